What follows belongs to an exercise in optimizing a design on an open flow for small area; a production flow would make more cautious choices.
In this exercise RTL edits were held to simulation tests only and were not proved equivalent to the original.
Order is by start time. A run may have started before the one above it ended, and the first run may already hold edits.
The series may have gaps, and a smaller design here may also do less where the tests do not look.

### constraint.sdc
create_clock -name core_clock -period 5.0 [get_ports {clk}]
set_input_delay 1.0000 -clock core_clock [delete_from_list [all_inputs] [get_ports {clk}]]
set_output_delay 1.0000 -clock core_clock [all_outputs]
set_load 0.01 [all_outputs]
### design.v
module conway_life #(
	parameter ROW = 16,
	parameter COL = 16
) (
	input clk,
	input rst,
	input load,
	input [255:0] data,
	output [255:0] q
); 
	reg [255:0] q_reg, q_next;
	assign q = q_reg;
	generate
		genvar i,j;
		for (i=0;i<16;i=i+1) begin: gen_row
			for (j=0;j<16;j=j+1) begin: gen_clm
				wire [9:1] t;
				assign t[1] = q_reg[((i+15)%16)*16+((j+15)%16)];
				assign t[2] = q_reg[((i+15)%16)*16+((j+0)%16)];
				assign t[3] = q_reg[((i+15)%16)*16+((j+1)%16)];
				assign t[4] = q_reg[i*16+((j+15)%16)];
				assign t[5] = q_reg[i*16+j];
				assign t[6] = q_reg[i*16+((j+1)%16)];
				assign t[7] = q_reg[((i+1)%16)*16+((j+15)%16)];
				assign t[8] = q_reg[((i+1)%16)*16+((j+0)%16)];
				assign t[9] = q_reg[((i+1)%16)*16+((j+1)%16)];
				wire [3:0] sum = t[1]+t[2]+t[3]+t[4]+t[6]+t[7]+t[8]+t[9];
				always @(*) begin
					case (sum) 
						0: begin
							q_next[i*16+j] = 1'b0;
						end 
						1: begin
							q_next[i*16+j] = 1'b0;
						end 
						2: begin
							q_next[i*16+j] = q_reg[i*16+j];
						end 
						3: begin
							q_next[i*16+j] = 1'b1;
						end
						default:
							q_next[i*16+j] = 1'b0;
					endcase
				end
			end
		end
	endgenerate
	always @(posedge clk) begin
		if (load) begin
			q_reg <= data;
		end else begin
			q_reg <= q_next;
		end
	end
endmodule
### config.mk
export PLATFORM = sky130hd
export DESIGN_NAME = conway_life
export DESIGN_NICKNAME = conway_life
export VERILOG_FILES = /design/flow/design.v
export SDC_FILE = /design/flow/constraint.sdc
export NUM_CORES = 4
export LEC_CHECK = 0
export CAP_MARGIN = 20
export CORE_MARGIN = 2
export CORE_UTILIZATION = 40
export SLEW_MARGIN = 20
### run.sh
#!/bin/bash
# synth_recipe.tcl (not shown) runs the flow's synth.tcl, then flattens the netlist and writes it again
# the make line also repeats each setting of config.mk as NAME=value (left out here)
make -C /OpenROAD-flow-scripts/flow DESIGN_CONFIG=/design/flow/config.mk WORK_HOME=/design/flow/orfs CLKGATE_MAP_FILE= SYNTH_SCRIPT=/design/flow/synth_recipe.tcl finish
==> results.py, run 1 <==
metrics = {
    "placement": {
        "post_dp_cell_area_um2": 61880,
        "io_buffers": 513,
        "hpwl_um": 131400,
        "dp_cells": 7709,
        "pre_cts_ws_ns": 0.7434,
        "gp_congestion": 0.8662,
    },
    "logic_synthesis": {
        "synth_xor_area_share_pct": 0,
        "ys_types": 21,
        "synth_nets": 7504,
        "synthAdderAreaFrac_pct": 55.03,
        "synthFlopType": "edfxtp_1",
        "synth_compound_area_share_pct": 8.233,
        "netlist_area_um2": 54680,
        "synth_area_per_cell_um2": 10.03,
        "synth-edff-count": 256,
        "synth-simple-area-share_pct": 12.87,
        "async_reset_ff_share_pct": 0,
        "muxShareOfSynthArea_pct": 0,
        "ys_seq_area_share_pct": 14.06,
        "synth_seq_cells": 256,
        "yosys_warnings": 1,
        "postSynthCellCount": 5454,
        "synth_top_family_by_area": "adder cells",
    },
    "cells_and_area": {
        "fin_area_um2": 63170,
        "multiInputGateArea_um2": 41630,
        "largest_register_ffs": 256,
        "final_cell_mix": "1279 x inv_1, 1023 x fa_1, 768 x ha_1",
        "stdcell_count": 7794,
        "ff_latch_area_um2": 7687,
        "drive_above_1_share_pct": 2.463,
        "n_fill_cell": 12845,
        "final_common_cell": "inv_1",
        "area_growth_syn_to_layout_pct": 15.53,
        "nNetsFinal": 8024,
    },
    "clock_network": {
        "holdBufCountCts": 0,
        "cts.sinks": 256,
        "numCtsBuffers": 44,
        "cts-root-buf": "clkbuf_16",
        "clk_pin_slew_ns": 0.06,
        "post_cts_buffers": 0,
        "htreeDepth": 2,
        "clk_path_buf_depth": 3,
        "clk_latency_ns": 0.63,
        "cts_tree": "yes",
        "post_cts_resized": 0,
    },
    "route": {
        "antenna_left": 0,
        "via_per_inst": 5.118,
        "wire_per_inst_um": 19.94,
        "dr.pass1.iters": 5,
        "initialDrtViolationCount": 1909,
        "num_vias": 39891,
        "drcViolationCount": 0,
        "wl_um": 155400,
    },
    "status": {
        "status": "no timing/DRC/antenna violations",
    },
    "critical_path": {
        "crit_path_max_fanout": 7,
        "crit_chain": "inv_1 -> fa_1 -> fa_1 -> fa_1 -> inv_1 -> ha_1 -> fa_1 -> nor2_1 -> a21oi_1 -> or4b_2",
        "worstPathRequired_ns": 5.37,
        "crit_type": "flop to flop",
        "crit_path_end_kind": "flop",
        "startpoint_type": "flop",
        "path_delay_family": "adder cells",
        "cp_common_cell": "fa_1",
        "crit_path_max_incr_delay_ns": 0.61,
        "path_buf_inv": 2,
        "cp_slowest_cell": "or4b_2",
        "worstPathArrival_ns": 4.60,
    },
    "timing": {
        "fin_crit_ns": 4.233,
        "setup_ws_ns": 0.7671,
        "finalHoldViolCount": 0,
        "worstMarginPinSlew_ns": 0.8344,
        "slew-limit-headroom_pct": 44.31,
        "tns_ns": 0,
        "finClkSkew_ns": 0.01801,
        "fmax_mhz": 236.2,
        "finalCritPeriodShare_pct": 84.66,
        "rsz0062_at_grt": "false",
        "setup_violations": 0,
        "slew_viol_final": 0,
    },
    "floorplan": {
        "fp-row-count": 135,
        "start_util_pct": 40.31,
        "ios": 515,
        "die_area_um2": 139700,
        "die_x_um": 373.7,
        "fp.dieH_um": 373.7,
        "coreArea_um2": 135600,
    },
    "global_route": {
        "grt_usage_pct": 22.85,
        "grt_max_degree": 125,
        "grt_overflow": 0,
        "antenna_found_initial": 8,
        "grt_pass1_vias": 41808,
        "grt_first_pass_wirelength_um": 243200,
    },
    "flow_run": {
        "cap_violations": 0,
    },
    "min_path": {
        "min_path_type": "flop to flop",
    },
}
## cell type report
type / count / share of cell area, %
Antenna cell: 3 / 0.01188
Clock buffer: 57 / 1.854
Clock inverter: 25 / 0.1782
Inverter: 1279 / 7.599
Multi-Input combinational cell: 3835 / 65.89
Sequential cell: 256 / 12.17
Tap cell: 1781 / 3.527
Timing Repair Buffer: 558 / 8.770
## layer usage
layer / wire (um) / share of wire [%] / GRT usage [%]
met5: 0 / 0 / 0
met4: 5999 / 3.9 / 7.761
met3: 9060 / 5.8 / 3.457
met2: 72990 / 47 / 37.89
met1: 67340 / 43 / 30.52
## tightest hold or removal path, delay by kind of cell, from the launching register on
kind	cells	cell delay [ns]
fa+ha+maj	1	0.16
flops	1	0.37
simple gates	1	0.11
## Yosys cell counts, drive strengths merged (5+ instances only)
cell | instances | share of area, %
ha | 768 | 18
fa | 1023 | 37
or4b | 252 | 4.6
a21oi | 504 | 4.6
edfxtp | 256 | 14
o21ai | 5 | 0.046
and2 | 252 | 2.9
o31ai | 251 | 3.4
clkbuf | 5 | 0.046
inv | 1279 | 8.8
nor2 | 252 | 1.7
buf | 79 | 0.99
nand2 | 507 | 3.5
nand3b | 5 | 0.069
## path summary, 6_finish.rpt
check,from,to,slack [ns],depth (start not counted)
max,q_reg[38],q_reg[39],0.77,10
min,q_reg[43],q_reg[58],0.77,2
max reg2reg,q_reg[38],q_reg[39],0.77,10
min reg2reg,q_reg[43],q_reg[58],0.77,2
## logic make-up (layout without fill, tap and decap cells)
| family | Yosys count | after routing |
|---|---|---|
| AND/OR/NAND/NOR | 1276 | 1276 |
| adder cells (fa/ha/maj) | 1791 | 1791 |
| other | 0 | 3 |
| AO/OA/AOI/OAI | 768 | 768 |
| buffers and inverters | 1363 | 1919 |
| flip-flops | 256 | 256 |
## metrics by stage
step | hold slack, ns | util [%]
finish | 0.7674 | 46.58
global route | 0.8087 | 46.57
CTS | 0.7732 | 46.57
detailed placement | 0.7479 | 45.62
global placement | 0.7402 | 45.62
floorplan | 0.7756 | -
Power of run 1 is not shown: default switching activity piles up to over one toggle a cycle in this logic, so the estimate is an artifact.
==> inputs of run 2 (changes only) <==
==> design.v (replaced) <==
module conway_life #(
	parameter ROW = 16,
	parameter COL = 16
) (
	input clk,
	input rst,
	input load,
	input [255:0] data,
	output [255:0] q
);
	reg [255:0] q_reg;
	assign q = q_reg;
	wire [255:0] hs, hk, nxt;
	genvar i, j;
	generate
		for (i = 0; i < 16; i = i + 1) begin : g_r
			for (j = 0; j < 16; j = j + 1) begin : g_c
				wire a = q_reg[i*16+(j+15)%16], b = q_reg[i*16+j], c = q_reg[i*16+(j+1)%16];
				assign hs[i*16+j] = a ^ b ^ c;
				assign hk[i*16+j] = (a & b) | (a & c) | (b & c);
			end
		end
		for (i = 0; i < 16; i = i + 1) begin : g_r2
			for (j = 0; j < 16; j = j + 1) begin : g_c2
				wire sa = hs[((i+15)%16)*16+j], sb = hs[i*16+j], sc = hs[((i+1)%16)*16+j];
				wire ka = hk[((i+15)%16)*16+j], kb = hk[i*16+j], kc = hk[((i+1)%16)*16+j];
				wire S0 = sa ^ sb ^ sc, S1 = (sa & sb) | (sa & sc) | (sb & sc);
				wire K0 = ka ^ kb ^ kc, K1 = (ka & kb) | (ka & kc) | (kb & kc);
				assign nxt[i*16+j] = S0 ? (~K1 & (S1 ^ K0)) : (q_reg[i*16+j] & ((~S1 & ~K0 & K1) | (S1 & K0 & ~K1)));
			end
		end
	endgenerate
	always @(posedge clk) begin
		if (load)
			q_reg <= data;
		else
			q_reg <= nxt;
	end
endmodule
--- a/config.mk
+++ b/config.mk
@@ -5,6 +5,7 @@
 export SDC_FILE = /design/flow/constraint.sdc
 export NUM_CORES = 4
 export LEC_CHECK = 0
+export ABC_AREA = 1
 export CAP_MARGIN = 20
 export CORE_MARGIN = 2
 export CORE_UTILIZATION = 40
==> run 2 against run 1 <==
Non-clock buffer count decreased by 40. Die area decreased by 12%. Global-route usage increased by 0.22 points. Routed wire length decreased by 8.0%. Via count decreased by 0.49%. Design area decreased by 14%. Clock-buffer cell count decreased by 12. Register-to-register slack improved by 1.2 ns.
==> results.py, run 2 <==
metrics = {
    "timing": {
        "setup_violations": 0,
        "rsz0062_at_grt": "false",
        "finClkSkew_ns": 0.01640,
        "tns_ns": 0,
        "slew-limit-headroom_pct": 30.03,
        "worstMarginPinSlew_ns": 1.049,
        "fmax_mhz": 324.7,
        "fin_crit_ns": 3.080,
        "finalHoldViolCount": 0,
        "finalCritPeriodShare_pct": 61.59,
        "slew_viol_final": 0,
    },
    "route": {
        "drcViolationCount": 0,
        "wl_um": 143000,
        "dr.pass1.iters": 5,
        "antenna_left": 0,
        "wire_per_inst_um": 17.15,
        "num_vias": 39695,
        "via_per_inst": 4.761,
        "initialDrtViolationCount": 2174,
    },
    "global_route": {
        "use_met3_pct": 3.112,
        "grt-busiest-layer": "met2",
        "met1_usage_pct": 30.45,
        "grtUsageMet2_pct": 39.26,
        "antenna_found_initial": 0,
        "grt_overflow": 0,
        "grt_usage_pct": 23.07,
        "grt_first_pass_wirelength_um": 219600,
        "grt_max_degree": 147,
        "grt_pass1_vias": 39841,
    },
    "logic_synthesis": {
        "synthMostInstantiatedCell": "nand2_1",
        "async_reset_ff_share_pct": 0,
        "yosys_warnings": 1,
        "ys_seq_area_share_pct": 10.61,
        "synth_seq_cells": 256,
        "netlist_area_um2": 48320,
        "yosysTopAreaCell": "fa_1",
        "synthTopCellsByArea": "fa_1 21%, ha_1 20%, nand2_1 11%",
        "synth_area_per_cell_um2": 7.474,
        "synthFlopType": "dfxtp_1",
        "synth_common_cells": "1394 x nand2_1, 1382 x inv_1, 768 x ha_1",
        "synth_top_area_share_pct": 21.30,
        "synth_nets": 8006,
        "postSynthCellCount": 6465,
        "synth-edff-count": 0,
        "ys_types": 25,
    },
    "clock_network": {
        "post_cts_buffers": 0,
        "htreeDepth": 2,
        "clk_latency_ns": 0.61,
        "cts.sinks": 256,
        "clk_pin_slew_ns": 0.07,
        "holdBufCountCts": 0,
        "cts_tree": "yes",
        "cts-root-buf": "clkbuf_16",
        "clk_path_buf_depth": 3,
        "numCtsBuffers": 37,
        "post_cts_resized": 0,
    },
    "floorplan": {
        "die_x_um": 351.6,
        "ios": 515,
        "start_util_pct": 40.33,
        "coreArea_um2": 119800,
        "die_area_um2": 123600,
        "fp-row-count": 127,
        "fp.dieH_um": 351.6,
    },
    "critical_path": {
        "crit_type": "flop to primary output",
        "crit_path_max_incr_delay_ns": 0.78,
        "path_delay_family": "flip-flops",
        "worstPathRequired_ns": 4.00,
        "crit_path_max_fanout": 5,
        "worstPathArrival_ns": 2.08,
        "crit_path_end_kind": "primary output",
        "startpoint_type": "flop",
        "cp_slowest_cell": "dfxtp_1",
        "path_buf_inv": 1,
        "crit_chain": "clkdlybuf4s50_1",
    },
    "cells_and_area": {
        "final_cell_mix": "1394 x nand2_1, 1382 x inv_1, 768 x ha_1",
        "nNetsFinal": 8236,
        "drive_above_1_share_pct": 1.324,
        "largest_register_ffs": 256,
        "final_common_cell": "nand2_1",
        "area_growth_syn_to_layout_pct": 12.77,
    },
    "min_path": {
        "min_path_type": "flop to flop",
    },
    "placement": {
        "io_buffers": 513,
        "gp_congestion": 0.9305,
        "hpwl_um": 124500,
    },
    "status": {
        "status": "no timing/DRC/antenna violations",
    },
    "flow_run": {
        "cap_violations": 0,
    },
}
run 2: kinds of logic after synthesis:
logic type,after synthesis,synth area share (%)
compound gates,257,2.732
xor+xnor,436,7.903
fa+ha+maj,1282,41.18
buf+inv,1711,15.78
flops,256,10.61
simple gates,2523,21.79
run 2: path summary, 6_finish.rpt:
check | from | endpoint | slack, ns | cells past startpoint
max | q_reg[245] | q[245] | 1.92 | 1
min | q_reg[57] | q_reg[57] | 0.57 | 4
max reg2reg | q_reg[33] | q_reg[18] | 2.01 | 13
min reg2reg | q_reg[57] | q_reg[57] | 0.57 | 4
run 2: layout make-up:
type | instances | area [um2]
Multi-Input combinational cell | 4498 | 35570
Antenna cell | 2 | 5.005
Sequential cell | 256 | 5125
Tap cell | 1612 | 2017
Fill cell | 11940 | 65320
Inverter | 1384 | 5202
Clock inverter | 23 | 320.3
Clock buffer | 45 | 1039
Timing Repair Buffer | 518 | 5214
run 2: routing by layer:
layer	vias up	wire length (um)
met5	-	0
met4	0	4227
met3	163	7171
met2	834	67620
met1	18788	63970
li1	19910	-
run 2: through the flow:
stage / instances / worst slack (ns) / util [%] / area, um2 / hold slack [ns]
floorplan: 6465 / 2.673 / - / 48320 / 0.5367
global placement: 8268 / 2.135 / 44.34 / 53130 / 0.5628
detailed placement: 8268 / 2.061 / 44.34 / 53130 / 0.5638
CTS: 8336 / 1.879 / 45.48 / 54480 / 0.5811
global route: 8336 / 1.835 / 45.48 / 54480 / 0.6110
finish: 8338 / 1.920 / 45.48 / 54490 / 0.5728
run 2: tightest hold or removal path: cells and delay by family, from the launching register on:
family	cells	cell delay [ns]
AND/OR/NAND/NOR	4	0.21
flip-flops	1	0.32
Power of run 2 is left out for the same reason.
==> inputs of run 3 (changes only) <==
==> flow/run.sh (new file) <==
#!/bin/bash
# Own layout flow: the standard synthesis (for the register names), then a hand-structured
# netlist of the same registers (flow/gen_net.py) in place of Yosys's logic, then the standard
# ORFS layout with 1x port buffers. Each tool's output goes to a log file in this folder.
set -euo pipefail
W=$(pwd)
R=$W/orfs/results/$FLOW_PLATFORM/conway_life/base
bash standard.sh synth > "$W/log_1_standard_synth.txt" 2>&1
python3 flow/gen_net.py > "$W/own_netlist.v" 2> "$W/log_2_gen_net.txt"
python3 flow/check_regs.py "$R/1_2_yosys.v" "$W/own_netlist.v" > "$W/log_3_check_regs.txt" 2>&1
cp "$R/1_2_yosys.v" "$W/standard_1_2_yosys.v"
cp "$W/own_netlist.v" "$R/1_2_yosys.v"
rm -f "$R/1_synth.odb" "$R/1_synth.sdc"
touch "$R/1_2_yosys.v"
BUFFER_PORTS_ARGS="-buffer_cell sky130_fd_sc_hd__buf_1" bash standard.sh finish > "$W/log_4_layout.txt" 2>&1
==> flow/check_regs.py (new file) <==
# Check that the generated netlist has exactly the standard synthesis's registers (name and cell type).
import re, sys
def regs(path):
    t = open(path).read()
    return sorted(re.findall(r'^\s*(sky130_fd_sc_hd__(?:dfxtp|dfxbp|edfxtp|dfrtp|sdfxtp)\w*)\s+(\\\S+|\S+)\s*\(', t, re.M))
a, b = regs(sys.argv[1]), regs(sys.argv[2])
norm = lambda l: sorted((re.sub(r'_\d+$', '', t), n) for t, n in l)
print(len(a), 'registers in the standard synthesis,', len(b), 'in the generated netlist')
if norm(a) != norm(b):
    print('MISMATCH'); print(set(norm(a)) ^ set(norm(b))); sys.exit(1)
print('registers match')
==> flow/gen_net.py (new file) <==
# Structural netlist for conway_life, architecture A:
#  per cell: FA for the horizontal 3-sum (s,k); FA over the three s of rows r-1..r+1 (S0,S1);
#  FA over the three k (K0,K1); rule+load logic; dfxtp flop.
import sys
P = 'sky130_fd_sc_hd__'
L = []
def cell(t, name, **pins):
    L.append(f'  {P}{t} {name} (' + ', '.join(f'.{p}({n})' for p, n in pins.items()) + ');')
def idx(i, j): return (i % 16) * 16 + (j % 16)
def q(i, j): return f'q[{idx(i, j)}]'
wires = []
def w(n): wires.append(n); return n
for i in range(16):
    for j in range(16):
        cell('fa_1', f'h_{i}_{j}', A=q(i, j - 1), B=q(i, j), CIN=q(i, j + 1), COUT=w(f'hk_{i}_{j}'), SUM=w(f'hs_{i}_{j}'))
for i in range(16):
    for j in range(16):
        c = f'{i}_{j}'
        r0, r2 = (i - 1) % 16, (i + 1) % 16
        cell('fa_1', f'vs_{c}', A=f'hs_{r0}_{j}', B=f'hs_{i}_{j}', CIN=f'hs_{r2}_{j}', COUT=w(f'S1_{c}'), SUM=w(f'S0_{c}'))
        cell('fa_1', f'vk_{c}', A=f'hk_{r0}_{j}', B=f'hk_{i}_{j}', CIN=f'hk_{r2}_{j}', COUT=w(f'K1_{c}'), SUM=w(f'K0_{c}'))
        S0, S1, K0, K1, me, d = f'S0_{c}', f'S1_{c}', f'K0_{c}', f'K1_{c}', q(i, j), f'data[{idx(i, j)}]'
        cell('inv_1', f'r0_{c}', A=d, Y=w(f'dn_{c}'))
        cell('or2_1', f'r1_{c}', A=S1, B=K0, X=w(f'n10_{c}'))
        cell('nand2_1', f'r2_{c}', A=f'n10_{c}', B=K1, Y=w(f'n11_{c}'))
        cell('a21oi_1', f'r3_{c}', A1=S1, A2=K0, B1=K1, Y=w(f'n12_{c}'))
        cell('nor2_1', f'r4_{c}', A=S0, B=f'n12_{c}', Y=w(f'n13_{c}'))
        cell('nand3_1', f'r5_{c}', A=f'n11_{c}', B=f'n13_{c}', C=me, Y=w(f'n14_{c}'))
        cell('a31oi_1', f'r6_{c}', A1=f'n10_{c}', A2=f'n12_{c}', A3=S0, B1='load', Y=w(f'n15_{c}'))
        cell('a22oi_1', f'r7_{c}', A1='load', A2=f'dn_{c}', B1=f'n14_{c}', B2=f'n15_{c}', Y=w(f'nx_{c}'))
        cell('dfxtp_1', f'\\q_reg[{idx(i, j)}]$_DFF_P_ ', CLK='clk', D=f'nx_{c}', Q=q(i, j))
print('module conway_life (clk, rst, load, data, q);')
print('  input clk;\n  input rst;\n  input load;\n  input [255:0] data;\n  output [255:0] q;')
for n in wires: print(f'  wire {n};')
print('\n'.join(L))
print('endmodule')
==> standard.sh (new file) <==
#!/bin/bash
# synth_recipe.tcl (not shown) runs the flow's synth.tcl, then flattens the netlist and writes it again
# the make line also repeats each setting of config.mk as NAME=value (left out here)
make -C /OpenROAD-flow-scripts/flow DESIGN_CONFIG=/design/flow/config.mk WORK_HOME=/design/flow/orfs CLKGATE_MAP_FILE= SYNTH_SCRIPT=/design/flow/synth_recipe.tcl "${@:-finish}"
--- a/config.mk
+++ b/config.mk
@@ -5,8 +5,8 @@
 export SDC_FILE = /design/flow/constraint.sdc
 export NUM_CORES = 4
 export LEC_CHECK = 0
-export ABC_AREA = 1
 export CAP_MARGIN = 20
 export CORE_MARGIN = 2
-export CORE_UTILIZATION = 40
+export CORE_UTILIZATION = 50
+export CTS_BUF_LIST = sky130_fd_sc_hd__clkbuf_4 sky130_fd_sc_hd__clkbuf_8
 export SLEW_MARGIN = 20
removed: run.sh
==> run 3 against run 2 <==
Fmax increased by 21%. Via count down 33%. Die area decreased by 48%. Sequential share of layout area increased by 5.1 points. Worst hold slack worse by 0.021 ns. Design area fell by 35%. Still clean on timing, DRC and antenna. Worst setup slack better by 0.53 ns. Sequential cell count unchanged. Clock-buffer cell count rose by 55.
==> results.py, run 3 <==
metrics = {
    "route": {
        "dr.pass1.iters": 5,
        "drcViolationCount": 0,
        "wl_um": 101900,
        "wire_per_inst_um": 22.50,
        "num_vias": 26642,
        "antenna_left": 0,
        "via_per_inst": 5.880,
        "initialDrtViolationCount": 2058,
    },
    "critical_path": {
        "path_delay_family": "flip-flops",
        "crit_path_max_fanout": 5,
        "startpoint_type": "flop",
        "cp_slowest_cell": "dfxtp_1",
        "path_buf_inv": 1,
        "r2r_cells": 5,
        "r2r-end": "q_reg[134]",
        "worstPathArrival_ns": 1.55,
        "worstPathRequired_ns": 4.00,
        "r2r_slack_ns": 2.59,
        "crit_chain": "buf_1",
        "crit_type": "flop to primary output",
        "reg2reg_from": "q_reg[118]",
        "crit_path_max_incr_delay_ns": 0.58,
        "crit_path_end_kind": "primary output",
    },
    "cells_and_area": {
        "area_growth_syn_to_layout_pct": 13.63,
        "largest_register_ffs": 256,
        "final_cell_mix": "768 x fa_1, 512 x buf_1",
        "n_fill_cell": 5521,
        "drive_above_1_share_pct": 2.899,
        "multiInputGateArea_um2": 24980,
        "final_common_cell": "fa_1",
        "nNetsFinal": 4676,
        "fin_area_um2": 35300,
        "ff_latch_area_um2": 5125,
    },
    "timing": {
        "hold_slack_ns": 0.5516,
        "rsz0062_at_grt": "false",
        "finalHoldViolCount": 0,
        "setup_ws_ns": 2.450,
        "slew_viol_final": 0,
        "fin_crit_ns": 2.550,
        "slew-limit-headroom_pct": 44.29,
        "finalCritPeriodShare_pct": 51.00,
        "setup_violations": 0,
        "finClkSkew_ns": 0.01682,
        "fmax_mhz": 392.1,
        "worstMarginPinSlew_ns": 0.8357,
        "tns_ns": 0,
    },
    "logic_synthesis": {
        "synth_nets": 4099,
        "netlist_area_um2": 31070,
        "synth_area_per_cell_um2": 10.11,
        "postSynthCellCount": 3072,
        "yosys_warnings": 1,
    },
    "clock_network": {
        "post_cts_resized": 0,
        "clk_path_buf_depth": 3,
        "clk_latency_ns": 0.68,
        "htreeDepth": 2,
        "cts-root-buf": "clkbuf_8",
        "cts.sinks": 256,
        "cts_tree": "yes",
        "clk_pin_slew_ns": 0.06,
        "post_cts_buffers": 0,
        "numCtsBuffers": 57,
        "holdBufCountCts": 0,
    },
    "floorplan": {
        "ios": 515,
        "fp.dieH_um": 253.3,
        "fp-row-count": 91,
        "die_area_um2": 64150,
        "coreArea_um2": 61600,
        "start_util_pct": 50.44,
        "die_x_um": 253.3,
    },
    "flow_run": {
        "cap_violations": 0,
    },
    "global_route": {
        "grt_overflow": 0,
        "antenna_found_initial": 12,
        "grt_first_pass_wirelength_um": 158500,
        "grt_pass1_vias": 28105,
        "grt_usage_pct": 32.63,
        "grt_max_degree": 167,
    },
    "status": {
        "status": "no timing/DRC/antenna violations",
    },
    "placement": {
        "io_buffers": 513,
        "post_dp_cell_area_um2": 34120,
        "hpwl_um": 86660,
        "pre_cts_ws_ns": 2.296,
        "gp_congestion": 0.9768,
    },
    "min_path": {
        "hold_end": "q_reg[149]",
        "hold_depth": 3,
        "hp-start": "data[149]",
        "min_path_type": "input pin to flop",
    },
}
==> run 3: changes by cell type in the layout (fill, tap and decap cells not counted), sizes merged, moves of 256 or more <==
cell / previous run / this run
ha: 768 / 0
buf: 5 / 517
inv: 1389 / 256
nand2: 1395 / 256
a22oi: 0 / 256
clkdlybuf4s50: 512 / 0
==> run 3: how the worst max path moves through the flow <==
stage | start | to | slack (ns) | cells after the start
after floorplan | q_reg[241] | q_reg[0] | 2.98 | 5
after global placement | load | q_reg[121] | 2.32 | 4
after detailed placement | load | q_reg[153] | 2.30 | 3
after CTS | q_reg[254] | q[254] | 2.38 | 1
after global routing | q_reg[250] | q[250] | 2.38 | 1
final | q_reg[254] | q[254] | 2.45 | 1
==> run 3: layout make-up <==
cell class	instances	area share [%]
clock buffer	100	3.314
timing repair buffer	518	5.678
antenna	3	0.02126
tap	837	2.966
sequential	256	14.52
multi-input combinational	2560	70.77
inverter	256	2.722
clock inverter	1	0.01418
==> run 3: routing by layer <==
metal,wire (um),GRT usage [%],up-vias
met5,108,0,-
met2,49370,53.63,961
met4,4094,12.48,18
li1,-,-,11868
met3,8053,7.278,238
met1,40310,42.36,13557
==> run 3: per-stage QoR <==
stage,util [%],cells
after floorplan,-,3072
after global placement,55.39,4427
after detailed placement,55.39,4427
after CTS,57.30,4528
after global routing,57.31,4531
final,57.31,4531
==> run 3: worst min-delay path: stages <==
cell and delay (ns):
buf_1 0.07, inv_1 0.04, a22oi_1 0.07
Power of run 3 is left out for the same reason.
==> inputs of run 4 (changes only) <==
--- a/flow/run.sh
+++ b/flow/run.sh
@@ -12,4 +12,7 @@
 cp "$W/own_netlist.v" "$R/1_2_yosys.v"
 rm -f "$R/1_synth.odb" "$R/1_synth.sdc"
 touch "$R/1_2_yosys.v"
-BUFFER_PORTS_ARGS="-buffer_cell sky130_fd_sc_hd__buf_1" bash standard.sh finish > "$W/log_4_layout.txt" 2>&1
+export BUFFER_PORTS_ARGS="-buffer_cell sky130_fd_sc_hd__buf_1"
+# fewer, larger sink clusters and no dummy loads: the clock tree only has to reach 256 flops
+export CTS_ARGS="-sink_clustering_enable -repair_clock_nets -dont_use_dummy_load -sink_clustering_size 20 -sink_clustering_max_diameter 60 -buf_list {sky130_fd_sc_hd__clkbuf_4 sky130_fd_sc_hd__clkbuf_8}"
+bash standard.sh finish > "$W/log_4_layout.txt" 2>&1
==> flow/gen_net.py (replaced) <==
P = 'sky130_fd_sc_hd__'
L, wires = [], []
def cell(t, name, **pins):
    L.append(f'  {P}{t} {name} (' + ', '.join(f'.{p}({n})' for p, n in pins.items()) + ');')
def w(n): wires.append(n); return n
def idx(i, j): return (i % 16) * 16 + (j % 16)
def q(i, j): return f'q[{idx(i, j)}]'

# rule for one cell: inputs o t f (pair sum), s k (the other row's 3-sum), m (cell), d (data)
RULE = [
    ('nor2_1',    dict(A='d', B='nload', Y='#16')),
    ('o21ai_0',   dict(A1='t', A2='k', B1='f', Y='#17')),
    ('a21o_1',    dict(A1='t', A2='k', B1='f', X='#19')),
    ('nor2_1',    dict(A='o', B='s', Y='#20')),
    ('nand4_1',   dict(A='#19', B='m', C='#17', D='#20', Y='#21')),
    ('nand2_1',   dict(A='o', B='s', Y='#22')),
    ('nor2_1',    dict(A='t', B='k', Y='#23')),
    ('nor3_1',    dict(A='#23', B='#20', C='#19', Y='#24')),
    ('o21ai_0',   dict(A1='m', A2='#22', B1='#24', Y='#25')),
    ('a31oi_1',   dict(A1='#25', A2='nload', A3='#21', B1='#16', Y='n')),
]
def rule(tag, nets):
    for g, (t, pins) in enumerate(RULE):
        pm = {}
        for p, n in pins.items():
            if n.startswith('#'):
                nn = f'x{n[1:]}_{tag}'
                if p in ('Y', 'X'): w(nn)
                pm[p] = nn
            else:
                pm[p] = nets.get(n, n)
        cell(t, f'g{g}_{tag}', **pm)

cell('inv_1', 'g_nload', A='load', Y=w('nload'))
for i in range(16):
    for j in range(16):
        cell('fa_1', f'h_{i}_{j}', A=q(i, j - 1), B=q(i, j), CIN=q(i, j + 1), COUT=w(f'hk_{i}_{j}'), SUM=w(f'hs_{i}_{j}'))
for i in range(0, 16, 2):
    for j in range(16):
        p = f'{i}_{j}'
        cell('ha_1', f'u_po_{p}', A=f'hs_{i}_{j}', B=f'hs_{i+1}_{j}', COUT=w(f'pc_{p}'), SUM=w(f'po_{p}'))
        cell('fa_1', f'u_pt_{p}', A=f'hk_{i}_{j}', B=f'hk_{i+1}_{j}', CIN=f'pc_{p}', COUT=w(f'pf_{p}'), SUM=w(f'pt_{p}'))
        for r, other in ((i, (i - 1) % 16), (i + 1, (i + 2) % 16)):
            c = f'{r}_{j}'
            rule(c, dict(o=f'po_{p}', t=f'pt_{p}', f=f'pf_{p}', s=f'hs_{other}_{j}', k=f'hk_{other}_{j}',
                         m=q(r, j), d=f'data[{idx(r, j)}]', n=w(f'nx_{c}')))
            cell('dfxtp_1', f'\\q_reg[{idx(r, j)}]$_DFF_P_ ', CLK='clk', D=f'nx_{c}', Q=q(r, j))
print('module conway_life (clk, rst, load, data, q);')
print('  input clk;\n  input rst;\n  input load;\n  input [255:0] data;\n  output [255:0] q;')
for n in wires: print(f'  wire {n};')
print('\n'.join(L))
print('endmodule')
==> run 4 against run 3 <==
Register-to-register slack lost 0.33 ns. Global-route usage grew 2.6 points. Via count grew 11%. Largest cell class unchanged. Critical path type is now flop to flop.
==> results.py, run 4 <==
metrics = {
    "status": {
        "status": "no timing/DRC/antenna violations",
    },
    "critical_path": {
        "critPathCapture": "q_reg[253]",
        "crit_type": "flop to flop",
        "worstPathRequired_ns": 5.55,
        "worstPathArrival_ns": 3.29,
        "cp_common_cell": "fa_1",
        "crit_chain": "fa_1 -> ha_1 -> fa_1 -> a21o_1 -> nor3_1 -> o21ai_0 -> a31oi_1",
        "crit_path_max_fanout": 6,
        "path_delay_family": "adder cells",
        "cp_num_cells": 7,
        "cp_slowest_cell": "dfxtp_1",
        "path_buf_inv": 0,
        "crit_path_max_incr_delay_ns": 0.65,
        "r2r_slack_ns": 2.26,
        "reg2reg_from": "q_reg[254]",
        "r2r_cells": 7,
        "r2r-end": "q_reg[253]",
        "startpoint": "q_reg[254]",
        "crit_path_end_kind": "flop",
        "startpoint_type": "flop",
    },
    "timing": {
        "finalCritPeriodShare_pct": 54.75,
        "slew-limit-headroom_pct": 40.99,
        "finClkSkew_ns": 0.03833,
        "tns_ns": 0,
        "setup_ws_ns": 2.262,
        "rsz0062_at_grt": "false",
        "fin_crit_ns": 2.738,
        "worstMarginPinSlew_ns": 0.8833,
        "slew_viol_final": 0,
        "setup_violations": 0,
        "finalHoldViolCount": 0,
        "fmax_mhz": 365.3,
    },
    "cells_and_area": {
        "drive_above_1_share_pct": 1.412,
        "final_cell_mix": "768 x nor2_1, 513 x buf_1, 512 x o21ai_0",
        "area_growth_syn_to_layout_pct": 13.05,
        "final_common_cell": "nor2_1",
        "n_fill_cell": 5139,
        "stdcell_count": 4601,
        "multiInputGateArea_um2": 22100,
        "nNetsFinal": 4669,
        "ff_latch_area_um2": 5125,
        "largest_register_ffs": 256,
    },
    "floorplan": {
        "ios": 515,
        "fp-row-count": 85,
        "coreArea_um2": 53810,
        "die_x_um": 237.4,
        "die_area_um2": 56340,
        "fp.dieH_um": 237.4,
        "start_util_pct": 50.60,
    },
    "route": {
        "m1WireLength_um": 41690,
        "antenna_left": 0,
        "wire_per_inst_um": 22.24,
        "drcViolationCount": 0,
        "via_per_inst": 6.436,
        "wl_met2_um": 46540,
        "initialDrtViolationCount": 2713,
        "dr.pass1.iters": 8,
        "wl_um": 102300,
        "num_vias": 29611,
        "top_layer_used": "met5",
        "wl_met3_um": 9429,
    },
    "global_route": {
        "grt_first_pass_wirelength_um": 155000,
        "grt_pass1_vias": 28129,
        "grt_overflow": 0,
        "antenna_found_initial": 18,
        "grt_max_degree": 132,
        "grt_usage_pct": 35.22,
    },
    "clock_network": {
        "post_cts_buffers": 0,
        "cts.sinks": 256,
        "clk_pin_slew_ns": 0.08,
        "numCtsBuffers": 44,
        "cts_tree": "yes",
        "clk_path_buf_depth": 3,
        "holdBufCountCts": 0,
        "clk_latency_ns": 0.66,
        "cts-root-buf": "clkbuf_8",
        "htreeDepth": 2,
        "post_cts_resized": 0,
    },
    "logic_synthesis": {
        "yosys_warnings": 1,
        "synth_nets": 4100,
        "postSynthCellCount": 3329,
        "netlist_area_um2": 27230,
        "synth_area_per_cell_um2": 8.180,
    },
    "flow_run": {
        "cap_violations": 0,
    },
    "placement": {
        "io_buffers": 513,
        "hpwl_um": 82560,
        "dp_cells": 4548,
        "gp_congestion": 0.9354,
        "pre_cts_ws_ns": 2.134,
    },
    "min_path": {
        "min_path_type": "input pin to flop",
    },
}
-- run 4: layout make-up --
| class | instances | share of cell area, % |
|---|---|---|
| multi-input cells | 3072 | 71.80 |
| flip-flops and latches | 256 | 16.65 |
| repair buffers | 523 | 6.662 |
| well taps | 696 | 2.829 |
| clock buffers | 44 | 1.967 |
| diodes | 9 | 0.07316 |
| inverters | 1 | 0.02439 |
-- run 4: metrics by stage --
step	utilization, %	instance area (um2)	hold WS (ns)
6_report	57.20	30780	0.5845
5_1_grt	57.20	30780	0.5839
4_1_cts	57.16	30760	0.5476
3_5_place_dp	56.04	30160	0.6389
3_3_place_gp	56.04	30160	0.6234
2_1_floorplan	-	27230	0.6195
-- run 4: worst min-delay path, stage by stage --
cell	delay (ns)
buf_1	0.07
nor2_1	0.09
a31oi_1	0.04
-- run 4: metal layers --
layer	GRT usage [%]	up-vias
li1	-	13522
met1	46.22	14364
met2	56.04	1448
met3	7.467	259
met4	16.10	18
met5	0	-
-- run 4: worst min path at each step --
stage	end	from	depth (start not counted)	slack (ns)
2_1_floorplan	q_reg[0]	q_reg[0]	2	0.62
3_3_place_gp	q_reg[151]	q_reg[151]	2	0.62
3_5_place_dp	q_reg[173]	q_reg[173]	2	0.64
4_1_cts	q_reg[25]	data[25]	3	0.55
5_1_grt	q_reg[60]	data[60]	3	0.58
6_report	q_reg[148]	data[148]	3	0.58
Power of run 4 is left out for the same reason.
==> inputs of run 5 (changes only) <==
--- a/flow/run.sh
+++ b/flow/run.sh
@@ -14,5 +14,5 @@
 touch "$R/1_2_yosys.v"
 export BUFFER_PORTS_ARGS="-buffer_cell sky130_fd_sc_hd__buf_1"
 # fewer, larger sink clusters and no dummy loads: the clock tree only has to reach 256 flops
-export CTS_ARGS="-sink_clustering_enable -repair_clock_nets -dont_use_dummy_load -sink_clustering_size 20 -sink_clustering_max_diameter 60 -buf_list {sky130_fd_sc_hd__clkbuf_4 sky130_fd_sc_hd__clkbuf_8}"
+export CTS_ARGS="-sink_clustering_enable -repair_clock_nets -dont_use_dummy_load -sink_clustering_size 12 -sink_clustering_max_diameter 60 -buf_list {sky130_fd_sc_hd__clkbuf_8}"
 bash standard.sh finish > "$W/log_4_layout.txt" 2>&1
--- a/config.mk
+++ b/config.mk
@@ -8,5 +8,4 @@
 export CAP_MARGIN = 20
 export CORE_MARGIN = 2
 export CORE_UTILIZATION = 50
-export CTS_BUF_LIST = sky130_fd_sc_hd__clkbuf_4 sky130_fd_sc_hd__clkbuf_8
 export SLEW_MARGIN = 20
==> run 5 against run 4 <==
Still clean on timing, DRC and antenna. Final cell count unchanged. Global-route usage about the same. Clock skew decreased by 0.0076 ns. Synthesized cell count unchanged. Design area unchanged. Non-clock buffer count unchanged. Worst setup slack got worse by 0.015 ns. Clock-buffer cell count unchanged. Area after synthesis unchanged. Sequential cell count unchanged. Highest routed layer unchanged.
==> results.py, run 5 <==
metrics = {
    "global_route": {
        "grt_max_degree": 132,
        "grt_usage_pct": 35.24,
        "grt_pass1_vias": 28130,
        "grt_overflow": 0,
        "antenna_found_initial": 18,
        "grt_first_pass_wirelength_um": 155000,
    },
    "logic_synthesis": {
        "synth_area_per_cell_um2": 8.180,
        "netlist_area_um2": 27230,
        "yosys_warnings": 1,
        "postSynthCellCount": 3329,
        "synth_nets": 4100,
    },
    "flow_run": {
        "cap_violations": 0,
    },
    "timing": {
        "fmax_mhz": 363.3,
        "finalCritPeriodShare_pct": 55.06,
        "worstMarginPinSlew_ns": 0.8993,
        "fin_crit_ns": 2.753,
        "slew-limit-headroom_pct": 39.92,
        "rsz0062_at_grt": "false",
        "setup_violations": 0,
        "tns_ns": 0,
        "finalHoldViolCount": 0,
        "slew_viol_final": 0,
        "finClkSkew_ns": 0.03076,
    },
    "clock_network": {
        "cts_tree": "yes",
        "clk_pin_slew_ns": 0.08,
        "post_cts_buffers": 0,
        "clk_latency_ns": 0.64,
        "cts.sinks": 256,
        "clk_path_buf_depth": 3,
        "holdBufCountCts": 0,
        "htreeDepth": 2,
        "numCtsBuffers": 44,
        "post_cts_resized": 0,
        "cts-root-buf": "clkbuf_8",
    },
    "critical_path": {
        "worstPathRequired_ns": 5.56,
        "crit_path_end_kind": "flop",
        "crit_chain": "fa_1 -> ha_1 -> fa_1 -> a21o_1 -> nor3_1 -> o21ai_0 -> a31oi_1",
        "path_buf_inv": 0,
        "crit_path_max_fanout": 6,
        "worstPathArrival_ns": 3.31,
        "startpoint_type": "flop",
        "crit_path_max_incr_delay_ns": 0.65,
        "crit_type": "flop to flop",
        "path_delay_family": "adder cells",
        "cp_slowest_cell": "dfxtp_1",
        "cp_common_cell": "fa_1",
    },
    "min_path": {
        "min_path_type": "input pin to flop",
    },
    "cells_and_area": {
        "nNetsFinal": 4669,
        "ff_latch_area_um2": 5125,
        "final_cell_mix": "768 x nor2_1, 513 x buf_1, 512 x o21ai_0",
        "n_fill_cell": 5140,
        "largest_register_ffs": 256,
        "stdcell_count": 4601,
        "area_growth_syn_to_layout_pct": 13.05,
        "drive_above_1_share_pct": 1.412,
        "final_common_cell": "nor2_1",
        "multiInputGateArea_um2": 22100,
        "utilization_pct": 57.20,
    },
    "floorplan": {
        "ios": 515,
        "fp-row-count": 85,
        "coreArea_um2": 53810,
        "start_util_pct": 50.60,
        "die_x_um": 237.4,
        "fp.dieH_um": 237.4,
        "die_area_um2": 56340,
    },
    "status": {
        "status": "no timing/DRC/antenna violations",
    },
    "placement": {
        "hpwl_um": 82560,
        "gp_congestion": 0.9354,
        "dp_cells": 4548,
        "io_buffers": 513,
    },
    "route": {
        "initialDrtViolationCount": 2723,
        "wire_per_inst_um": 22.29,
        "drcViolationCount": 0,
        "via_per_inst": 6.424,
        "antenna_left": 0,
        "wl_um": 102600,
        "num_vias": 29555,
        "dr.pass1.iters": 6,
    },
}
## run 5: worst paths after layout
check	from	endpoint	slack, ns	cells past startpoint
worst max-delay path	q_reg[254]	q_reg[253]	2.25	7
worst min-delay path	data[45]	q_reg[45]	0.59	3
worst max register to register	q_reg[254]	q_reg[253]	2.25	7
worst min register to register	q_reg[173]	q_reg[173]	0.64	2
## run 5: routing by layer
| layer | GRT usage (%) | vias up | part of all wire, % |
|---|---|---|---|
| li1 | - | 13496 | - |
| met4 | 16.12 | 18 | 4.3 |
| met2 | 56.07 | 1410 | 46 |
| met1 | 46.24 | 14373 | 41 |
| met5 | 0 | - | 0.12 |
| met3 | 7.467 | 258 | 9.1 |
## run 5: through the flow
step / setup WS, ns / cell area, um2 / hold WS, ns
after floorplan: -1.168 / 27230 / 0.6195
after global placement: 2.180 / 30160 / 0.6234
after detailed placement: 2.134 / 30160 / 0.6389
after CTS: 2.321 / 30760 / 0.5475
after global routing: 2.151 / 30780 / 0.5806
final: 2.247 / 30780 / 0.5863
## run 5: layout make-up
type	count	area share, %
Tap cell	696	2.829
Multi-Input combinational cell	3072	71.80
Sequential cell	256	16.65
Timing Repair Buffer	523	6.662
Inverter	1	0.02439
Clock buffer	44	1.967
Antenna cell	9	0.07316
## run 5: worst reg2reg max path, stage by stage, from the launching register on
cell	delay, ns
dfxtp_1	0.65
fa_1	0.57
ha_1	0.22
fa_1	0.53
a21o_1	0.22
nor3_1	0.18
o21ai_0	0.13
a31oi_1	0.16
Power of run 5 is left out for the same reason.
==> inputs of run 6 (changes only) <==
--- a/flow/run.sh
+++ b/flow/run.sh
@@ -14,5 +14,5 @@
 touch "$R/1_2_yosys.v"
 export BUFFER_PORTS_ARGS="-buffer_cell sky130_fd_sc_hd__buf_1"
 # fewer, larger sink clusters and no dummy loads: the clock tree only has to reach 256 flops
-export CTS_ARGS="-sink_clustering_enable -repair_clock_nets -dont_use_dummy_load -sink_clustering_size 12 -sink_clustering_max_diameter 60 -buf_list {sky130_fd_sc_hd__clkbuf_8}"
+export CTS_ARGS="-sink_clustering_enable -repair_clock_nets -dont_use_dummy_load -sink_clustering_size 14 -sink_clustering_max_diameter 70 -buf_list {sky130_fd_sc_hd__clkbuf_8}"
 bash standard.sh finish > "$W/log_4_layout.txt" 2>&1
--- a/config.mk
+++ b/config.mk
@@ -7,5 +7,5 @@
 export LEC_CHECK = 0
 export CAP_MARGIN = 20
 export CORE_MARGIN = 2
-export CORE_UTILIZATION = 50
+export CORE_UTILIZATION = 65
 export SLEW_MARGIN = 20
==> run 6 against run 5 <==
Routed wire length shrank 2.3%. Clock skew up 0.033 ns. Critical path depth unchanged. Synthesized cell count stayed put. Sequential share of layout area up 0.21 points. Utilization grew 17 points. Fmax down 2.2%. Sequential cell count is the same. Final cell count down 3.8%. Non-clock buffer count fell by 4. Die area down 23%. Via count is 4.5% higher. Critical endpoint is now q_reg[23].
==> results.py, run 6 <==
metrics = {
    "clock_network": {
        "clk_path_buf_depth": 3,
        "post_cts_buffers": 0,
        "clk_pin_slew_ns": 0.09,
        "cts_tree": "yes",
        "holdBufCountCts": 0,
        "numCtsBuffers": 35,
        "cts-root-buf": "clkbuf_8",
        "post_cts_resized": 0,
        "clk_latency_ns": 0.65,
        "htreeDepth": 2,
        "cts.sinks": 256,
    },
    "critical_path": {
        "startpoint_type": "flop",
        "r2r-end": "q_reg[23]",
        "reg2reg_from": "q_reg[6]",
        "crit_type": "flop to flop",
        "r2r_slack_ns": 2.19,
        "worstPathArrival_ns": 3.36,
        "r2r_cells": 7,
        "worstPathRequired_ns": 5.54,
        "crit_path_max_fanout": 6,
        "crit_path_end_kind": "flop",
    },
    "timing": {
        "setup_ws_ns": 2.185,
        "rsz0062_at_grt": "false",
        "slew-limit-headroom_pct": 49.86,
        "fmax_mhz": 355.2,
        "slew_viol_final": 0,
        "fin_crit_ns": 2.815,
        "worstMarginPinSlew_ns": 0.7506,
        "hold_slack_ns": 0.6035,
        "finClkSkew_ns": 0.06418,
        "setup_violations": 0,
        "finalHoldViolCount": 0,
        "finalCritPeriodShare_pct": 56.30,
    },
    "floorplan": {
        "die_area_um2": 43550,
        "fp-row-count": 74,
        "start_util_pct": 66.24,
        "fp.dieH_um": 208.7,
        "coreArea_um2": 41110,
        "die_x_um": 208.7,
        "ios": 515,
    },
    "route": {
        "antenna_left": 0,
        "wire_per_inst_um": 22.64,
        "initialDrtViolationCount": 4631,
        "num_vias": 30895,
        "via_per_inst": 6.980,
        "drcViolationCount": 0,
        "dr.pass1.iters": 10,
        "wl_um": 100200,
    },
    "cells_and_area": {
        "fin_area_um2": 30400,
        "area_growth_syn_to_layout_pct": 11.66,
        "utilization_pct": 73.96,
        "n_fill_cell": 3153,
        "final_common_cell": "nor2_1",
        "largest_register_ffs": 256,
        "drive_above_1_share_pct": 1.082,
        "nNetsFinal": 4656,
        "final_cell_mix": "768 x nor2_1, 513 x buf_1, 512 x o21ai_0",
    },
    "min_path": {
        "hold_depth": 3,
        "min_path_type": "input pin to flop",
        "hp-start": "data[91]",
        "hold_end": "q_reg[91]",
    },
    "placement": {
        "pre_cts_ws_ns": 2.137,
        "hpwl_um": 79550,
        "post_dp_cell_area_um2": 29890,
        "io_buffers": 513,
        "gp_congestion": 1.001,
    },
    "global_route": {
        "grt_pass1_vias": 29653,
        "grt_overflow": 0,
        "grt_first_pass_wirelength_um": 154000,
        "antenna_found_initial": 13,
        "grt_usage_pct": 44.60,
        "grt_max_degree": 165,
    },
    "logic_synthesis": {
        "yosys_warnings": 1,
        "synth_area_per_cell_um2": 8.180,
        "netlist_area_um2": 27230,
        "postSynthCellCount": 3329,
        "synth_nets": 4100,
    },
    "flow_run": {
        "cap_violations": 0,
    },
    "status": {
        "status": "no timing/DRC/antenna violations",
    },
}
## run 6: worst max-delay path, stage by stage, from the launching register on
cell and delay (ns):
dfxtp_1 0.60, fa_1 0.54, ha_1 0.24, fa_1 0.53
a21o_1 0.21, nor3_1 0.24, o21ai_0 0.16, a31oi_1 0.20
## run 6: worst max path at each step
stage	from	to	slack [ns]	cells past startpoint
2_1_floorplan	load	q_reg[0]	-1.17	2
3_3_place_gp	load	q_reg[42]	2.18	5
3_5_place_dp	load	q_reg[89]	2.14	5
4_1_cts	q_reg[206]	q_reg[205]	2.34	7
5_1_grt	q_reg[193]	q_reg[193]	2.12	7
6_report	q_reg[6]	q_reg[23]	2.19	7
## run 6: metrics by stage
step,cells,TNS [ns]
2_1_floorplan,3329,-298.97
3_3_place_gp,4380,0
3_5_place_dp,4380,0
4_1_cts,4415,0
5_1_grt,4424,0
6_report,4426,0
## run 6: cell type report
type	instances	area (um2)	share of cell area [%]
repair buffers	519	1996	6.564
clock buffers	35	481.7	1.584
flip-flops and latches	256	5125	16.86
inverters	1	7.507	0.02469
diodes	11	27.53	0.09053
well taps	532	665.6	2.189
multi-input cells	3072	22100	72.69
## run 6: per-layer routing
layer  vias up  share of wire [%]  track usage [%]  wire length [um]
met5         -              0.056                0                56
met4         8                6.4            27.02              6392
met3       451                 12            10.54             11630
met2      2311                 45            70.01             45130
met1     14644                 37            56.33             37010
li1      13481                  -                -                 -
Power of run 6 is left out for the same reason.
==> inputs of run 7 (changes only) <==
--- a/flow/run.sh
+++ b/flow/run.sh
@@ -14,5 +14,5 @@
 touch "$R/1_2_yosys.v"
 export BUFFER_PORTS_ARGS="-buffer_cell sky130_fd_sc_hd__buf_1"
 # fewer, larger sink clusters and no dummy loads: the clock tree only has to reach 256 flops
-export CTS_ARGS="-sink_clustering_enable -repair_clock_nets -dont_use_dummy_load -sink_clustering_size 14 -sink_clustering_max_diameter 70 -buf_list {sky130_fd_sc_hd__clkbuf_8}"
+export CTS_ARGS="-sink_clustering_enable -repair_clock_nets -dont_use_dummy_load -sink_clustering_size 6 -sink_clustering_max_diameter 50 -buf_list {sky130_fd_sc_hd__clkbuf_4}"
 bash standard.sh finish > "$W/log_4_layout.txt" 2>&1
==> run 7 against run 6 <==
Final cell count increased by 0.38%. Synthesized cell count unchanged. Utilization down 0.22 points. Non-clock buffer count unchanged. Clock-buffer cell count increased by 17. Global-route usage about the same. Largest cell class unchanged. Die area is the same. Register-to-register slack worse by 0.02 ns. Critical endpoint is now q_reg[173]. Sequential share of layout area up 0.051 points. Still clean on timing, DRC and antenna. Via count about the same. Fmax shrank 0.83%. Critical path depth is the same.
==> results.py, run 7 <==
metrics = {
    "status": {
        "status": "no timing/DRC/antenna violations",
    },
    "route": {
        "via_per_inst": 6.950,
        "wire_per_inst_um": 22.50,
        "dr.pass1.iters": 10,
        "initialDrtViolationCount": 4631,
        "antenna_left": 0,
        "drcViolationCount": 0,
        "wl_um": 99970,
        "num_vias": 30878,
    },
    "critical_path": {
        "worstPathArrival_ns": 3.57,
        "path_buf_inv": 0,
        "startpoint_type": "flop",
        "cp_common_cell": "fa_1",
        "crit_path_max_fanout": 6,
        "crit_path_max_incr_delay_ns": 0.65,
        "crit_chain": "fa_1 -> ha_1 -> fa_1 -> nor2_1 -> nor3_1 -> o21ai_0 -> a31oi_1",
        "worstPathRequired_ns": 5.73,
        "path_delay_family": "adder cells",
        "cp_slowest_cell": "dfxtp_1",
        "crit_type": "flop to flop",
        "crit_path_end_kind": "flop",
    },
    "logic_synthesis": {
        "yosys_warnings": 1,
        "synth_nets": 4100,
        "synth_area_per_cell_um2": 8.180,
        "postSynthCellCount": 3329,
        "netlist_area_um2": 27230,
    },
    "clock_network": {
        "clk_pin_slew_ns": 0.09,
        "cts-root-buf": "clkbuf_4",
        "numCtsBuffers": 52,
        "cts_tree": "yes",
        "post_cts_buffers": 0,
        "htreeDepth": 2,
        "clk_latency_ns": 0.86,
        "holdBufCountCts": 0,
        "cts.sinks": 256,
        "post_cts_resized": 0,
        "clk_path_buf_depth": 3,
    },
    "floorplan": {
        "die_x_um": 208.7,
        "start_util_pct": 66.24,
        "coreArea_um2": 41110,
        "die_area_um2": 43550,
        "fp.dieH_um": 208.7,
        "fp-row-count": 74,
        "ios": 515,
    },
    "cells_and_area": {
        "nNetsFinal": 4673,
        "final_common_cell": "nor2_1",
        "final_cell_mix": "768 x nor2_1, 513 x buf_1, 512 x o21ai_0",
        "area_growth_syn_to_layout_pct": 11.32,
        "drive_above_1_share_pct": 1.513,
        "largest_register_ffs": 256,
    },
    "timing": {
        "slew-limit-headroom_pct": 47.16,
        "finalCritPeriodShare_pct": 56.77,
        "slew_viol_final": 0,
        "finClkSkew_ns": 0.05940,
        "setup_ws_ns": 2.161,
        "hold_slack_ns": 0.3713,
        "finalHoldViolCount": 0,
        "rsz0062_at_grt": "false",
        "fin_crit_ns": 2.839,
        "fmax_mhz": 352.3,
        "worstMarginPinSlew_ns": 0.7927,
        "setup_violations": 0,
    },
    "global_route": {
        "grt_pass1_vias": 29713,
        "grt_max_degree": 165,
        "grt_usage_pct": 44.60,
        "grt_overflow": 0,
        "grt_first_pass_wirelength_um": 153900,
        "antenna_found_initial": 13,
    },
    "min_path": {
        "min_path_type": "input pin to flop",
    },
    "placement": {
        "pre_cts_ws_ns": 2.137,
        "gp_congestion": 1.001,
        "io_buffers": 513,
        "hpwl_um": 79550,
    },
    "flow_run": {
        "cap_violations": 0,
    },
}
run 7: cell count changes in the layout (fill, tap and decap cells not counted), sizes merged:
cell    change
clkbuf     +17
run 7: worst min-delay path, stage by stage:
cell,delay (ns)
buf_1,0.07
nor2_1,0.09
a31oi_1,0.04
run 7: worst paths after layout:
| kind | from | end | slack, ns | depth (start not counted) |
|---|---|---|---|---|
| setup / recovery | q_reg[174] | q_reg[173] | 2.16 | 7 |
| hold / removal | data[227] | q_reg[227] | 0.37 | 3 |
| setup reg to reg | q_reg[174] | q_reg[173] | 2.16 | 7 |
| hold reg to reg | q_reg[204] | q_reg[204] | 0.65 | 2 |
run 7: layer usage:
layer  up-vias  share of wire, %  track usage (%)
met5         -             0.058                0
met4         8               6.3            26.75
met3       443                12            10.46
met2      2342                45            70.71
met1     14528                37            55.91
li1      13557                 -                -
run 7: cell type report:
type / instances / area, um2
diodes: 11 / 27.53
inverters: 1 / 7.507
repair buffers: 519 / 1996
clock buffers: 52 / 390.4
well taps: 532 / 665.6
fillers: 3185 / 10800
flip-flops and latches: 256 / 5125
multi-input cells: 3072 / 22100
run 7: through the flow:
step                util, %  cells  cell area, um2  setup TNS, ns
floorplan                 -   3329           27230        -298.97
global placement      72.72   4380           29890              0
detailed placement    72.72   4380           29890              0
CTS                   73.67   4432           30290              0
global route          73.72   4441           30310              0
finish                73.74   4443           30310              0
Power of run 7 is left out for the same reason.
==> inputs of run 8 (changes only) <==
--- a/flow/run.sh
+++ b/flow/run.sh
@@ -14,5 +14,5 @@
 touch "$R/1_2_yosys.v"
 export BUFFER_PORTS_ARGS="-buffer_cell sky130_fd_sc_hd__buf_1"
 # fewer, larger sink clusters and no dummy loads: the clock tree only has to reach 256 flops
-export CTS_ARGS="-sink_clustering_enable -repair_clock_nets -dont_use_dummy_load -sink_clustering_size 6 -sink_clustering_max_diameter 50 -buf_list {sky130_fd_sc_hd__clkbuf_4}"
+export CTS_ARGS="-sink_clustering_enable -repair_clock_nets -dont_use_dummy_load -sink_clustering_size 14 -sink_clustering_max_diameter 70 -buf_list {sky130_fd_sc_hd__clkbuf_8}"
 bash standard.sh finish > "$W/log_4_layout.txt" 2>&1
--- a/flow/gen_net.py
+++ b/flow/gen_net.py
@@ -6,18 +6,19 @@
 def idx(i, j): return (i % 16) * 16 + (j % 16)
 def q(i, j): return f'q[{idx(i, j)}]'
 
-# rule for one cell: inputs o t f (pair sum), s k (the other row's 3-sum), m (cell), d (data)
+# rule for one cell: inputs o t f (pair sum PH = o + 2t + 4f), G = t ^ f (per pair), s k (the other
+# row's 3-sum H = s + 2k), m (the cell), d (data). With U = t + k + 2f the count is (o + s) + 2U:
+# birth needs U == 1 and o + s == 1; survival (m) needs U == 1 and o + s == 2, or U == 2 and o + s == 0.
+# U == 1 is (t != k) & ~f; U == 2 is (t == k) & (t != f).
 RULE = [
-    ('nor2_1',    dict(A='d', B='nload', Y='#16')),
-    ('o21ai_0',   dict(A1='t', A2='k', B1='f', Y='#17')),
-    ('a21o_1',    dict(A1='t', A2='k', B1='f', X='#19')),
-    ('nor2_1',    dict(A='o', B='s', Y='#20')),
-    ('nand4_1',   dict(A='#19', B='m', C='#17', D='#20', Y='#21')),
-    ('nand2_1',   dict(A='o', B='s', Y='#22')),
-    ('nor2_1',    dict(A='t', B='k', Y='#23')),
-    ('nor3_1',    dict(A='#23', B='#20', C='#19', Y='#24')),
-    ('o21ai_0',   dict(A1='m', A2='#22', B1='#24', Y='#25')),
-    ('a31oi_1',   dict(A1='#25', A2='nload', A3='#21', B1='#16', Y='n')),
+    ('nor2_1',    dict(A='d', B='nload', Y='#dl')),          # d & load
+    ('xnor2_1',   dict(A='t', B='k', Y='#X')),               # t == k
+    ('nor2_1',    dict(A='o', B='s', Y='#z')),               # o + s == 0
+    ('nand4_1',   dict(A='#X', B='G', C='m', D='#z', Y='#a')),  # ~(m & U==2 & o+s==0)
+    ('nand2_1',   dict(A='o', B='s', Y='#b')),               # o + s < 2
+    ('nor3_1',    dict(A='#X', B='f', C='#z', Y='#c')),      # U==1 & o+s > 0
+    ('o21ai_0',   dict(A1='m', A2='#b', B1='#c', Y='#e')),   # ~(U==1 & (o+s==1 | m & o+s==2))
+    ('a31oi_1',   dict(A1='#e', A2='nload', A3='#a', B1='#dl', Y='n')),
 ]
 def rule(tag, nets):
     for g, (t, pins) in enumerate(RULE):
@@ -40,9 +41,10 @@
         p = f'{i}_{j}'
         cell('ha_1', f'u_po_{p}', A=f'hs_{i}_{j}', B=f'hs_{i+1}_{j}', COUT=w(f'pc_{p}'), SUM=w(f'po_{p}'))
         cell('fa_1', f'u_pt_{p}', A=f'hk_{i}_{j}', B=f'hk_{i+1}_{j}', CIN=f'pc_{p}', COUT=w(f'pf_{p}'), SUM=w(f'pt_{p}'))
+        cell('xor2_1', f'u_pg_{p}', A=f'pt_{p}', B=f'pf_{p}', X=w(f'pg_{p}'))
         for r, other in ((i, (i - 1) % 16), (i + 1, (i + 2) % 16)):
             c = f'{r}_{j}'
-            rule(c, dict(o=f'po_{p}', t=f'pt_{p}', f=f'pf_{p}', s=f'hs_{other}_{j}', k=f'hk_{other}_{j}',
+            rule(c, dict(o=f'po_{p}', t=f'pt_{p}', f=f'pf_{p}', G=f'pg_{p}', s=f'hs_{other}_{j}', k=f'hk_{other}_{j}',
                          m=q(r, j), d=f'data[{idx(r, j)}]', n=w(f'nx_{c}')))
             cell('dfxtp_1', f'\\q_reg[{idx(r, j)}]$_DFF_P_ ', CLK='clk', D=f'nx_{c}', Q=q(r, j))
 print('module conway_life (clk, rst, load, data, q);')
==> run 8 against run 7 <==
Still clean. Routed wire length decreased by 9.2%. First-iteration DRC count shrank 28%. Sequential cell count stayed put. Clock skew fell by 0.020 ns. Utilization is 0.18 points higher. Fmax rose by 2.4%. Worst setup slack better by 0.067 ns. Highest routed layer unchanged.
==> results.py, run 8 <==
metrics = {
    "cells_and_area": {
        "nNetsFinal": 4264,
        "area_growth_syn_to_layout_pct": 11.64,
        "ff_latch_area_um2": 5125,
        "stdcell_count": 4030,
        "final_common_cell": "buf_1",
        "n_fill_cell": 3020,
        "drive_above_1_share_pct": 0.9739,
        "final_cell_mix": "513 x buf_1, 512 x nor2_1, 384 x fa_1",
        "utilization_pct": 73.92,
        "multiInputGateArea_um2": 21300,
        "largest_register_ffs": 256,
    },
    "timing": {
        "worstMarginPinSlew_ns": 1.044,
        "slew-limit-headroom_pct": 30.41,
        "finClkSkew_ns": 0.03960,
        "setup_ws_ns": 2.229,
        "fmax_mhz": 360.9,
        "finalCritPeriodShare_pct": 55.42,
        "slew_viol_final": 0,
        "fin_crit_ns": 2.771,
        "setup_violations": 0,
        "finalHoldViolCount": 0,
        "hold_slack_ns": 0.5836,
        "rsz0062_at_grt": "false",
    },
    "floorplan": {
        "die_x_um": 205.6,
        "fp-row-count": 73,
        "ios": 515,
        "fp.dieH_um": 205.6,
        "die_area_um2": 42290,
        "start_util_pct": 66.21,
        "coreArea_um2": 39910,
    },
    "critical_path": {
        "worstPathArrival_ns": 3.36,
        "worstPathRequired_ns": 5.59,
        "crit_path_end_kind": "flop",
        "crit_path_max_fanout": 6,
        "r2r_slack_ns": 2.23,
        "crit_type": "flop to flop",
        "startpoint_type": "flop",
    },
    "global_route": {
        "grt_pass1_vias": 26415,
        "grt_max_degree": 208,
        "grt_usage_pct": 42.00,
        "grt_first_pass_wirelength_um": 137800,
        "grt_overflow": 0,
        "antenna_found_initial": 17,
    },
    "clock_network": {
        "post_cts_buffers": 0,
        "clk_latency_ns": 0.66,
        "clk_path_buf_depth": 3,
        "cts-root-buf": "clkbuf_8",
        "post_cts_resized": 0,
        "cts_tree": "yes",
        "holdBufCountCts": 0,
        "htreeDepth": 1,
        "clk_pin_slew_ns": 0.10,
        "numCtsBuffers": 29,
        "cts.sinks": 256,
    },
    "logic_synthesis": {
        "synth_nets": 3716,
        "yosys_warnings": 1,
        "netlist_area_um2": 26430,
        "postSynthCellCount": 2945,
        "synth_area_per_cell_um2": 8.974,
    },
    "route": {
        "dr.pass1.iters": 8,
        "drcViolationCount": 0,
        "wl_um": 90770,
        "initialDrtViolationCount": 3313,
        "wire_per_inst_um": 22.52,
        "antenna_left": 0,
        "via_per_inst": 6.673,
        "num_vias": 26891,
    },
    "min_path": {
        "min_path_type": "input pin to flop",
    },
    "placement": {
        "dp_cells": 3987,
        "io_buffers": 513,
        "gp_congestion": 0.9684,
        "pre_cts_ws_ns": 2.095,
        "hpwl_um": 74210,
    },
    "flow_run": {
        "cap_violations": 0,
    },
    "status": {
        "status": "no timing/DRC/antenna violations",
    },
}
## run 8: area by class of cell
| cell class | instances | share of cell area, % |
|---|---|---|
| Clock buffer | 29 | 1.353 |
| Inverter | 1 | 0.02544 |
| Sequential cell | 256 | 17.37 |
| Timing Repair Buffer | 517 | 6.713 |
| Antenna cell | 14 | 0.1187 |
| Tap cell | 525 | 2.226 |
| Multi-Input combinational cell | 2688 | 72.19 |
## run 8: final timing paths
path / cells past startpoint / startpoint / to
worst min-delay path: 3 / data[34] / q_reg[34]
worst max register to register: 7 / q_reg[167] / q_reg[183]
worst min register to register: 2 / q_reg[89] / q_reg[89]
worst max-delay path: 7 / q_reg[167] / q_reg[183]
## run 8: stage by stage
step                setup TNS [ns]  instance area [um2]
CTS                              0                29470
floorplan                  -298.97                26430
global placement                 0                29070
detailed placement               0                29070
finish                           0                29500
global route                     0                29490
## run 8: critical path, stage by stage, from the launching register on
cell,delay (ns)
dfxtp_1,0.61
fa_1,0.56
ha_1,0.25
fa_1,0.58
xnor2_1,0.15
nor3_1,0.28
o21ai_0,0.13
a31oi_1,0.14
## run 8: routing by layer
layer	GRT usage (%)	vias up	wire (um)
li1	-	11785	-
met2	66.25	1763	41210
met3	8.901	351	9805
met1	53.35	12982	33830
met5	0	-	69
met4	25.05	10	5850
Power of run 8 is left out for the same reason.
==> inputs of run 9 (changes only) <==
--- a/flow/run.sh
+++ b/flow/run.sh
@@ -14,5 +14,5 @@
 touch "$R/1_2_yosys.v"
 export BUFFER_PORTS_ARGS="-buffer_cell sky130_fd_sc_hd__buf_1"
 # fewer, larger sink clusters and no dummy loads: the clock tree only has to reach 256 flops
-export CTS_ARGS="-sink_clustering_enable -repair_clock_nets -dont_use_dummy_load -sink_clustering_size 14 -sink_clustering_max_diameter 70 -buf_list {sky130_fd_sc_hd__clkbuf_8}"
+export CTS_ARGS="-sink_clustering_enable -repair_clock_nets -dont_use_dummy_load -sink_clustering_size 6 -sink_clustering_max_diameter 50 -buf_list {sky130_fd_sc_hd__clkbuf_4}"
 bash standard.sh finish > "$W/log_4_layout.txt" 2>&1
==> run 9 against run 8 <==
Sequential cell count unchanged. Fmax is 0.19% higher. Design area about the same. Global-route usage is 0.35 points higher. Die area unchanged. Worst setup slack better by 0.0053 ns. Still clean. Sequential share of layout area about the same. Via count increased by 0.37%. Critical path depth unchanged. Clock-buffer cell count increased by 23. Utilization about the same.
==> results.py, run 9 <==
metrics = {
    "floorplan": {
        "fp-row-count": 73,
        "die_x_um": 205.6,
        "fp.dieH_um": 205.6,
        "coreArea_um2": 39910,
        "ios": 515,
        "start_util_pct": 66.21,
        "die_area_um2": 42290,
    },
    "critical_path": {
        "cp_slowest_cell": "dfxtp_1",
        "crit_type": "flop to flop",
        "crit_path_max_incr_delay_ns": 0.59,
        "worstPathRequired_ns": 5.70,
        "reg2reg_from": "q_reg[75]",
        "crit_path_max_fanout": 6,
        "startpoint": "q_reg[75]",
        "r2r-end": "q_reg[91]",
        "cp_common_cell": "fa_1",
        "critPathCapture": "q_reg[91]",
        "crit_path_end_kind": "flop",
        "worstPathArrival_ns": 3.47,
        "r2r_slack_ns": 2.23,
        "r2r_cells": 7,
        "crit_chain": "fa_1 -> ha_1 -> fa_1 -> xnor2_1 -> nor3_1 -> o21ai_0 -> a31oi_1",
        "startpoint_type": "flop",
    },
    "logic_synthesis": {
        "synth_area_per_cell_um2": 8.974,
        "yosys_warnings": 1,
        "postSynthCellCount": 2945,
        "synth_nets": 3716,
        "netlist_area_um2": 26430,
    },
    "placement": {
        "hpwl_um": 74210,
        "gp_congestion": 0.9684,
        "dp_cells": 3987,
        "io_buffers": 513,
        "post_dp_cell_area_um2": 29070,
    },
    "timing": {
        "finClkSkew_ns": 0.07242,
        "fin_crit_ns": 2.766,
        "finalCritPeriodShare_pct": 55.32,
        "rsz0062_at_grt": "false",
        "hold_slack_ns": 0.3886,
        "setup_violations": 0,
        "finalHoldViolCount": 0,
        "slew-limit-headroom_pct": 29.18,
        "slew_viol_final": 0,
        "worstMarginPinSlew_ns": 1.062,
        "fmax_mhz": 361.6,
    },
    "flow_run": {
        "cap_violations": 0,
    },
    "clock_network": {
        "htreeDepth": 2,
        "post_cts_resized": 0,
        "post_cts_buffers": 0,
        "clk_latency_ns": 0.85,
        "clk_pin_slew_ns": 0.09,
        "clk_path_buf_depth": 3,
        "holdBufCountCts": 0,
        "numCtsBuffers": 52,
        "cts-root-buf": "clkbuf_4",
        "cts.sinks": 256,
        "cts_tree": "yes",
    },
    "route": {
        "drcViolationCount": 0,
        "dr.pass1.iters": 7,
        "initialDrtViolationCount": 3515,
        "num_vias": 26991,
        "wl_um": 90860,
        "antenna_left": 0,
        "via_per_inst": 6.655,
        "wire_per_inst_um": 22.40,
    },
    "min_path": {
        "hp-start": "data[38]",
        "hold_depth": 3,
        "min_path_type": "input pin to flop",
    },
    "cells_and_area": {
        "fin_area_um2": 29500,
        "nNetsFinal": 4287,
        "area_growth_syn_to_layout_pct": 11.63,
        "drive_above_1_share_pct": 1.622,
        "final_common_cell": "buf_1",
        "stdcell_count": 4056,
        "final_cell_mix": "513 x buf_1, 512 x nor2_1, 384 x fa_1",
        "largest_register_ffs": 256,
    },
    "global_route": {
        "grt_first_pass_wirelength_um": 138300,
        "grt_overflow": 0,
        "grt_pass1_vias": 26473,
        "grt_max_degree": 208,
        "grt_usage_pct": 42.35,
        "antenna_found_initial": 18,
    },
    "status": {
        "status": "no timing/DRC/antenna violations",
    },
}
run 9: changes by cell type in the layout (fill, tap and decap cells not counted), sizes merged:
cell and delta:
clkbuf +23, diode +3
run 9: how the worst min path moves through the flow:
stage,end,slack [ns]
6_report,q_reg[38],0.39
5_1_grt,q_reg[164],0.37
4_1_cts,q_reg[2],0.35
3_5_place_dp,q_reg[98],0.64
3_3_place_gp,q_reg[98],0.63
2_1_floorplan,q_reg[0],0.63
run 9: area by class of cell:
class / count / area, um2
tap: 525 / 656.9
sequential: 256 / 5125
fill: 3033 / 10410
multi-input combinational: 2688 / 21300
timing repair buffer: 517 / 1981
antenna: 17 / 42.54
clock buffer: 52 / 390.4
inverter: 1 / 7.507
run 9: worst max-delay path: cells and delay by family (launching register included):
kind	cells	cell delay, ns
and+or+nand+nor	1	0.19
AOI/OAI and AO/OA	2	0.32
DFF	1	0.59
xor gates and xnor gates	1	0.14
adders and majority gates	3	1.40
run 9: metal layers:
metal | up-vias | part of all wire, % | track usage [%]
met3 | 366 | 11 | 9.550
met4 | 8 | 6.0 | 25.23
met1 | 12940 | 38 | 53.82
met2 | 1819 | 45 | 66.34
li1 | 11858 | - | -
met5 | - | 0.053 | 0
run 9: through the flow:
step / worst slack [ns] / util [%] / TNS, ns
final: 2.234 / 73.92 / 0
after global routing: 2.112 / 73.87 / 0
after CTS: 2.270 / 73.81 / 0
after detailed placement: 2.095 / 72.83 / 0
after global placement: 2.148 / 72.83 / 0
after floorplan: -1.168 / - / -298.97
Power of run 9 is left out for the same reason.

-- static timing again, ports no longer ideal --
The results above use ideal ports. As a check the final layouts listed here were re-extracted and re-timed, cells and wires unchanged.
Step 1: set_driving_cell puts a clkbuf_16 on clk and a buf_2 on each other input, an assumption about the parent block.
Step 2 moves the port delays by t, midway between the first and last clock arrival at a register: inputs arrive t later, outputs are due t later. That takes back most of the time a late clock gives input paths.
a / b / c = ideal ports / drivers / drivers and shift; a / b = the first two.
| run | t (ns) | setup slack, ns | worst setup path after step 2 | slew at the worst register clock pin (ns) | pins driven straight from the clock port |
|---|---|---|---|---|---|
| run 1 | 0.694 | 0.767 / 0.767 / 0.767 | register to register | 0.06 / 0.06 | 1 |
| run 2 | 0.678 | 1.920 / 1.844 / 2.010 | register to register | 0.07 / 0.07 | 1 |
| run 3 | 0.733 | 2.450 / 2.387 / 2.206 | input to register | 0.06 / 0.06 | 1 |
| run 4 | 0.695 | 2.262 / 2.262 / 2.049 | input to register | 0.09 / 0.09 | 1 |
| run 5 | 0.694 | 2.247 / 2.247 / 1.984 | input to register | 0.09 / 0.09 | 1 |
| run 6 | 0.669 | 2.185 / 2.185 / 2.055 | input to register | 0.09 / 0.09 | 1 |
| run 7 | 0.891 | 2.161 / 2.161 / 2.058 | input to register | 0.10 / 0.10 | 1 |
| run 8 | 0.691 | 2.229 / 2.229 / 1.957 | input to register | 0.11 / 0.11 | 1 |
| run 9 | 0.870 | 2.234 / 2.232 / 1.971 | input to register | 0.10 / 0.10 | 1 |
After both steps setup and hold are still met in every run listed. For run 8, which loses most, drivers alone change the setup slack by 0.000 ns; drivers and shift together by -0.272 ns.
